Background: an optimization exercise with open tools, aiming at a short achievable clock period and few clock cycles per item. Do not read the settings as production practice.
Where RTL was checked, it was by simulation tests only, not by an equivalence proof against the original.
Runs are listed by start time; runs that overlapped did not see each other's results, and the first one shown may already differ from the original design.
The series may have gaps, and a smaller design here may also do less where the tests do not look.
No functional check of the RTL was part of run 2.
Power figures rest on the tool's default switching activity, not on a simulated workload.

[flow/run.sh]
#!/bin/bash
# synth_recipe.tcl (not shown) runs the flow's synth.tcl, then flattens the netlist and writes it again
# the make line also repeats each setting of config.mk as NAME=value (left out here)
make -C /OpenROAD-flow-scripts/flow DESIGN_CONFIG=/design/flow/config.mk WORK_HOME=/design/flow/orfs CLKGATE_MAP_FILE= SYNTH_SCRIPT=/design/flow/synth_recipe.tcl finish
[flow/config.mk]
export PLATFORM = sky130hd
export DESIGN_NAME = Raptor64Div
export DESIGN_NICKNAME = Raptor64Div
export VERILOG_FILES = /design/flow/design.v
export SDC_FILE = /design/flow/constraint.sdc
export NUM_CORES = 4
export LEC_CHECK = 0
export CAP_MARGIN = 20
export CORE_MARGIN = 2
export CORE_UTILIZATION = 40
export SLEW_MARGIN = 20
[flow/constraint.sdc]
create_clock -name core_clock -period 8.0 [get_ports {clk}]
set_input_delay 1.6000 -clock core_clock [delete_from_list [all_inputs] [get_ports {clk}]]
set_output_delay 1.6000 -clock core_clock [all_outputs]
set_load 0.01 [all_outputs]
[flow/design.v]
module Raptor64Div(rst, clk, ld, sgn, isDivi, a, b, imm, qo, ro, dvByZr, done);
parameter DIV=3'd3;
parameter IDLE=3'd4;
parameter DONE=3'd5;
input clk;
input rst;
input ld;
input sgn;
input isDivi;
input [63:0] a;
input [63:0] b;
input [63:0] imm;
output [63:0] qo;
reg [63:0] qo;
output [63:0] ro;
reg [63:0] ro;
output done;
output dvByZr;
reg dvByZr;
reg [63:0] aa,bb;
reg so;
reg [2:0] state;
reg [7:0] cnt;
wire cnt_done = cnt==8'd0;
assign done = state==DONE;
reg ce1;
reg [63:0] q;
reg [64:0] r;
wire b0 = bb <= r;
wire [63:0] r1 = b0 ? r - bb : r;
always @(posedge clk)
if (rst) begin
	aa <= 64'd0;
	bb <= 64'd0;
	q <= 64'd0;
	r <= 64'd0;
	qo <= 64'd0;
	ro <= 64'd0;
	cnt <= 8'd0;
	state <= IDLE;
end
else
begin
if (!cnt_done)
	cnt <= cnt - 8'd1;
case(state)
IDLE:
	if (ld) begin
		if (sgn) begin
			q <= a[63] ? -a : a;
			bb <= isDivi ? (imm[63] ? -imm : imm) :(b[63] ? -b : b);
			so <= isDivi ? a[63] ^ imm[63] : a[63] ^ b[63];
		end
		else begin
			q <= a;
			bb <= isDivi ? imm : b;
			so <= 1'b0;
		end
		dvByZr <= isDivi ? imm==64'd0 : b==64'd0;
		r <= 64'd0;
		cnt <= 8'd65;
		state <= DIV;
	end
DIV:
	if (!cnt_done) begin
		q <= {q[62:0],b0};
		r <= {r1,q[63]};
	end
	else begin
		if (sgn) begin
			if (so) begin
				qo <= -q;
				ro <= -r[64:1];
			end
			else begin
				qo <= q;
				ro <= r[64:1];
			end
		end
		else begin
			qo <= q;
			ro <= r[64:1];
		end
		state <= DONE;
	end
DONE:
	state <= IDLE;
endcase
end
endmodule
==> results.py, run 1 <==
metrics = {
    "logic_synthesis": {
        "synth_area_leaders": "sky130_fd_sc_hd__dfxtp_1, sky130_fd_sc_hd__a21oi_1, sky130_fd_sc_hd__ha_1, sky130_fd_sc_hd__xnor2_1, sky130_fd_sc_hd__nor2_1",
        "synth-edff-count": 2,
        "syn_area_per_cell_um2": 7.34,
        "yosys_warnings": 1,
        "post_synth_cell_types": 84,
        "syn-num-nets": 3932,
        "synth_flop_cell": "sky130_fd_sc_hd__dfxtp_1",
        "synth_seq_area_share_pct": 25.4,
        "synth_top_cell_by_area": "sky130_fd_sc_hd__dfxtp_1",
        "async_reset_ff_share_pct": 0,
        "netlist_area_um2": 26400,
        "ys_seq_elements": 334,
        "postSynthCellCount": 3600,
        "post-synth-top-area-fraction_pct": 25.2,
    },
    "sta": {
        "final_clock_period_utilization_by_the_worst_path_pct": 62.8,
        "report.final.setup_viol": 0,
        "rsz0062_at_grt": "no",
        "worst_slew_pin_slew_ns": 1.11,
        "timing.fmax_mhz": 199,
        "finalHoldViolations": 0,
        "clock-skew-final_ns": 0.0259,
        "final_period_minus_worst_setup_slack_ns": 5.03,
        "worst_slew_slack_as_a_fraction_of_its_limit_pct": 26.1,
        "fin_setup_tns_ns": 0,
        "finalMaxSlewViolations": 0,
    },
    "global_routing": {
        "grt_antenna_before_repair": 4,
        "grtUsageTotal_pct": 28.9,
        "global_route_wire_length_before_repair_um": 154000,
        "grt_start_max_net_pins": 75,
        "gr-total-overflow": 0,
        "via_count_of_the_first_global_routing_pass": 25400,
    },
    "power_and_ir_drop": {
        "peakVddDrop_mv": 0.140,
        "powerDensity_nw_per_um2": 196,
        "p_leak_nw": 11.4,
        "design_power_total_mw": 6.18,
    },
    "place": {
        "io_buffers": 326,
        "place_hpwl_um": 76600,
        "gp_routability_congestion": 0.987,
    },
    "worst_setup_path": {
        "timing.critical_path.buf_inv": 1,
        "highest_fanout_seen_on_the_critical_path": 5,
        "critical-path-slowest-cell": "sky130_fd_sc_hd__nor3_1",
        "worst_path_most_repeated_cell": "sky130_fd_sc_hd__nor3_1",
        "end_kind": "flop",
        "worstSetupStartpoint": "imm[22]",
        "worst_ep_required_ns": 8.49,
        "cp_cell_sequence": "clkdlybuf4s50_1 -> or4_1 -> nor4_1 -> nand3_1 -> nor3_1 -> nand4_1 -> nor3_1 -> nand2b_1 -> a311oi_1 -> a221oi_1",
        "ff2ff_path_depth": 12,
        "critical_path.top_delay_family": "simple AND/OR/NAND/NOR gates",
        "r2r_end": "r[52]$_SDFFE_PP0P_",
        "setup.worst_path.class": "in2reg",
        "r2r_setup_slack_ns": 3.11,
        "crit_path_start_kind": "input pin",
        "cp_data_arrival_time_ns": 5.51,
        "endpoint": "bb[61]$_SDFFE_PP0P_",
        "worst-path-stages": 10,
        "r2r-start": "bb[47]$_SDFFE_PP0P_",
        "timing.critical_path.slowest_cell_delay_ns": 0.75,
    },
    "finish": {
        "final_core_utilization_pct": 48.1,
        "layout-drive-gt1-share_pct": 4.56,
        "syn2layout_area_growth_pct": 19.3,
        "nNetsFinal": 4076,
    },
    "cts": {
        "post-cts-setup-buffer-count": 0,
        "clk_pin_slew_worst_paths_ns": 0.06,
        "bufs_on_longest_clock_path": 3,
        "clock_tree.htree_level_count": 2,
        "tritoncts": "yes",
        "postCtsHoldBufs": 0,
        "clock-sinks": 334,
        "ctsRootBufferMaster": "sky130_fd_sc_hd__clkbuf_16",
        "ctsResizeCount": 0,
        "cts_made_buffers": 41,
        "clk-insertion-delay-late_ns": 0.59,
    },
    "drt": {
        "detail_route.iter0.violations": 3088,
        "routed_wl_um": 103000,
        "route.detailed.wl_per_inst_um": 22.1,
        "drc": 0,
        "antenna_left": 0,
        "drt-vias-per-instance": 6.04,
        "dr_total_vias": 28000,
        "firstDrtPassIters": 8,
    },
    "floorplan": {
        "fp.dieH_um": 261,
        "die_wd_um": 261,
        "die_area_um2": 68100,
        "floorplan.io_pins": 327,
        "fp.coreArea_um2": 65500,
        "initial_core_util_pct": 40.3,
        "placementRows": 94,
    },
    "flow_run": {
        "cap_violations": 0,
    },
    "run_status": {
        "run_status": "timing/DRC/antenna clean",
    },
    "min_path": {
        "hp-class": "reg2reg",
    },
}
## layer usage
layer  track usage [%]  vias to the layer above  wire length, um
li1                  -                    13400                -
met1              41.2                    13200            46300
met2              44.1                     1198            44300
met3              5.80                      165             9280
met4              7.70                        0             2740
met5                 0                        -                0
## flip-flops by register name, summed over array words and instances, names as in the netlist
signal,count
bb,64
cnt,8
dvByZr,1
q,64
qo,64
r,65
ro,64
so,1
state,3
## cell families (layout without fill, tap and decap cells)
logic type	after synthesis	in the layout	share of synthesized area (%)
and+or+nand+nor	1213	1213	22.4
AOI/OAI and AO/OA	1155	1155	28.3
buffers and inverters	438	612	6.23
DFF	334	334	25.4
xor gates and xnor gates	248	248	8.22
adders and majority gates	135	135	6.42
muxes	77	77	3.03
other	0	2	0
## synthesized netlist by cell type, types with 15 or more instances
library cell / number
sky130_fd_sc_hd__mux2i_1: 62
sky130_fd_sc_hd__and2_1: 22
sky130_fd_sc_hd__clkbuf_1: 238
sky130_fd_sc_hd__nor3_1: 86
sky130_fd_sc_hd__and3_1: 24
sky130_fd_sc_hd__a22oi_1: 32
sky130_fd_sc_hd__or2_2: 15
sky130_fd_sc_hd__nor4_1: 41
sky130_fd_sc_hd__nand2b_1: 39
sky130_fd_sc_hd__or4_1: 46
sky130_fd_sc_hd__a221oi_1: 45
sky130_fd_sc_hd__o31ai_1: 65
sky130_fd_sc_hd__nor2b_1: 32
sky130_fd_sc_hd__a21oi_1: 371
sky130_fd_sc_hd__nand4_1: 40
sky130_fd_sc_hd__nand3_1: 68
sky130_fd_sc_hd__inv_1: 179
sky130_fd_sc_hd__xnor2_1: 162
sky130_fd_sc_hd__ha_1: 134
sky130_fd_sc_hd__a211oi_1: 133
sky130_fd_sc_hd__o21ai_0: 206
sky130_fd_sc_hd__a311oi_1: 20
sky130_fd_sc_hd__or3_1: 59
sky130_fd_sc_hd__xor2_1: 86
sky130_fd_sc_hd__a21o_1: 53
sky130_fd_sc_hd__nor2_1: 364
sky130_fd_sc_hd__nand2_1: 316
sky130_fd_sc_hd__dfxtp_1: 332
sky130_fd_sc_hd__buf_1: 20
sky130_fd_sc_hd__a31oi_1: 41
sky130_fd_sc_hd__o41ai_1: 24
## through the flow
stage	instances	setup slack (ns)	cell area [um^2]	hold slack, ns
after global routing	4640	2.69	31500	0.463
after CTS	4636	3.09	31500	0.449
after detailed placement	4563	2.50	30100	0.442
after global placement	4563	2.52	30100	0.442
final	4640	2.97	31500	0.448
after floorplan	3600	3.52	26400	0.441
## worst register-to-register path: stages (launching register included)
cell                      delay [ns]
sky130_fd_sc_hd__dfxtp_1        0.56
sky130_fd_sc_hd__inv_1          0.09
sky130_fd_sc_hd__ha_1           0.49
sky130_fd_sc_hd__nand4_1        0.22
sky130_fd_sc_hd__nor4_1         0.80
sky130_fd_sc_hd__nand2_1        0.16
sky130_fd_sc_hd__a311o_1        0.40
sky130_fd_sc_hd__a31oi_4        0.19
sky130_fd_sc_hd__buf_4          0.69
sky130_fd_sc_hd__and2_1         0.58
sky130_fd_sc_hd__buf_4          0.36
sky130_fd_sc_hd__a22oi_1        0.13
sky130_fd_sc_hd__o21ai_0        0.14
## cell usage in the layout, fill, tap and decap left out, drive strengths merged, types with 16 or more instances in the layout
master / n
a221oi: 45
nor2b: 32
a211oi: 133
a21o: 53
o31ai: 65
nand3: 69
nand2b: 39
nor2: 364
clkbuf: 55
a311oi: 20
or3: 59
inv: 180
a22oi: 32
o21ai: 206
nand4: 40
a21oi: 371
nand2: 316
nor4: 41
and3: 24
o41ai: 24
mux2i: 62
xor2: 86
or4: 48
nor3: 87
a31oi: 41
or2: 16
and2: 23
buf: 37
xnor2: 162
clkdlybuf4s50: 322
ha: 134
dfxtp: 332
## how the worst min path moves through the flow
stage / from / to / slack, ns / depth (start not counted)
2_1_floorplan: bb[63]$_SDFFE_PP0P_ / bb[63]$_SDFFE_PP0P_ / 0.44 / 2
3_3_place_gp: ro[61]$_SDFFE_PP0P_ / ro[61]$_SDFFE_PP0P_ / 0.44 / 2
3_5_place_dp: ro[55]$_SDFFE_PP0P_ / ro[55]$_SDFFE_PP0P_ / 0.44 / 2
4_1_cts: ro[55]$_SDFFE_PP0P_ / ro[55]$_SDFFE_PP0P_ / 0.45 / 2
5_1_grt: ro[61]$_SDFFE_PP0P_ / ro[61]$_SDFFE_PP0P_ / 0.46 / 2
6_report: ro[57]$_SDFFE_PP0P_ / ro[57]$_SDFFE_PP0P_ / 0.45 / 2
## area by class of cell
type,count,area (um^2)
repair buffers,360,3540
clock buffers,54,1170
multi-input cells,2828,18100
well taps,864,1080
diodes,2,5.00
clock inverters,19,218
inverters,179,672
flip-flops and latches,334,6710
fillers,6577,34000
## report_power, final
part / internal (mW) / leakage, nW / switching (mW)
logic: 0.876 / 8.01 / 1.41
clock network: 1.13 / 0.662 / 0.814
registers: 1.77 / 2.71 / 0.170
total: 3.78 / 11.4 / 2.40
Testbench counts, summed over its fixed seeds: cycles 163,200, items 2,400.
==> run 2, diff against run 1 <==
==> flow/design.v (replaced) <==
module Raptor64Div(rst, clk, ld, sgn, isDivi, a, b, imm, qo, ro, dvByZr, done);
input clk;
input rst;
input ld;
input sgn;
input isDivi;
input [63:0] a;
input [63:0] b;
input [63:0] imm;
output [63:0] qo;
output [63:0] ro;
output done;
output dvByZr;
reg dvByZr;
localparam IDLE = 2'd0;
localparam NORM = 2'd1;
localparam ITER = 2'd2;
localparam DONE = 2'd3;
reg [1:0] state;
assign done = state==DONE;
wire [63:0] dsel = isDivi ? imm : b;
wire sa = sgn & a[63];
wire sd = sgn & dsel[63];
wire [63:0] a_neg = -a;
wire [63:0] d_neg = -dsel;
wire [63:0] a_abs = sa ? a_neg : a;
wire [63:0] d_abs = sd ? d_neg : dsel;
wire [63:0] ta = sa ? ~a : a;
wire [63:0] td = sd ? ~dsel : dsel;
wire pa = sa & (&(~ta[63:1] | ta[62:0]));
wire pd = sd & (&(~td[63:1] | td[62:0]));
wire [6:0] lzta, lztd;
Raptor64Div_lzc u_lza(.x(ta), .n(lzta));
Raptor64Div_lzc u_lzd(.x(td), .n(lztd));
wire [6:0] lza = lzta - {6'd0, pa};
wire [6:0] lzd = lztd - {6'd0, pd};
wire dz = dsel == 64'd0;
wire qk = lza > lzd;		 
reg [63:0] A, D;
reg [6:0] lzA, lzD;
reg so;
wire [6:0] nq = lzD - lzA + 7'd4;		 
wire [4:0] m = nq[6:2];					 
wire [3:0] sh4 = 4'd0 - m[3:0];			 
wire [127:0] ash = {64'd0, A} << {sh4, 2'b00};
wire [67:0] D1 = {4'd0, D};
wire [67:0] D2 = {3'd0, D, 1'b0};
wire [67:0] D4 = {2'd0, D, 2'b0};
wire [67:0] D8 = {1'd0, D, 3'b0};
wire [67:0] D16 = {D, 4'b0};
reg [67:0] M3, M5, M7, M9, M11, M13, M15;
reg [63:0] r;		 
reg [63:0] qs;		 
reg [63:0] Q, QM;	 
reg [4:0] cnt;
reg lst;			 
reg negl;			 
wire [67:0] rp = {r, qs[63:60]};
wire [67:0] M [0:15];
assign M[0] = 68'd0;
assign M[1] = D1;
assign M[2] = D2;
assign M[3] = M3;
assign M[4] = D4;
assign M[5] = M5;
assign M[6] = {M3[66:0], 1'b0};
assign M[7] = M7;
assign M[8] = D8;
assign M[9] = M9;
assign M[10] = {M5[66:0], 1'b0};
assign M[11] = M11;
assign M[12] = {M3[65:0], 2'b0};
assign M[13] = M13;
assign M[14] = {M7[66:0], 1'b0};
assign M[15] = M15;
wire [15:0] ge;
wire [63:0] cand [0:15];
assign ge[0] = 1'b1;
assign cand[0] = negl ? -rp[63:0] : rp[63:0];
genvar j;
generate
for (j = 1; j < 16; j = j + 1) begin : g_cmp
	wire [68:0] df = {1'b0, rp} - {1'b0, M[j]};
	wire [63:0] dn = M[j][63:0] - rp[63:0];
	assign ge[j] = ~df[68];
	assign cand[j] = negl ? dn : df[63:0];
end
endgenerate
wire [15:0] sel;
generate
for (j = 0; j < 15; j = j + 1) begin : g_sel
	assign sel[j] = ge[j] & ~ge[j+1];
end
endgenerate
assign sel[15] = ge[15];
wire [63:0] ao [0:16];
wire [3:0] dgo [0:16];
assign ao[0] = 64'd0;
assign dgo[0] = 4'd0;
generate
for (j = 0; j < 16; j = j + 1) begin : g_ao
	assign ao[j+1] = ao[j] | ({64{sel[j]}} & cand[j]);
	assign dgo[j+1] = dgo[j] | ({4{sel[j]}} & j);
end
endgenerate
wire [63:0] rn = ao[16];
wire [3:0] dg = dgo[16];
wire [63:0] Qn = {Q[59:0], dg};
wire [63:0] QMn = dg != 4'd0 ? {Q[59:0], dg - 4'd1} : {QM[59:0], 4'hF};
always @(posedge clk)
if (rst) begin
	state <= IDLE;
end
else begin
case(state)
IDLE:
	if (ld) begin
		A <= a_abs;
		D <= d_abs;
		lzA <= lza;
		lzD <= lzd;
		so <= sa ^ sd;
		dvByZr <= dz;
		if (dz) begin
			Q <= sa ? 64'd1 : {64{1'b1}};
			r <= a;
			state <= DONE;
		end
		else if (qk) begin
			Q <= 64'd0;
			r <= sd ? a_neg : a;
			state <= DONE;
		end
		else
			state <= NORM;
	end
NORM:
	begin
		r <= ash[127:64];
		qs <= ash[63:0];
		Q <= 64'd0;
		QM <= {64{1'b1}};
		cnt <= m;
		lst <= m == 5'd1;
		negl <= (m == 5'd1) & so;
		M3 <= D2 + D1;
		M5 <= D4 + D1;
		M7 <= D8 - D1;
		M9 <= D8 + D1;
		M11 <= D8 + D2 + D1;
		M13 <= D16 - D2 - D1;
		M15 <= D16 - D1;
		state <= ITER;
	end
ITER:
	begin
		r <= rn;
		qs <= {qs[59:0], 4'd0};
		Q <= Qn;
		QM <= QMn;
		cnt <= cnt - 5'd1;
		lst <= cnt == 5'd2;
		negl <= (cnt == 5'd2) & so;
		if (lst) begin
			Q <= so ? ~QMn : Qn;
			state <= DONE;
		end
	end
DONE:
	state <= IDLE;
endcase
end
assign qo = Q;
assign ro = r;
endmodule
module Raptor64Div_lzc(input [63:0] x, output [6:0] n);
wire [15:0] v1;
wire [31:0] c1;
genvar i;
generate
for (i = 0; i < 16; i = i + 1) begin : g_n
	wire [3:0] w = x[4*i+3:4*i];
	assign v1[i] = |w;
	assign c1[2*i+1:2*i] = w[3] ? 2'd0 : w[2] ? 2'd1 : w[1] ? 2'd2 : 2'd3;
end
endgenerate
wire [7:0] v2;
wire [23:0] c2;
generate
for (i = 0; i < 8; i = i + 1) begin : g_2
	assign v2[i] = v1[2*i+1] | v1[2*i];
	assign c2[3*i+2:3*i] = v1[2*i+1] ? {1'b0, c1[4*i+3:4*i+2]} : {1'b1, c1[4*i+1:4*i]};
end
endgenerate
wire [3:0] v3;
wire [15:0] c3;
generate
for (i = 0; i < 4; i = i + 1) begin : g_3
	assign v3[i] = v2[2*i+1] | v2[2*i];
	assign c3[4*i+3:4*i] = v2[2*i+1] ? {1'b0, c2[6*i+5:6*i+3]} : {1'b1, c2[6*i+2:6*i]};
end
endgenerate
wire [1:0] v4;
wire [9:0] c4;
generate
for (i = 0; i < 2; i = i + 1) begin : g_4
	assign v4[i] = v3[2*i+1] | v3[2*i];
	assign c4[5*i+4:5*i] = v3[2*i+1] ? {1'b0, c3[8*i+7:8*i+4]} : {1'b1, c3[8*i+3:8*i]};
end
endgenerate
assign n = v4[1] ? {2'b00, c4[9:5]} : v4[0] ? {2'b01, c4[4:0]} : 7'd64;
endmodule
--- a/flow/config.mk
+++ b/flow/config.mk
@@ -8,4 +8,5 @@
 export CAP_MARGIN = 20
 export CORE_MARGIN = 2
 export CORE_UTILIZATION = 40
+export SETUP_SLACK_MARGIN = 4.0
 export SLEW_MARGIN = 20
==> run 2 against run 1 <==
Against the previous run:
- the flow now stops in 5_1_grt
- synthesized cell count rose to 7.1 times the previous value
- area after synthesis rose to 7.0 times the previous value
==> results.py, run 2 <==
metrics = {
    "logic_synthesis": {
        "postSynthCellCount": 25400,
        "syn_area_per_cell_um2": 7.28,
        "ys_seq_elements": 866,
        "synth_top_family_by_area": "compound AO/OA/AOI/OAI gates",
        "synthMostInstantiatedCell": "sky130_fd_sc_hd__a21oi_1",
        "synth-edff-count": 864,
        "netlist_area_um2": 185000,
        "synth_flop_cell": "sky130_fd_sc_hd__edfxtp_1",
        "post-synth-top-area-fraction_pct": 16.4,
        "synth_seq_area_share_pct": 14.0,
        "adder_cell_fraction_of_synth_area_pct": 18.0,
        "syn-num-nets": 28200,
        "synth_area_leaders": "sky130_fd_sc_hd__ha_1, sky130_fd_sc_hd__edfxtp_1, sky130_fd_sc_hd__a21oi_1, sky130_fd_sc_hd__o21ai_0, sky130_fd_sc_hd__xnor2_1",
        "synth-simple-area-share_pct": 17.1,
        "synth_mux_area_share_pct": 1.85,
        "async_reset_ff_share_pct": 0,
        "yosys_warnings": 1,
        "synth_compound_gate_area_share_pct": 36.3,
        "post_synth_cell_types": 106,
        "ys_top_cells_by_count": "sky130_fd_sc_hd__a21oi_1, sky130_fd_sc_hd__ha_1, sky130_fd_sc_hd__nand2_1, sky130_fd_sc_hd__o21ai_0, sky130_fd_sc_hd__nor2_1",
        "synth-xor-area-share_pct": 7.43,
        "synth_top_cell_by_area": "sky130_fd_sc_hd__ha_1",
    },
    "floorplan": {
        "placementRows": 249,
        "fp.dieH_um": 684,
        "initial_core_util_pct": 40.2,
        "floorplan.io_pins": 327,
        "die_wd_um": 684,
    },
    "cts": {
        "bufs_on_longest_clock_path": 4,
        "clock-sinks": 866,
        "postCtsHoldBufs": 0,
        "ctsRootBufferMaster": "sky130_fd_sc_hd__clkbuf_16",
        "cts_made_buffers": 137,
        "clock_tree.htree_level_count": 4,
    },
    "place": {
        "place_hpwl_um": 1230000,
        "io_buffers": 326,
        "detailed_place.area_um2": 202000,
        "gp_routability_congestion": 1.28,
    },
    "global_routing": {
        "via_count_of_the_first_global_routing_pass": 255000,
        "global_route_wire_length_before_repair_um": 2200000,
        "grtUsageTotal_pct": 68.0,
        "gr-total-overflow": 11,
        "grt_start_max_net_pins": 131,
    },
    "run_status": {
        "stop_error": "[ERROR GRT-0116] Global routing finished with congestion. Check the congestion regions in the DRC Viewer.",
        "stop_stage": "5_1_grt",
        "run_status": "stopped before the end",
    },
}
[run 2: changes by cell type after synthesis, sizes merged, moves of 384 or more]
cell,previous run,this run
nand4,40,464
nor2,364,1963
a211oi,133,551
clkbuf,238,1166
edfxtp,2,864
nand2,316,2323
inv,179,1184
ha,134,2430
o21bai,13,562
o21ai,206,2242
xnor2,162,1101
a21oi,371,3424
a21o,53,851
nand3,69,453
[run 2: stage by stage]
stage	worst slack, ns	setup TNS (ns)	hold WS (ns)	std cells
after floorplan	-0.808	-395.79	0.489	25400
after global placement	-0.679	-77.04	0.509	31800
after detailed placement	-0.522	-57.20	0.520	31800
after CTS	1.86	0	0.496	33200
[run 2: what timing repair did]
item	CTS
gates cloned	38
hold endpoints to repair	0
setup endpoints to repair	822
resized for setup	4183
pin swaps	786
setup buffers	1107
[run 2: layer usage]
layer,GRT overflow,track usage (%)
met1,0,67.8
met2,4,87.9
met3,1,48.2
met4,6,69.2
met5,0,19.2
[run 2: worst max-delay path by stage]
stage,start,endpoint,slack (ns),depth (start not counted)
after CTS,isDivi,r[10]$_DFFE_PP_,1.86,34
after detailed placement,sgn,Q[8]$_DFFE_PP_,-0.52,30
after global placement,sgn,Q[60]$_DFFE_PP_,-0.68,28
after floorplan,rst,M11[10]$_DFFE_PP_,-0.81,1
[run 2: logic make-up after synthesis]
family | after synthesis
AOI/OAI and AO/OA | 10600
and+or+nand+nor | 6866
adders and majority gates | 2572
buffers and inverters | 2567
xor gates and xnor gates | 1568
DFF | 866
muxes | 321
==> run 3, diff against run 2 <==
==> flow/design.v (replaced) <==
module Raptor64Div(rst, clk, ld, sgn, isDivi, a, b, imm, qo, ro, dvByZr, done);
input clk;
input rst;
input ld;
input sgn;
input isDivi;
input [63:0] a;
input [63:0] b;
input [63:0] imm;
output [63:0] qo;
output [63:0] ro;
output done;
output dvByZr;
reg dvByZr;
localparam IDLE = 3'd0;
localparam NORM = 3'd1;
localparam ITER = 3'd2;
localparam DONE = 3'd3;
localparam NEG = 3'd4;
reg [2:0] state;
assign done = state==DONE;
wire [63:0] dsel = isDivi ? imm : b;
wire sa = sgn & a[63];
wire sd = sgn & dsel[63];
wire [63:0] a_neg = -a;
wire [63:0] d_neg = -dsel;
wire [63:0] a_abs = sa ? a_neg : a;
wire [63:0] d_abs = sd ? d_neg : dsel;
wire [63:0] ta = sa ? ~a : a;
wire [63:0] td = sd ? ~dsel : dsel;
wire pa = sa & (&(~ta[63:1] | ta[62:0]));
wire pd = sd & (&(~td[63:1] | td[62:0]));
wire [6:0] lzta, lztd;
Raptor64Div_lzc u_lza(.x(ta), .n(lzta));
Raptor64Div_lzc u_lzd(.x(td), .n(lztd));
wire [6:0] lza = lzta - {6'd0, pa};
wire [6:0] lzd = lztd - {6'd0, pd};
wire lz_gt = lzta > lztd;
wire lz_ge = lzta >= lztd;
wire lz_gt1 = lzta > lztd + 7'd1;
wire dz = dsel == 64'd0;
wire qk = (pa == pd) ? lz_gt : pa ? lz_gt1 : lz_ge;
reg [63:0] A, D;
reg [6:0] lzA, lzD;
reg so;
wire [7:0] nb = {1'b0, lzD} - {1'b0, lzA} + 8'd4;	 
wire [4:0] m = nb / 4;				 
wire [4:0] shd = 16 - m;			 
wire [127:0] ash = {64'd0, A} << (shd * 4);
reg [63:0] r;			 
reg [63:0] qs;		 
reg [63:0] Q, QM;		 
reg [4:0] cnt;
reg lst;				 
wire [67:0] rp = {r, qs[63:60]};
wire [67:0] DD = {4'd0, D};
wire [67:0] M [0:15];
assign M[0] = 68'd0;
assign M[1] = {4'd0, D};
assign M[2] = {M[1][66:0], 1'd0};
reg [67:0] M3;
assign M[3] = M3;
wire [67:0] M3_n = (DD << 1) + (DD << 0);
assign M[4] = {M[1][65:0], 2'd0};
reg [67:0] M5;
assign M[5] = M5;
wire [67:0] M5_n = (DD << 2) + (DD << 0);
assign M[6] = {M[3][66:0], 1'd0};
reg [67:0] M7;
assign M[7] = M7;
wire [67:0] M7_n = (DD << 3) - (DD << 0);
assign M[8] = {M[1][64:0], 3'd0};
reg [67:0] M9;
assign M[9] = M9;
wire [67:0] M9_n = (DD << 3) + (DD << 0);
assign M[10] = {M[5][66:0], 1'd0};
reg [67:0] M11;
assign M[11] = M11;
wire [67:0] M11_s0 = (DD << 3) ^ (DD << 1) ^ (DD << 0);
wire [67:0] M11_c0x = ((DD << 3) & (DD << 1)) | ((DD << 3) & (DD << 0)) | ((DD << 1) & (DD << 0));
wire [67:0] M11_c0 = {M11_c0x[66:0], 1'b0};
wire [67:0] M11_n = M11_s0 + M11_c0;
assign M[12] = {M[3][65:0], 2'd0};
reg [67:0] M13;
assign M[13] = M13;
wire [67:0] M13_s0 = (DD << 3) ^ (DD << 2) ^ (DD << 0);
wire [67:0] M13_c0x = ((DD << 3) & (DD << 2)) | ((DD << 3) & (DD << 0)) | ((DD << 2) & (DD << 0));
wire [67:0] M13_c0 = {M13_c0x[66:0], 1'b0};
wire [67:0] M13_n = M13_s0 + M13_c0;
assign M[14] = {M[7][66:0], 1'd0};
reg [67:0] M15;
assign M[15] = M15;
wire [67:0] M15_n = (DD << 4) - (DD << 0);
wire [15:0] ge;
wire [63:0] cand [0:15];
assign ge[0] = 1'b1;
assign cand[0] = rp[63:0];
genvar j;
generate
for (j = 1; j < 16; j = j + 1) begin : g_cmp
	wire [68:0] df = {1'b0, rp} - {1'b0, M[j]};
	Raptor64Div_ge u_ge(.x(rp), .y(M[j]), .ge(ge[j]));
	assign cand[j] = df[63:0];
end
endgenerate
wire [15:0] sel;
generate
for (j = 0; j < 15; j = j + 1) begin : g_sel
	assign sel[j] = ge[j] & ~ge[j+1];
end
endgenerate
assign sel[15] = ge[15];
wire [63:0] ao [0:16];
wire [3:0] dgo [0:16];
assign ao[0] = 64'd0;
assign dgo[0] = 4'd0;
generate
for (j = 0; j < 16; j = j + 1) begin : g_ao
	assign ao[j+1] = ao[j] | ({64{sel[j]}} & cand[j]);
	assign dgo[j+1] = dgo[j] | ({4{sel[j]}} & j);
end
endgenerate
wire [63:0] rn = ao[16];
wire [3:0] dg = dgo[16];
wire [63:0] Qn = {Q[59:0], dg};
wire [63:0] QMn = dg != 4'd0 ? {Q[59:0], dg - 4'd1} : {QM[59:0], {4{1'b1}}};
always @(posedge clk)
if (rst)
	state <= IDLE;
else
	case (state)
	IDLE: if (ld) state <= (dz | qk) ? DONE : NORM;
	NORM: state <= ITER;
	ITER: if (lst) state <= so ? NEG : DONE;
	DONE: state <= IDLE;
	default: state <= DONE;
	endcase
always @(posedge clk)
begin
case (state)
IDLE, DONE:
	begin
		A <= a_abs;
		D <= d_abs;
		lzA <= lza;
		lzD <= lzd;
		so <= sa ^ sd;
		dvByZr <= dz;
		Q <= {{63{dz & ~sa}}, dz};
		r <= sd ? a_neg : a;
	end
NORM:
	begin
		r <= ash[127:64];
		qs <= ash[63:0];
		Q <= 64'd0;
		QM <= {64{1'b1}};
		cnt <= m;
		lst <= m == 1;
	end
NEG:
	r <= -r;
default:	 
	begin
		r <= rn;
		qs <= {qs[59:0], 4'd0};
		Q <= lst ? (so ? ~QMn : Qn) : Qn;
		QM <= QMn;
		cnt <= cnt - 1'd1;
		lst <= cnt == 2;
	end
endcase
	M3 <= M3_n;
	M5 <= M5_n;
	M7 <= M7_n;
	M9 <= M9_n;
	M11 <= M11_n;
	M13 <= M13_n;
	M15 <= M15_n;
end
assign qo = Q;
assign ro = r;
endmodule
module Raptor64Div_lzc(input [63:0] x, output [6:0] n);
wire [15:0] v1;
wire [31:0] c1;
genvar i;
generate
for (i = 0; i < 16; i = i + 1) begin : g_n
	wire [3:0] w = x[4*i+3:4*i];
	assign v1[i] = |w;
	assign c1[2*i+1:2*i] = w[3] ? 2'd0 : w[2] ? 2'd1 : w[1] ? 2'd2 : 2'd3;
end
endgenerate
wire [7:0] v2;
wire [23:0] c2;
generate
for (i = 0; i < 8; i = i + 1) begin : g_2
	assign v2[i] = v1[2*i+1] | v1[2*i];
	assign c2[3*i+2:3*i] = v1[2*i+1] ? {1'b0, c1[4*i+3:4*i+2]} : {1'b1, c1[4*i+1:4*i]};
end
endgenerate
wire [3:0] v3;
wire [15:0] c3;
generate
for (i = 0; i < 4; i = i + 1) begin : g_3
	assign v3[i] = v2[2*i+1] | v2[2*i];
	assign c3[4*i+3:4*i] = v2[2*i+1] ? {1'b0, c2[6*i+5:6*i+3]} : {1'b1, c2[6*i+2:6*i]};
end
endgenerate
wire [1:0] v4;
wire [9:0] c4;
generate
for (i = 0; i < 2; i = i + 1) begin : g_4
	assign v4[i] = v3[2*i+1] | v3[2*i];
	assign c4[5*i+4:5*i] = v3[2*i+1] ? {1'b0, c3[8*i+7:8*i+4]} : {1'b1, c3[8*i+3:8*i]};
end
endgenerate
assign n = v4[1] ? {2'b00, c4[9:5]} : v4[0] ? {2'b01, c4[4:0]} : 7'd64;
endmodule
module Raptor64Div_ge(input [67:0] x, input [67:0] y, output ge);
wire [127:0] g0, p0;
assign g0[0] = x[0] | ~y[0];
assign p0[0] = 1'b0;
assign g0[67:1] = x[67:1] & ~y[67:1];
assign p0[67:1] = x[67:1] | ~y[67:1];
assign g0[127:68] = 60'd0;
assign p0[127:68] = {60{1'b1}};
wire [63:0] g1, p1;
genvar i1;
generate
for (i1 = 0; i1 < 64; i1 = i1 + 1) begin : t1
	assign g1[i1] = g0[2*i1+1] | p0[2*i1+1] & g0[2*i1];
	assign p1[i1] = p0[2*i1+1] & p0[2*i1];
end
endgenerate
wire [31:0] g2, p2;
genvar i2;
generate
for (i2 = 0; i2 < 32; i2 = i2 + 1) begin : t2
	assign g2[i2] = g1[2*i2+1] | p1[2*i2+1] & g1[2*i2];
	assign p2[i2] = p1[2*i2+1] & p1[2*i2];
end
endgenerate
wire [15:0] g3, p3;
genvar i3;
generate
for (i3 = 0; i3 < 16; i3 = i3 + 1) begin : t3
	assign g3[i3] = g2[2*i3+1] | p2[2*i3+1] & g2[2*i3];
	assign p3[i3] = p2[2*i3+1] & p2[2*i3];
end
endgenerate
wire [7:0] g4, p4;
genvar i4;
generate
for (i4 = 0; i4 < 8; i4 = i4 + 1) begin : t4
	assign g4[i4] = g3[2*i4+1] | p3[2*i4+1] & g3[2*i4];
	assign p4[i4] = p3[2*i4+1] & p3[2*i4];
end
endgenerate
wire [3:0] g5, p5;
genvar i5;
generate
for (i5 = 0; i5 < 4; i5 = i5 + 1) begin : t5
	assign g5[i5] = g4[2*i5+1] | p4[2*i5+1] & g4[2*i5];
	assign p5[i5] = p4[2*i5+1] & p4[2*i5];
end
endgenerate
wire [1:0] g6, p6;
genvar i6;
generate
for (i6 = 0; i6 < 2; i6 = i6 + 1) begin : t6
	assign g6[i6] = g5[2*i6+1] | p5[2*i6+1] & g5[2*i6];
	assign p6[i6] = p5[2*i6+1] & p5[2*i6];
end
endgenerate
wire [0:0] g7, p7;
genvar i7;
generate
for (i7 = 0; i7 < 1; i7 = i7 + 1) begin : t7
	assign g7[i7] = g6[2*i7+1] | p6[2*i7+1] & g6[2*i7];
	assign p7[i7] = p6[2*i7+1] & p6[2*i7];
end
endgenerate
assign ge = g7[0];
endmodule
--- a/flow/config.mk
+++ b/flow/config.mk
@@ -7,6 +7,7 @@
 export LEC_CHECK = 0
 export CAP_MARGIN = 20
 export CORE_MARGIN = 2
-export CORE_UTILIZATION = 40
+export CORE_UTILIZATION = 25
+export PLACE_DENSITY = 0.45
 export SETUP_SLACK_MARGIN = 4.0
 export SLEW_MARGIN = 20
==> run 3 against run 2 <==
Against the previous run:
- now clean on timing, DRC and antenna
- area after synthesis decreased by 21%
- synthesized cell count decreased by 24%
==> results.py, run 3 <==
metrics = {
    "sta": {
        "fin_setup_tns_ns": 0,
        "timing.fmax_mhz": 167,
        "final_period_minus_worst_setup_slack_ns": 5.98,
        "finalMaxSlewViolations": 0,
        "post-route-worst-setup-slack_ns": 2.02,
        "worst_slew_pin_slew_ns": 1.33,
        "final_clock_period_utilization_by_the_worst_path_pct": 74.8,
        "rsz0062_at_grt": "yes",
        "report.final.setup_viol": 0,
        "worst_slew_slack_as_a_fraction_of_its_limit_pct": 8.78,
        "finalHoldViolations": 0,
        "clock-skew-final_ns": 0.100,
    },
    "floorplan": {
        "die_wd_um": 767,
        "initial_core_util_pct": 25.0,
        "floorplan.io_pins": 327,
        "fp.dieH_um": 767,
        "fp.coreArea_um2": 581000,
        "die_area_um2": 588000,
        "placementRows": 280,
    },
    "flow_run": {
        "cap_violations": 0,
    },
    "logic_synthesis": {
        "synth_area_leaders": "sky130_fd_sc_hd__ha_1, sky130_fd_sc_hd__dfxtp_1, sky130_fd_sc_hd__a21oi_1, sky130_fd_sc_hd__edfxtp_1, sky130_fd_sc_hd__xnor2_1",
        "synthMostInstantiatedCell": "sky130_fd_sc_hd__ha_1",
        "synth-edff-count": 338,
        "async_reset_ff_share_pct": 0,
        "syn-num-nets": 21900,
        "ys_top_cells_by_count": "sky130_fd_sc_hd__ha_1, sky130_fd_sc_hd__a21oi_1, sky130_fd_sc_hd__nand2_1, sky130_fd_sc_hd__nor2_1, sky130_fd_sc_hd__inv_1",
        "postSynthCellCount": 19300,
        "post_synth_cell_types": 96,
        "post-synth-top-area-fraction_pct": 20.1,
        "synth_top_cell_by_area": "sky130_fd_sc_hd__ha_1",
        "ys_seq_elements": 864,
        "syn_area_per_cell_um2": 7.55,
        "synth_seq_area_share_pct": 14.2,
        "synth_flop_cell": "sky130_fd_sc_hd__dfxtp_1",
        "yosys_warnings": 1,
        "netlist_area_um2": 145000,
    },
    "cts": {
        "clk_pin_slew_worst_paths_ns": 0.06,
        "cts_made_buffers": 141,
        "postCtsHoldBufs": 0,
        "tritoncts": "yes",
        "ctsRootBufferMaster": "sky130_fd_sc_hd__clkbuf_16",
        "clock-sinks": 864,
        "clk-insertion-delay-late_ns": 0.98,
        "clock_tree.htree_level_count": 4,
        "bufs_on_longest_clock_path": 4,
    },
    "drt": {
        "drc": 0,
        "route.detailed.wl_per_inst_um": 35.0,
        "antenna_left": 0,
        "firstDrtPassIters": 8,
        "drt-vias-per-instance": 5.90,
        "detail_route.iter0.violations": 20100,
        "dr_total_vias": 170000,
        "routed_wl_um": 1010000,
    },
    "global_routing": {
        "most_used_layer_global_route": "met2",
        "groute.layer.met3.usage_pct": 8.08,
        "gr-total-overflow": 0,
        "grt_antenna_before_repair": 76,
        "global_route_wire_length_before_repair_um": 1340000,
        "via_count_of_the_first_global_routing_pass": 162000,
        "grtUsageMet2_pct": 48.9,
        "grt_start_max_net_pins": 112,
        "grtUsageTotal_pct": 32.3,
        "globalRouteMet1Util_pct": 41.5,
    },
    "finish": {
        "nNetsFinal": 23600,
        "layout_commonest_cell": "sky130_fd_sc_hd__ha_1",
        "final_design_area_no_fill_um2": 197000,
        "registers.top_by_ff_count": "M15",
        "syn2layout_area_growth_pct": 35.2,
        "layout-drive-gt1-share_pct": 22.7,
        "largestRegisters": "M15: 68 flops, M13: 67 flops",
        "largest_register_ff_count": 68,
        "most-common-layout-cells": "sky130_fd_sc_hd__ha_1, sky130_fd_sc_hd__a21oi_1, sky130_fd_sc_hd__nand2_1",
    },
    "place": {
        "detailed_place.area_um2": 164000,
        "gp_routability_congestion": 1.05,
        "place_hpwl_um": 809000,
        "place_worst_setup_slack_ns": 0.550,
        "io_buffers": 326,
    },
    "worst_setup_path": {
        "timing.critical_path.buf_inv": 10,
        "worst_ep_required_ns": 8.61,
        "cp_data_arrival_time_ns": 6.60,
        "setup.worst_path.class": "reg2reg",
        "timing.critical_path.slowest_cell_delay_ns": 0.45,
        "critical_path.top_delay_family": "simple AND/OR/NAND/NOR gates",
        "worst_path_most_repeated_cell": "sky130_fd_sc_hd__buf_12",
        "crit_path_start_kind": "flop",
        "critical-path-slowest-cell": "sky130_fd_sc_hd__or4_4",
        "highest_fanout_seen_on_the_critical_path": 7,
        "end_kind": "flop",
    },
    "run_status": {
        "run_status": "timing/DRC/antenna clean",
    },
    "min_path": {
        "hp-class": "reg2reg",
    },
}
==> run 3: area by class of cell <==
class	instances	area [um^2]
Fill cell	61600	384000
Multi-Input combinational cell	16200	132000
Timing Repair Buffer	2325	23300
Sequential cell	864	20900
Tap cell	7755	9700
Inverter	1325	5420
Clock buffer	174	3860
Clock inverter	76	872
Antenna cell	36	90.1
==> run 3: stage by stage <==
stage | hold slack [ns] | cells | utilization, %
2_1_floorplan | 0.484 | 19300 | -
3_3_place_gp | 0.498 | 27300 | 28.3
3_5_place_dp | 0.501 | 27300 | 28.3
4_1_cts | 0.519 | 28400 | 32.4
5_1_grt | 0.539 | 28800 | 33.8
6_report | 0.519 | 28800 | 33.9
==> run 3: what timing repair did <==
| action | 4_1_cts | 5_1_grt |
|---|---|---|
| endpoints found under the setup margin | 667 | 519 |
| pin swaps | 622 | 636 |
| cloned | 26 | 16 |
| resized for setup | 2501 | 1133 |
| setup buffers | 810 | 350 |
==> run 3: worst reg2reg max path, stage by stage (launching register included) <==
cell                         delay, ns
sky130_fd_sc_hd__dfxtp_4          0.38
sky130_fd_sc_hd__clkinvlp_4       0.14
sky130_fd_sc_hd__buf_4            0.23
sky130_fd_sc_hd__ha_1             0.27
sky130_fd_sc_hd__nor4_4           0.37
sky130_fd_sc_hd__nand4_1          0.17
sky130_fd_sc_hd__buf_6            0.19
sky130_fd_sc_hd__or3_4            0.44
sky130_fd_sc_hd__or4_4            0.45
sky130_fd_sc_hd__a31oi_4          0.16
sky130_fd_sc_hd__buf_6            0.18
sky130_fd_sc_hd__nor4_4           0.05
sky130_fd_sc_hd__a211o_4          0.42
sky130_fd_sc_hd__nor2b_4          0.17
sky130_fd_sc_hd__nand2b_4         0.14
sky130_fd_sc_hd__or3_4            0.44
sky130_fd_sc_hd__nor2_4           0.13
sky130_fd_sc_hd__buf_12           0.15
sky130_fd_sc_hd__ha_4             0.16
sky130_fd_sc_hd__inv_2            0.04
sky130_fd_sc_hd__nor4b_4          0.21
sky130_fd_sc_hd__buf_6            0.14
sky130_fd_sc_hd__buf_12           0.13
sky130_fd_sc_hd__buf_12           0.13
sky130_fd_sc_hd__buf_12           0.12
sky130_fd_sc_hd__nand2_4          0.05
sky130_fd_sc_hd__a22oi_2          0.16
sky130_fd_sc_hd__o21ai_1          0.08
==> run 3: cell families after synthesis <==
group,count (synthesis),share of synthesized area (%)
compound gates,6656,29.3
xor+xnor,1484,8.94
fa+ha+maj,2492,22.1
buf+inv,2145,5.74
flops,864,14.2
mux,204,1.59
simple gates,5405,18.0
==> run 3: worst paths after layout <==
path                    startpoint                to  slack, ns  cells past startpoint
hold / removal    qs[53]$_DFFE_PN_  qs[57]$_DFFE_PN_       0.52                      2
setup reg to reg     r[44]$_DFF_P_   Q[37]$_DFFE_PN_       2.02                     27
hold reg to reg   qs[53]$_DFFE_PN_  qs[57]$_DFFE_PN_       0.52                      2
setup / recovery     r[44]$_DFF_P_   Q[37]$_DFFE_PN_       2.02                     27
==> run 3: routing by layer <==
metal  wire, um  up-vias
li1           -    73900
met1     410000    84900
met2     418000     9043
met3     103000     2070
met4      76900       28
met5        213        -
Testbench counts for the RTL of run 3, summed over its fixed seeds: cycles 14,287, items 2,400.
Power of run 3 is not shown: default switching activity piles up to over one toggle a cycle in this logic, so the estimate is an artifact.
==> run 4, diff against run 3 <==
--- a/flow/design.v
+++ b/flow/design.v
@@ -44,15 +44,91 @@
 reg [6:0] lzA, lzD;
 reg so;
 wire [7:0] nb = {1'b0, lzD} - {1'b0, lzA} + 8'd4;	 
-wire [4:0] m = nb / 4;				 
-wire [4:0] shd = 16 - m;			 
-wire [127:0] ash = {64'd0, A} << (shd * 4);
+reg [4:0] m;				 
+reg [6:0] shamt;			 
+always @*
+	case (nb)
+	8'd0: begin m = 5'd1; shamt = 7'd60; end
+	8'd1: begin m = 5'd1; shamt = 7'd60; end
+	8'd2: begin m = 5'd1; shamt = 7'd60; end
+	8'd3: begin m = 5'd1; shamt = 7'd60; end
+	8'd4: begin m = 5'd1; shamt = 7'd60; end
+	8'd5: begin m = 5'd1; shamt = 7'd60; end
+	8'd6: begin m = 5'd1; shamt = 7'd60; end
+	8'd7: begin m = 5'd1; shamt = 7'd60; end
+	8'd8: begin m = 5'd2; shamt = 7'd56; end
+	8'd9: begin m = 5'd2; shamt = 7'd56; end
+	8'd10: begin m = 5'd2; shamt = 7'd56; end
+	8'd11: begin m = 5'd2; shamt = 7'd56; end
+	8'd12: begin m = 5'd3; shamt = 7'd52; end
+	8'd13: begin m = 5'd3; shamt = 7'd52; end
+	8'd14: begin m = 5'd3; shamt = 7'd52; end
+	8'd15: begin m = 5'd3; shamt = 7'd52; end
+	8'd16: begin m = 5'd4; shamt = 7'd48; end
+	8'd17: begin m = 5'd4; shamt = 7'd48; end
+	8'd18: begin m = 5'd4; shamt = 7'd48; end
+	8'd19: begin m = 5'd4; shamt = 7'd48; end
+	8'd20: begin m = 5'd5; shamt = 7'd44; end
+	8'd21: begin m = 5'd5; shamt = 7'd44; end
+	8'd22: begin m = 5'd5; shamt = 7'd44; end
+	8'd23: begin m = 5'd5; shamt = 7'd44; end
+	8'd24: begin m = 5'd6; shamt = 7'd40; end
+	8'd25: begin m = 5'd6; shamt = 7'd40; end
+	8'd26: begin m = 5'd6; shamt = 7'd40; end
+	8'd27: begin m = 5'd6; shamt = 7'd40; end
+	8'd28: begin m = 5'd7; shamt = 7'd36; end
+	8'd29: begin m = 5'd7; shamt = 7'd36; end
+	8'd30: begin m = 5'd7; shamt = 7'd36; end
+	8'd31: begin m = 5'd7; shamt = 7'd36; end
+	8'd32: begin m = 5'd8; shamt = 7'd32; end
+	8'd33: begin m = 5'd8; shamt = 7'd32; end
+	8'd34: begin m = 5'd8; shamt = 7'd32; end
+	8'd35: begin m = 5'd8; shamt = 7'd32; end
+	8'd36: begin m = 5'd9; shamt = 7'd28; end
+	8'd37: begin m = 5'd9; shamt = 7'd28; end
+	8'd38: begin m = 5'd9; shamt = 7'd28; end
+	8'd39: begin m = 5'd9; shamt = 7'd28; end
+	8'd40: begin m = 5'd10; shamt = 7'd24; end
+	8'd41: begin m = 5'd10; shamt = 7'd24; end
+	8'd42: begin m = 5'd10; shamt = 7'd24; end
+	8'd43: begin m = 5'd10; shamt = 7'd24; end
+	8'd44: begin m = 5'd11; shamt = 7'd20; end
+	8'd45: begin m = 5'd11; shamt = 7'd20; end
+	8'd46: begin m = 5'd11; shamt = 7'd20; end
+	8'd47: begin m = 5'd11; shamt = 7'd20; end
+	8'd48: begin m = 5'd12; shamt = 7'd16; end
+	8'd49: begin m = 5'd12; shamt = 7'd16; end
+	8'd50: begin m = 5'd12; shamt = 7'd16; end
+	8'd51: begin m = 5'd12; shamt = 7'd16; end
+	8'd52: begin m = 5'd13; shamt = 7'd12; end
+	8'd53: begin m = 5'd13; shamt = 7'd12; end
+	8'd54: begin m = 5'd13; shamt = 7'd12; end
+	8'd55: begin m = 5'd13; shamt = 7'd12; end
+	8'd56: begin m = 5'd14; shamt = 7'd8; end
+	8'd57: begin m = 5'd14; shamt = 7'd8; end
+	8'd58: begin m = 5'd14; shamt = 7'd8; end
+	8'd59: begin m = 5'd14; shamt = 7'd8; end
+	8'd60: begin m = 5'd15; shamt = 7'd4; end
+	8'd61: begin m = 5'd15; shamt = 7'd4; end
+	8'd62: begin m = 5'd15; shamt = 7'd4; end
+	8'd63: begin m = 5'd15; shamt = 7'd4; end
+	8'd64: begin m = 5'd16; shamt = 7'd0; end
+	8'd65: begin m = 5'd16; shamt = 7'd0; end
+	8'd66: begin m = 5'd16; shamt = 7'd0; end
+	8'd67: begin m = 5'd16; shamt = 7'd0; end
+	default: begin m = 5'd16; shamt = 7'd0; end
+	endcase
+wire [127:0] ash = {64'd0, A} << shamt;
 reg [63:0] r;			 
+reg [63:0] rc1;			 
 reg [63:0] qs;		 
 reg [63:0] Q, QM;		 
 reg [4:0] cnt;
 reg lst;				 
 wire [67:0] rp = {r, qs[63:60]};
+wire [67:0] rpc [0:1];
+assign rpc[0] = rp;
+assign rpc[1] = {rc1 ^ {64{1'b1}}, qs[63:60]};
 wire [67:0] DD = {4'd0, D};
 wire [67:0] M [0:15];
 assign M[0] = 68'd0;
@@ -98,8 +174,8 @@
 genvar j;
 generate
 for (j = 1; j < 16; j = j + 1) begin : g_cmp
-	wire [68:0] df = {1'b0, rp} - {1'b0, M[j]};
-	Raptor64Div_ge u_ge(.x(rp), .y(M[j]), .ge(ge[j]));
+	wire [68:0] df = {1'b0, rpc[j % 2]} - {1'b0, M[j]};
+	Raptor64Div_ge u_ge(.x(rpc[j % 2]), .y(M[j]), .ge(ge[j]));
 	assign cand[j] = df[63:0];
 end
 endgenerate
@@ -148,10 +224,12 @@
 		dvByZr <= dz;
 		Q <= {{63{dz & ~sa}}, dz};
 		r <= sd ? a_neg : a;
+		rc1 <= (sd ? a_neg : a) ^ {64{1'b1}};
 	end
 NORM:
 	begin
 		r <= ash[127:64];
+		rc1 <= (ash[127:64]) ^ {64{1'b1}};
 		qs <= ash[63:0];
 		Q <= 64'd0;
 		QM <= {64{1'b1}};
@@ -159,10 +237,14 @@
 		lst <= m == 1;
 	end
 NEG:
-	r <= -r;
+	begin
+		r <= -r;
+		rc1 <= (-r) ^ {64{1'b1}};
+	end
 default:	 
 	begin
 		r <= rn;
+		rc1 <= (rn) ^ {64{1'b1}};
 		qs <= {qs[59:0], 4'd0};
 		Q <= lst ? (so ? ~QMn : Qn) : Qn;
 		QM <= QMn;
--- a/flow/config.mk
+++ b/flow/config.mk
@@ -5,9 +5,9 @@
 export SDC_FILE = /design/flow/constraint.sdc
 export NUM_CORES = 4
 export LEC_CHECK = 0
-export CAP_MARGIN = 20
+export CAP_MARGIN = 30
 export CORE_MARGIN = 2
 export CORE_UTILIZATION = 25
 export PLACE_DENSITY = 0.45
 export SETUP_SLACK_MARGIN = 4.0
-export SLEW_MARGIN = 20
+export SLEW_MARGIN = 40
==> run 4 against run 3 <==
Against the previous run:
- still clean
- clock skew is 0.030 ns higher
- non-clock buffer count grew 227
- register-to-register slack improved by 0.15 ns
- worst setup slack gained 0.15 ns
- count of clock-buffer cells in the layout up 14
==> results.py, run 4 <==
metrics = {
    "run_status": {
        "run_status": "timing/DRC/antenna clean",
    },
    "finish": {
        "multi_input_area_um2": 136000,
        "layout-drive-gt1-share_pct": 24.2,
        "largestRegisters": "M15: 68 flops, M13: 67 flops",
        "nNetsFinal": 24200,
        "largest_register_ff_count": 68,
        "final_design_area_no_fill_um2": 205000,
        "syn2layout_area_growth_pct": 37.5,
        "sequential_cell_area_um2": 22200,
        "most-common-layout-cells": "sky130_fd_sc_hd__ha_1, sky130_fd_sc_hd__a21oi_1, sky130_fd_sc_hd__buf_4",
        "layout_commonest_cell": "sky130_fd_sc_hd__ha_1",
        "fill_cells": 62200,
        "registers.top_by_ff_count": "M15",
    },
    "logic_synthesis": {
        "yosys_warnings": 1,
        "syn_area_per_cell_um2": 7.57,
        "synth_flop_cell": "sky130_fd_sc_hd__dfxtp_1",
        "synth_top_cell_by_area": "sky130_fd_sc_hd__ha_1",
        "post-synth-top-area-fraction_pct": 19.7,
        "synth-edff-count": 338,
        "postSynthCellCount": 19700,
        "synthMostInstantiatedCell": "sky130_fd_sc_hd__ha_1",
        "synth_seq_area_share_pct": 14.7,
        "synth_area_leaders": "sky130_fd_sc_hd__ha_1, sky130_fd_sc_hd__dfxtp_1, sky130_fd_sc_hd__edfxtp_1, sky130_fd_sc_hd__a21oi_1, sky130_fd_sc_hd__xnor2_1",
        "netlist_area_um2": 149000,
        "syn-num-nets": 22300,
        "post_synth_cell_types": 113,
        "ys_seq_elements": 928,
        "ys_top_cells_by_count": "sky130_fd_sc_hd__ha_1, sky130_fd_sc_hd__a21oi_1, sky130_fd_sc_hd__nand2_1, sky130_fd_sc_hd__inv_1, sky130_fd_sc_hd__nor2_1",
        "async_reset_ff_share_pct": 0,
    },
    "floorplan": {
        "fp.dieH_um": 776,
        "fp.coreArea_um2": 594000,
        "die_area_um2": 602000,
        "initial_core_util_pct": 25.1,
        "placementRows": 283,
        "floorplan.io_pins": 327,
        "die_wd_um": 776,
    },
    "cts": {
        "clock-sinks": 928,
        "bufs_on_longest_clock_path": 4,
        "cts_made_buffers": 147,
        "ctsRootBufferMaster": "sky130_fd_sc_hd__clkbuf_16",
        "tritoncts": "yes",
        "clock_tree.htree_level_count": 4,
        "clk_pin_slew_worst_paths_ns": 0.07,
        "clk-insertion-delay-late_ns": 0.99,
    },
    "sta": {
        "clock-skew-final_ns": 0.130,
        "rsz0062_at_grt": "yes",
        "finalHoldViolations": 0,
        "timing.fmax_mhz": 171,
        "final_period_minus_worst_setup_slack_ns": 5.83,
        "worst_slew_pin_slew_ns": 1.10,
        "finalMaxSlewViolations": 0,
        "report.final.setup_viol": 0,
        "worst_slew_slack_as_a_fraction_of_its_limit_pct": 26.5,
        "final_clock_period_utilization_by_the_worst_path_pct": 72.9,
    },
    "worst_setup_path": {
        "cp_data_arrival_time_ns": 6.43,
        "setup.worst_path.class": "reg2reg",
        "worst_ep_required_ns": 8.60,
        "end_kind": "flop",
        "crit_path_start_kind": "flop",
        "highest_fanout_seen_on_the_critical_path": 8,
    },
    "drt": {
        "detail_route.iter0.violations": 23800,
        "firstDrtPassIters": 9,
        "drc": 0,
        "dr_total_vias": 177000,
        "route.detailed.wl_per_inst_um": 37.1,
        "routed_wl_um": 1090000,
        "antenna_left": 0,
        "drt-vias-per-instance": 6.00,
    },
    "place": {
        "place_hpwl_um": 892000,
        "io_buffers": 326,
        "detailed_place.area_um2": 169000,
        "gp_routability_congestion": 1.08,
    },
    "global_routing": {
        "grtUsageMet2_pct": 49.4,
        "grt_antenna_before_repair": 123,
        "groute.layer.met3.usage_pct": 11.7,
        "globalRouteMet1Util_pct": 45.2,
        "gr-total-overflow": 0,
        "grt_start_max_net_pins": 79,
        "global_route_wire_length_before_repair_um": 1420000,
        "most_used_layer_global_route": "met2",
        "via_count_of_the_first_global_routing_pass": 166000,
        "grtUsageTotal_pct": 34.2,
    },
    "min_path": {
        "hp-class": "reg2reg",
    },
    "flow_run": {
        "cap_violations": 0,
    },
}
==> run 4: cell count changes in the layout (fill, tap and decap cells not counted), moves of 35 or more <==
cell | previous run | this run
sky130_fd_sc_hd__a21o_1 | 744 | 782
sky130_fd_sc_hd__a21oi_1 | 1811 | 1696
sky130_fd_sc_hd__a21oi_2 | 183 | 223
sky130_fd_sc_hd__buf_4 | 1313 | 1467
sky130_fd_sc_hd__dfxtp_2 | 26 | 95
sky130_fd_sc_hd__inv_1 | 1178 | 1277
sky130_fd_sc_hd__mux2i_1 | 63 | 115
sky130_fd_sc_hd__nand2_1 | 1341 | 1447
sky130_fd_sc_hd__nand4_1 | 353 | 318
sky130_fd_sc_hd__o21ai_0 | 971 | 918
sky130_fd_sc_hd__xnor2_1 | 893 | 856
==> run 4: final timing paths <==
kind	end	cells past startpoint	from	slack, ns
min reg2reg	qs[30]$_DFFE_PN_	2	qs[26]$_DFFE_PN_	0.50
min	qs[30]$_DFFE_PN_	2	qs[26]$_DFFE_PN_	0.50
max	Q[9]$_DFFE_PN_	20	r[35]$_DFF_P_	2.17
max reg2reg	Q[9]$_DFFE_PN_	20	r[35]$_DFF_P_	2.17
==> run 4: kinds of logic after synthesis <==
family | count (synthesis) | synth area share, %
xor gates and xnor gates | 1443 | 8.48
adders and majority gates | 2487 | 21.6
muxes | 289 | 2.00
buffers and inverters | 2250 | 5.88
DFF | 928 | 14.7
AOI/OAI and AO/OA | 6702 | 29.2
and+or+nand+nor | 5571 | 18.2
==> run 4: per-stage QoR <==
step                hold WS, ns  worst slack [ns]  utilization, %  cells  setup TNS (ns)
floorplan                 0.496              2.25               -  19700               0
global placement          0.499            -0.204            28.2  27800           -5.12
detailed placement        0.511             0.367            28.4  27800               0
CTS                       0.484              2.39            32.9  29000               0
global route              0.548              2.31            34.5  29500               0
finish                    0.500              2.17            34.5  29500               0
==> run 4: cell type report <==
type | instances | share of cell area (%)
Timing Repair Buffer | 2552 | 12.6
Multi-Input combinational cell | 16500 | 66.6
Clock buffer | 188 | 1.97
Inverter | 1421 | 2.80
Antenna cell | 43 | 0.0525
Tap cell | 7837 | 4.79
Sequential cell | 928 | 10.8
Clock inverter | 74 | 0.390
==> run 4: worst max-delay path: stages, from the launching register on <==
cell and delay (ns):
sky130_fd_sc_hd__dfxtp_2 0.37, sky130_fd_sc_hd__clkinvlp_4 0.28, sky130_fd_sc_hd__ha_2 0.30, sky130_fd_sc_hd__or4_1 0.59
sky130_fd_sc_hd__nor2_4 0.26, sky130_fd_sc_hd__o211a_4 0.34, sky130_fd_sc_hd__nand4_1 0.45, sky130_fd_sc_hd__a31oi_4 0.63
sky130_fd_sc_hd__a311oi_4 0.17, sky130_fd_sc_hd__and2_4 0.25, sky130_fd_sc_hd__nor4_4 0.19, sky130_fd_sc_hd__and4_4 0.36
sky130_fd_sc_hd__ha_4 0.14, sky130_fd_sc_hd__nor2b_4 0.14, sky130_fd_sc_hd__and4_4 0.27, sky130_fd_sc_hd__buf_12 0.15
sky130_fd_sc_hd__buf_12 0.11, sky130_fd_sc_hd__buf_16 0.12, sky130_fd_sc_hd__nand2_1 0.07, sky130_fd_sc_hd__a22oi_1 0.16
sky130_fd_sc_hd__o21ai_1 0.07
==> run 4: timing repair <==
action,CTS,global route
gates resized for setup,2923,1111
setup buffers,902,472
gates cloned,40,11
pin swaps,871,777
hold buffers,0,0
setup endpoints to repair,880,660
==> run 4: metal layers <==
layer / wire length (um) / share of wire, %
met1: 449000 / 41
met2: 437000 / 40
met3: 139000 / 13
met4: 69200 / 6.3
met5: 411 / 0.038
Testbench counts for the RTL of run 4, summed over its fixed seeds: cycles 14,287, items 2,400.
Power of run 4 is left out for the same reason.
==> run 5, diff against run 4 <==
--- a/flow/design.v
+++ b/flow/design.v
@@ -35,13 +35,24 @@
 Raptor64Div_lzc u_lzd(.x(td), .n(lztd));
 wire [6:0] lza = lzta - {6'd0, pa};
 wire [6:0] lzd = lztd - {6'd0, pd};
-wire lz_gt = lzta > lztd;
-wire lz_ge = lzta >= lztd;
-wire lz_gt1 = lzta > lztd + 7'd1;
+wire [63:0] ls0 = td;
+wire [63:0] ls1 = ls0 | {1'd0, ls0[63:1]};
+wire [63:0] ls2 = ls1 | {2'd0, ls1[63:2]};
+wire [63:0] ls3 = ls2 | {4'd0, ls2[63:4]};
+wire [63:0] ls4 = ls3 | {8'd0, ls3[63:8]};
+wire [63:0] ls5 = ls4 | {16'd0, ls4[63:16]};
+wire [63:0] ls6 = ls5 | {32'd0, ls5[63:32]};
+wire [63:0] ls = ls6;
+wire lz_ge = ~|(ta & ~ls);						 
+wire lz_gt = ls[0] & ~|(ta & ~{1'b0, ls[63:1]});	 
+wire lz_gt1 = ls[1] & ~|(ta & ~{2'b0, ls[63:2]});	 
 wire dz = dsel == 64'd0;
 wire qk = (pa == pd) ? lz_gt : pa ? lz_gt1 : lz_ge;
 reg [63:0] A, D;
-reg [6:0] lzA, lzD;
+reg [6:0] lzTA, lzTD;
+reg pA, pD;
+wire [6:0] lzA = lzTA - {6'd0, pA};
+wire [6:0] lzD = lzTD - {6'd0, pD};
 reg so;
 wire [7:0] nb = {1'b0, lzD} - {1'b0, lzA} + 8'd4;	 
 reg [4:0] m;				 
@@ -199,13 +210,22 @@
 wire [63:0] rn = ao[16];
 wire [3:0] dg = dgo[16];
 wire [63:0] Qn = {Q[59:0], dg};
-wire [63:0] QMn = dg != 4'd0 ? {Q[59:0], dg - 4'd1} : {QM[59:0], {4{1'b1}}};
+wire [3:0] dgmo [0:16];
+assign dgmo[0] = 4'd0;
+assign dgmo[1] = 4'd0;
+generate
+for (j = 1; j < 16; j = j + 1) begin : g_dgm
+	assign dgmo[j+1] = dgmo[j] | ({4{sel[j]}} & (j - 1));
+end
+endgenerate
+wire [3:0] dgm1 = dgmo[16];	 
+wire [63:0] QMn = sel[0] ? {QM[59:0], {4{1'b1}}} : {Q[59:0], dgm1};
 always @(posedge clk)
 if (rst)
 	state <= IDLE;
 else
 	case (state)
-	IDLE: if (ld) state <= (dz | qk) ? DONE : NORM;
+	IDLE: if (ld) state <= dz ? DONE : qk ? (sd ? NEG : DONE) : NORM;
 	NORM: state <= ITER;
 	ITER: if (lst) state <= so ? NEG : DONE;
 	DONE: state <= IDLE;
@@ -218,13 +238,16 @@
 	begin
 		A <= a_abs;
 		D <= d_abs;
-		lzA <= lza;
-		lzD <= lzd;
+		lzTA <= lzta;
+		lzTD <= lztd;
+		pA <= pa;
+		pD <= pd;
 		so <= sa ^ sd;
 		dvByZr <= dz;
 		Q <= {{63{dz & ~sa}}, dz};
-		r <= sd ? a_neg : a;
-		rc1 <= (sd ? a_neg : a) ^ {64{1'b1}};
+		QM <= {64{1'b1}};
+		r <= a;
+		rc1 <= (a) ^ {64{1'b1}};
 	end
 NORM:
 	begin
@@ -240,13 +263,14 @@
 	begin
 		r <= -r;
 		rc1 <= (-r) ^ {64{1'b1}};
+		Q <= ~QM;
 	end
 default:	 
 	begin
 		r <= rn;
 		rc1 <= (rn) ^ {64{1'b1}};
 		qs <= {qs[59:0], 4'd0};
-		Q <= lst ? (so ? ~QMn : Qn) : Qn;
+		Q <= Qn;
 		QM <= QMn;
 		cnt <= cnt - 1'd1;
 		lst <= cnt == 2;
==> run 5 against run 4 <==
Against the previous run:
- still clean
- clock skew down 0.026 ns
- maximum frequency up 1.7%
- routed wire length up 13%
- final cell count up 3.7%
- area after synthesis up 1.9%
- register-to-register slack better by 0.097 ns
- synthesized cell count up 2.4%
- sequential share of layout area down 0.63 points
- highest routed layer unchanged
==> results.py, run 5 <==
metrics = {
    "drt": {
        "routed_wl_um": 1240000,
        "antenna_left": 0,
        "route.detailed.wl_per_inst_um": 40.5,
        "dr_total_vias": 188000,
        "detail_route.iter0.violations": 27000,
        "firstDrtPassIters": 10,
        "drc": 0,
        "drt-vias-per-instance": 6.12,
    },
    "finish": {
        "largest_register_ff_count": 68,
        "layout-drive-gt1-share_pct": 26.2,
        "largestRegisters": "M15: 68 flops, M13: 67 flops",
        "most-common-layout-cells": "sky130_fd_sc_hd__ha_1, sky130_fd_sc_hd__a21oi_1, sky130_fd_sc_hd__buf_4",
        "fill_cells": 63600,
        "layout_commonest_cell": "sky130_fd_sc_hd__ha_1",
        "syn2layout_area_growth_pct": 40.6,
        "multi_input_area_um2": 140000,
        "nNetsFinal": 25100,
        "registers.top_by_ff_count": "M15",
        "sequential_cell_area_um2": 21800,
    },
    "cts": {
        "postCtsHoldBufs": 0,
        "ctsRootBufferMaster": "sky130_fd_sc_hd__clkbuf_16",
        "bufs_on_longest_clock_path": 4,
        "clk-insertion-delay-late_ns": 0.97,
        "clock-sinks": 934,
        "tritoncts": "yes",
        "cts_made_buffers": 147,
        "clock_tree.htree_level_count": 4,
        "clk_pin_slew_worst_paths_ns": 0.06,
    },
    "sta": {
        "final_clock_period_utilization_by_the_worst_path_pct": 71.7,
        "fin_setup_tns_ns": 0,
        "clock-skew-final_ns": 0.104,
        "rsz0062_at_grt": "yes",
        "final_period_minus_worst_setup_slack_ns": 5.74,
        "worst_slew_pin_slew_ns": 1.14,
        "finalMaxSlewViolations": 0,
        "finalHoldViolations": 0,
        "report.final.setup_viol": 0,
        "worst_slew_slack_as_a_fraction_of_its_limit_pct": 23.4,
        "timing.fmax_mhz": 174,
    },
    "logic_synthesis": {
        "synth_top_cell_by_area": "sky130_fd_sc_hd__ha_1",
        "synthMostInstantiatedCell": "sky130_fd_sc_hd__ha_1",
        "synth_seq_area_share_pct": 14.2,
        "ys_seq_elements": 934,
        "post_synth_cell_types": 121,
        "synth_flop_cell": "sky130_fd_sc_hd__dfxtp_1",
        "synth-edff-count": 280,
        "netlist_area_um2": 152000,
        "ys_top_cells_by_count": "sky130_fd_sc_hd__ha_1, sky130_fd_sc_hd__a21oi_1, sky130_fd_sc_hd__nand2_1, sky130_fd_sc_hd__inv_1, sky130_fd_sc_hd__nor2_1",
        "syn_area_per_cell_um2": 7.53,
        "syn-num-nets": 22800,
        "post-synth-top-area-fraction_pct": 19.2,
        "synth_area_leaders": "sky130_fd_sc_hd__ha_1, sky130_fd_sc_hd__dfxtp_1, sky130_fd_sc_hd__a21oi_1, sky130_fd_sc_hd__xnor2_1, sky130_fd_sc_hd__edfxtp_1",
        "postSynthCellCount": 20100,
        "async_reset_ff_share_pct": 0,
        "yosys_warnings": 1,
    },
    "floorplan": {
        "initial_core_util_pct": 25.1,
        "floorplan.io_pins": 327,
        "placementRows": 286,
        "fp.dieH_um": 783,
        "die_area_um2": 613000,
        "fp.coreArea_um2": 605000,
        "die_wd_um": 783,
    },
    "worst_setup_path": {
        "worst_ep_required_ns": 8.76,
        "critical-path-slowest-cell": "sky130_fd_sc_hd__or4b_1",
        "crit_path_start_kind": "flop",
        "cp_cell_sequence": "ha_4 -> ha_4 -> inv_1 -> ha_4 -> nand2_1 -> fa_2 -> nand2b_4 -> a21oi_4 -> buf_12 -> xnor2_4 -> a21o_1 -> and4_4 -> buf_6 -> mux2i_4 -> or3_4 -> a211oi_4 -> buf_6 -> or3_4 -> a221oi_2 -> nand3_1 -> or4b_1 -> nand3b_1 -> o32a_1",
        "ff2ff_path_depth": 23,
        "timing.critical_path.slowest_cell_delay_ns": 0.53,
        "highest_fanout_seen_on_the_critical_path": 5,
        "r2r-start": "pD$_DFFE_PN_",
        "setup.worst_path.class": "reg2reg",
        "end_kind": "flop",
        "r2r_setup_slack_ns": 2.26,
        "r2r_end": "r[53]$_DFF_P_",
        "critical_path.top_delay_family": "simple AND/OR/NAND/NOR gates",
        "cp_data_arrival_time_ns": 6.50,
        "timing.critical_path.buf_inv": 4,
        "worst_path_most_repeated_cell": "sky130_fd_sc_hd__ha_4",
    },
    "global_routing": {
        "grt_start_max_net_pins": 86,
        "gr-total-overflow": 0,
        "grtUsageTotal_pct": 38.1,
        "via_count_of_the_first_global_routing_pass": 175000,
        "global_route_wire_length_before_repair_um": 1590000,
        "grt_antenna_before_repair": 155,
    },
    "min_path": {
        "hp-class": "reg2reg",
        "min_path_cells": 2,
        "worstHoldStart": "Q[21]$_DFF_P_",
        "worst_hold_end": "Q[25]$_DFF_P_",
    },
    "run_status": {
        "run_status": "timing/DRC/antenna clean",
    },
    "place": {
        "place_hpwl_um": 1010000,
        "gp_routability_congestion": 1.08,
        "io_buffers": 326,
    },
    "flow_run": {
        "cap_violations": 0,
    },
}
## run 5: layout make-up
class | count | area share [%]
Multi-Input combinational cell | 16900 | 65.8
Timing Repair Buffer | 2942 | 14.0
Sequential cell | 934 | 10.2
Tap cell | 8064 | 4.73
Inverter | 1429 | 2.73
Clock buffer | 199 | 1.95
Clock inverter | 64 | 0.504
Antenna cell | 61 | 0.0715
Timing Repair inverter | 2 | 0.00821
## run 5: kinds of logic (layout without fill, tap and decap cells)
group	after synthesis	in the layout	share of synthesized area (%)
AOI/OAI and AO/OA	6784	6784	29.2
DFF	934	934	14.2
adders and majority gates	2469	2469	21.0
other	0	61	0
and+or+nand+nor	5992	5996	19.7
xor gates and xnor gates	1450	1450	8.37
buffers and inverters	2269	4636	5.91
muxes	248	248	1.68
## run 5: what timing repair did
| item | in CTS | in global routing |
|---|---|---|
| gates resized for setup | 3380 | 1172 |
| gates cloned | 51 | 13 |
| hold endpoints to repair | 0 | 0 |
| setup endpoints to repair | 709 | 594 |
| pin swaps | 804 | 718 |
| setup buffers | 1145 | 412 |
## run 5: worst max path at each step
stage                           startpoint            end  slack [ns]  depth (start not counted)
after floorplan                     isDivi   Q[3]$_DFF_P_        2.23                         26
after global placement    qs[63]$_DFFE_PN_  r[60]$_DFF_P_       -1.69                         17
after detailed placement     r[34]$_DFF_P_  r[62]$_DFF_P_        0.66                         17
after CTS                     pA$_DFFE_PN_  r[47]$_DFF_P_        2.36                         21
after global routing          pD$_DFFE_PN_  r[53]$_DFF_P_        2.19                         23
final                         pD$_DFFE_PN_  r[53]$_DFF_P_        2.26                         23
## run 5: worst min-delay path, cell delays in order (launching register included)
cell                      delay, ns
sky130_fd_sc_hd__dfxtp_1       0.32
sky130_fd_sc_hd__nor2_1        0.10
sky130_fd_sc_hd__a21oi_1       0.04
## run 5: per-stage QoR
step	cells	util (%)	hold WS (ns)	setup WS [ns]	cell area [um^2]
2_1_floorplan	20100	-	0.476	2.23	154000
3_3_place_gp	28700	28.3	0.498	-1.69	171000
3_5_place_dp	28700	28.5	0.494	0.661	172000
4_1_cts	30200	33.7	0.502	2.36	204000
5_1_grt	30600	35.2	0.536	2.19	213000
6_report	30600	35.2	0.506	2.26	213000
## run 5: per-layer routing
layer | track usage, % | wire [um] | vias to the layer above | share of wire [%]
met5 | 0 | 384 | - | 0.031
met2 | 54.6 | 494000 | 11900 | 40
met3 | 12.6 | 155000 | 2370 | 12
met4 | 20.0 | 88300 | 58 | 7.1
met1 | 50.2 | 504000 | 94700 | 41
li1 | - | - | 78600 | -
Testbench counts for the RTL of run 5, summed over its fixed seeds: cycles 14,496, items 2,400.
Power of run 5 is left out for the same reason.
==> run 6, diff against run 5 <==
--- a/flow/config.mk
+++ b/flow/config.mk
@@ -7,7 +7,7 @@
 export LEC_CHECK = 0
 export CAP_MARGIN = 30
 export CORE_MARGIN = 2
-export CORE_UTILIZATION = 25
-export PLACE_DENSITY = 0.45
+export CORE_UTILIZATION = 32
+export PLACE_DENSITY = 0.55
 export SETUP_SLACK_MARGIN = 4.0
 export SLEW_MARGIN = 40
==> run 6 against run 5 <==
Against the previous run:
- critical path depth fell by 2
- non-clock buffer count rose by 51
- critical path type unchanged
- die area fell by 22%
- highest routed layer unchanged
- utilization rose by 9.4 points
- worst setup slack got worse by 0.073 ns
- flip-flop and latch count did not move
- final cell count fell by 5.8%
- synthesized cell count did not move
==> results.py, run 6 <==
metrics = {
    "run_status": {
        "run_status": "timing/DRC/antenna clean",
    },
    "finish": {
        "most-common-layout-cells": "sky130_fd_sc_hd__ha_1, sky130_fd_sc_hd__buf_4, sky130_fd_sc_hd__a21oi_1",
        "sequential_cell_area_um2": 21800,
        "layout_commonest_cell": "sky130_fd_sc_hd__ha_1",
        "fill_cells": 47000,
        "largestRegisters": "M15: 68 flops, M13: 67 flops",
        "registers.top_by_ff_count": "M15",
        "largest_register_ff_count": 68,
        "multi_input_area_um2": 140000,
        "syn2layout_area_growth_pct": 38.7,
        "layout-drive-gt1-share_pct": 26.2,
        "nNetsFinal": 25100,
    },
    "drt": {
        "routed_wl_um": 1220000,
        "drt-vias-per-instance": 6.66,
        "drc": 0,
        "dr_total_vias": 192000,
        "detail_route.iter0.violations": 28300,
        "antenna_left": 0,
        "route.detailed.wl_per_inst_um": 42.2,
        "firstDrtPassIters": 10,
    },
    "cts": {
        "cts_made_buffers": 142,
        "tritoncts": "yes",
        "ctsRootBufferMaster": "sky130_fd_sc_hd__clkbuf_16",
        "postCtsHoldBufs": 0,
        "bufs_on_longest_clock_path": 4,
        "clock_tree.htree_level_count": 4,
        "clock-sinks": 934,
        "clk-insertion-delay-late_ns": 0.97,
        "clk_pin_slew_worst_paths_ns": 0.06,
    },
    "sta": {
        "worst_slew_slack_as_a_fraction_of_its_limit_pct": 27.7,
        "finalMaxSlewViolations": 0,
        "fin_setup_tns_ns": 0,
        "worst_slew_pin_slew_ns": 1.08,
        "finalHoldViolations": 0,
        "clock-skew-final_ns": 0.109,
        "timing.fmax_mhz": 172,
        "post-route-worst-setup-slack_ns": 2.19,
        "report.final.setup_viol": 0,
        "final_period_minus_worst_setup_slack_ns": 5.81,
        "rsz0062_at_grt": "yes",
        "final_clock_period_utilization_by_the_worst_path_pct": 72.6,
    },
    "place": {
        "io_buffers": 326,
        "gp_routability_congestion": 1.13,
        "place_hpwl_um": 973000,
        "place_worst_setup_slack_ns": 0.273,
    },
    "global_routing": {
        "gr-total-overflow": 0,
        "global_route_wire_length_before_repair_um": 1560000,
        "grt_antenna_before_repair": 135,
        "via_count_of_the_first_global_routing_pass": 176000,
        "grt_start_max_net_pins": 91,
        "grtUsageTotal_pct": 47.5,
    },
    "logic_synthesis": {
        "async_reset_ff_share_pct": 0,
        "netlist_area_um2": 152000,
        "synth_area_leaders": "sky130_fd_sc_hd__ha_1, sky130_fd_sc_hd__dfxtp_1, sky130_fd_sc_hd__a21oi_1, sky130_fd_sc_hd__xnor2_1, sky130_fd_sc_hd__edfxtp_1",
        "synth-edff-count": 280,
        "synth_top_cell_by_area": "sky130_fd_sc_hd__ha_1",
        "ys_seq_elements": 934,
        "ys_top_cells_by_count": "sky130_fd_sc_hd__ha_1, sky130_fd_sc_hd__a21oi_1, sky130_fd_sc_hd__nand2_1, sky130_fd_sc_hd__inv_1, sky130_fd_sc_hd__nor2_1",
        "post_synth_cell_types": 121,
        "synthMostInstantiatedCell": "sky130_fd_sc_hd__ha_1",
        "syn_area_per_cell_um2": 7.53,
        "post-synth-top-area-fraction_pct": 19.2,
        "synth_flop_cell": "sky130_fd_sc_hd__dfxtp_1",
        "yosys_warnings": 1,
        "synth_seq_area_share_pct": 14.2,
        "postSynthCellCount": 20100,
        "syn-num-nets": 22800,
    },
    "floorplan": {
        "die_wd_um": 693,
        "initial_core_util_pct": 32.2,
        "floorplan.io_pins": 327,
        "die_area_um2": 480000,
        "fp.dieH_um": 693,
        "fp.coreArea_um2": 472000,
        "placementRows": 252,
    },
    "worst_setup_path": {
        "r2r_end": "r[53]$_DFF_P_",
        "timing.critical_path.buf_inv": 2,
        "worst_path_most_repeated_cell": "sky130_fd_sc_hd__ha_4",
        "cp_data_arrival_time_ns": 6.59,
        "setup.worst_path.class": "reg2reg",
        "timing.critical_path.slowest_cell_delay_ns": 0.56,
        "cp_cell_sequence": "inv_2 -> ha_4 -> nand2_4 -> nor2_4 -> xor2_4 -> ha_4 -> ha_4 -> a311o_1 -> a221o_2 -> nor2_1 -> nor2_4 -> nand2_8 -> or3_4 -> a211oi_4 -> buf_6 -> or3_4 -> a221oi_2 -> nand3_1 -> or4b_4 -> nand3b_1 -> o32a_1",
        "critical_path.top_delay_family": "simple AND/OR/NAND/NOR gates",
        "crit_path_start_kind": "flop",
        "end_kind": "flop",
        "ff2ff_path_depth": 21,
        "critical-path-slowest-cell": "sky130_fd_sc_hd__or4b_4",
        "r2r_setup_slack_ns": 2.19,
        "highest_fanout_seen_on_the_critical_path": 13,
        "r2r-start": "lzTD[0]$_DFFE_PN_",
        "worst_ep_required_ns": 8.78,
    },
    "min_path": {
        "hp-class": "reg2reg",
        "min_path_cells": 2,
        "worst_hold_end": "Q[14]$_DFF_P_",
        "worstHoldStart": "Q[10]$_DFF_P_",
    },
    "flow_run": {
        "cap_violations": 0,
    },
}
==> run 6: cell counts after synthesis <==
No cell type changed its count.
==> run 6: cells by family after synthesis <==
family | count (synthesis) | synth area share (%)
flip-flops | 934 | 14.2
adder cells (fa/ha/maj) | 2469 | 21.0
multiplexers | 248 | 1.68
XOR/XNOR | 1450 | 8.37
AND/OR/NAND/NOR | 5992 | 19.7
AO/OA/AOI/OAI | 6784 | 29.2
buffers and inverters | 2269 | 5.91
==> run 6: area by class of cell <==
cell class | count | share of cell area, %
timing repair buffer | 2993 | 14.2
inverter | 1429 | 2.79
tap | 6223 | 3.70
clock buffer | 187 | 1.90
clock inverter | 66 | 0.364
sequential | 934 | 10.4
multi-input combinational | 16900 | 66.5
timing repair inverter | 1 | 0.00773
antenna | 72 | 0.0856
==> run 6: how the worst max path moves through the flow <==
stage | to | cells after the start | slack, ns | start
after floorplan | Q[3]$_DFF_P_ | 26 | 2.23 | isDivi
after global placement | r[23]$_DFF_P_ | 14 | -1.35 | D[29]$_DFFE_PN_
after detailed placement | state[2]$_SDFFE_PP0P_ | 18 | 0.27 | imm[63]
after CTS | r[53]$_DFF_P_ | 20 | 2.44 | pD$_DFFE_PN_
after global routing | r[53]$_DFF_P_ | 19 | 2.14 | lzTA[2]$_DFFE_PN_
final | r[53]$_DFF_P_ | 21 | 2.19 | lzTD[0]$_DFFE_PN_
==> run 6: layer usage <==
layer  track usage (%)  vias up  wire (um)
li1                  -    78700          -
met1              60.3    95700     473000
met2              63.2    14500     452000
met3              24.3     3286     197000
met4              27.2       78      93100
met5              1.12        -       1880
==> run 6: worst register-to-register path: stages, from the launching register on <==
cell and delay, ns:
sky130_fd_sc_hd__edfxtp_1 0.37, sky130_fd_sc_hd__inv_2 0.08, sky130_fd_sc_hd__ha_4 0.16, sky130_fd_sc_hd__nand2_4 0.07
sky130_fd_sc_hd__nor2_4 0.15, sky130_fd_sc_hd__xor2_4 0.36, sky130_fd_sc_hd__ha_4 0.28, sky130_fd_sc_hd__ha_4 0.16
sky130_fd_sc_hd__a311o_1 0.34, sky130_fd_sc_hd__a221o_2 0.47, sky130_fd_sc_hd__nor2_1 0.40, sky130_fd_sc_hd__nor2_4 0.14
sky130_fd_sc_hd__nand2_8 0.19, sky130_fd_sc_hd__or3_4 0.34, sky130_fd_sc_hd__a211oi_4 0.13, sky130_fd_sc_hd__buf_6 0.20
sky130_fd_sc_hd__or3_4 0.36, sky130_fd_sc_hd__a221oi_2 0.18, sky130_fd_sc_hd__nand3_1 0.16, sky130_fd_sc_hd__or4b_4 0.56
sky130_fd_sc_hd__nand3b_1 0.21, sky130_fd_sc_hd__o32a_1 0.31
==> run 6: what timing repair did <==
| item | in CTS | in global routing |
|---|---|---|
| resized for setup | 3452 | 1142 |
| pin swaps | 895 | 707 |
| setup endpoints to repair | 865 | 671 |
| buffers inserted | 1214 | 393 |
| gates cloned | 48 | 8 |
==> run 6: per-stage QoR <==
stage	cell area (um^2)	std cells	util [%]	hold slack (ns)
after floorplan	154000	20100	-	0.476
after global placement	169000	26800	35.8	0.499
after detailed placement	170000	26900	36.0	0.500
after CTS	201000	28400	42.7	0.509
after global routing	210000	28800	44.6	0.541
final	210000	28900	44.6	0.516
Power of run 6 is left out for the same reason.

## afterwards: timing with drivers on the ports
Ports are ideal in the flow. The routed layouts listed here were re-timed in OpenROAD. Step 1 assumes that a clkbuf_16 drives the clock port and a buf_2 every other input. Step 2 moves the port delays by t, midway between the first and last clock arrival at a register: inputs arrive t later, outputs are due t later. That takes back most of the time a late clock gives input paths. a / b / c = no drivers / after step 1 / after step 2; a / b = the first two.
| run | shift t [ns] | setup WS [ns] | hold slack, ns | worst register clock-pin slew, ns | worst slew at a driven data input, ns |
|---|---|---|---|---|---|
| run 1 | 0.637 | 2.975 / 3.013 / 2.376 | 0.448 / 0.448 / 0.448 | 0.07 / 0.07 | 0.09 |
| run 3 | 1.055 | 2.018 / 2.018 / 1.609 | 0.519 / 0.519 / 0.519 | 0.08 / 0.08 | 0.18 |
| run 4 | 1.053 | 2.166 / 2.166 / 1.572 | 0.500 / 0.500 / 0.500 | 0.07 / 0.07 | 0.24 |
| run 5 | 1.062 | 2.263 / 2.263 / 2.176 | 0.506 / 0.506 / 0.506 | 0.08 / 0.08 | 0.23 |
| run 6 | 1.057 | 2.190 / 2.190 / 1.994 | 0.516 / 0.516 / 0.516 | 0.08 / 0.08 | 0.20 |
After both steps every run listed still meets setup and hold. For run 1, which loses most, drivers alone change the setup slack by +0.038 ns; drivers and shift together by -0.599 ns.
